This design comes from an exercise in tuning for small area on the open sky130 flow, not from production work. The RTL was checked by simulation tests, not by an equivalence proof against the original design. The runs stand in the order in which they began. Some may have run side by side, so a run need not build on the results above it, and the first need not be the original design. Not every run is shown, and edits may drop behaviour that the tests do not exercise. The flow treats the clock pin as an ideal source, which a real chip does not have. Power figures rest on the tool's default switching activity, not on a simulated workload.

==> flow/design.v <==
module DP_RAM #(
	parameter WIDTH  = 8,              
	parameter DEPTH  = 16,             
	parameter ADDR_W = $clog2(DEPTH)   
)(
	input RSTn,
	input WR_CLK, RD_CLK,                  
	input WR_EN, RD_EN,                    
	input [ADDR_W-1:0] WR_ADDR, RD_ADDR,   
	input [WIDTH-1:0]  WR_DATA,            
	output logic [WIDTH-1:0] RD_DATA       
);
logic [WIDTH-1:0] ram_model [0:DEPTH-1];
integer i;
always_ff @(posedge WR_CLK) begin
	if (~RSTn) begin
		for (i = 0; i < DEPTH; i++) begin
			ram_model[i] <= 'h0;
		end
	end else if (WR_EN) ram_model[WR_ADDR] <= WR_DATA;
end
always_ff @(posedge RD_CLK) begin
	if (RD_EN)  RD_DATA <= ram_model[RD_ADDR];
end
endmodule
module SYNC_FIFO #(
	parameter WIDTH  = 8,              
	parameter DEPTH  = 16,             
	parameter PTR_W  = $clog2(DEPTH)   
)(
	input CLK,
	input RSTn,
	input WR_EN, RD_EN,                
	input [WIDTH-1:0] DATA_IN,         
	output FIFO_FULL, FIFO_EMPTY,      
	output [WIDTH-1:0] DATA_OUT        
);
logic [PTR_W-1:0] wr_pointer, rd_pointer;
logic [PTR_W:0] fifo_cnt;
logic ram_wr_en, ram_rd_en;
always_comb begin
  ram_wr_en = 1'b0;
  if (WR_EN && (~FIFO_FULL || RD_EN)) begin
    if (RD_EN && FIFO_EMPTY)
      ram_wr_en = 1'b0;
    else
      ram_wr_en = 1'b1;
  end
end
always_comb begin
  ram_rd_en = 1'b0;
  if (RD_EN && ~FIFO_EMPTY) begin
    if (WR_EN && FIFO_EMPTY)
      ram_rd_en = 1'b0;
    else
      ram_rd_en = 1'b1;
  end
end
logic [WIDTH-1:0] ram_data_out;
DP_RAM #(
	.WIDTH(WIDTH),
	.DEPTH(DEPTH),
	.ADDR_W(PTR_W)
) u0_dp_ram (
	.RSTn(RSTn),
	.WR_CLK(CLK),
	.RD_CLK(CLK),
	.WR_EN(ram_wr_en),
	.RD_EN(ram_rd_en),
	.WR_ADDR(wr_pointer),
	.RD_ADDR(rd_pointer),
	.WR_DATA(DATA_IN),
	.RD_DATA(ram_data_out)
);
always_ff @(posedge CLK) begin
  if (!RSTn) {rd_pointer, wr_pointer, fifo_cnt} <= 0;
  else begin
    case ({WR_EN, RD_EN})
      2'b10: if (!FIFO_FULL) begin
        wr_pointer <= wr_pointer + 1;
        fifo_cnt   <= fifo_cnt + 1;
      end
      2'b01: if (!FIFO_EMPTY) begin
        rd_pointer <= rd_pointer + 1;
        fifo_cnt   <= fifo_cnt - 1;
      end
      2'b11: begin
        wr_pointer <= wr_pointer + 1;
        rd_pointer <= rd_pointer + 1;
      end
      default: begin
        {rd_pointer, wr_pointer, fifo_cnt} <= {rd_pointer, wr_pointer, fifo_cnt};
      end
    endcase
  end
end
assign FIFO_FULL  = (fifo_cnt == 2**PTR_W);
assign FIFO_EMPTY = (fifo_cnt == 'h0);
logic bypass_en, bypass_en_reg;
assign bypass_en = FIFO_EMPTY && RD_EN && WR_EN;
logic [WIDTH-1:0] data_in_reg;
always_ff @(posedge CLK) begin
  if (!RSTn) begin
    data_in_reg   <= 'h0;
    bypass_en_reg <= 1'b0;
  end
  else begin
    data_in_reg   <= DATA_IN;
    bypass_en_reg <= bypass_en;
  end
end
assign DATA_OUT = bypass_en_reg ? data_in_reg : ram_data_out;
endmodule
==> flow/run.sh <==
#!/bin/bash
# synth_recipe.tcl (not shown) runs the flow's synth.tcl, then flattens the netlist and writes it again
# the make line also repeats each setting of config.mk as NAME=value (left out here)
make -C /OpenROAD-flow-scripts/flow DESIGN_CONFIG=/design/flow/config.mk WORK_HOME=/design/flow/orfs CLKGATE_MAP_FILE= SYNTH_SCRIPT=/design/flow/synth_recipe.tcl finish
==> flow/config.mk <==
export PLATFORM = sky130hd
export DESIGN_NAME = SYNC_FIFO
export DESIGN_NICKNAME = SYNC_FIFO
export VERILOG_FILES = /design/flow/design.v
export SDC_FILE = /design/flow/constraint.sdc
export NUM_CORES = 4
export LEC_CHECK = 0
export CAP_MARGIN = 20
export CORE_MARGIN = 2
export CORE_UTILIZATION = 40
export SLEW_MARGIN = 20
==> flow/constraint.sdc <==
create_clock -name core_clock -period 5.0 [get_ports {CLK}]
set_input_delay 1.0000 -clock core_clock [delete_from_list [all_inputs] [get_ports {CLK}]]
set_output_delay 1.0000 -clock core_clock [all_outputs]
set_load 0.01 [all_outputs]
==> results.yml, run 1 <==
floorplanning:
  chipHeight_um: 137
  die_w_um: 137
  coreArea_um2: 17300
  num_rows: 48
  ios: 22
  start_util: 0.410
  dieArea_um2: 18800
power:
  leakagePower_nw: 2.82
  internal_power_mw: 2.61
  power.density_nw_per_um2: 406
  p_sw_frac: 0.218
  p_total_mw: 3.33
  ir_drop_mv: 0.261
  pwr-share-clk: 0.422
  pwr-share-comb: 0.117
  pwr-share-seq: 0.461
  switchingPower_mw: 0.726
yosys:
  ys_ff_latch: 158
  synth-main-ff-cell: "edfxtp_1"
  syn_area_per_cell_um2: 13.0
  async_flop_share: 0
  synth_seq_area_share: 0.639
  yosysTopAreaCell: "edfxtp_1"
  synth_edf_count: 136
  synth.area.top_cells: "edfxtp_1 58%, mux4_2 10%, nor2_1 7.3%"
  ys_warn_count: 2
  syn_nets: 564
  synth_top_area_frac: 0.576
  synth.cell_area_um2: 7090
  syn_inst: 543
  synthDistinctLibCells: 37
global_routing:
  track_usage: 0.194
  use_met2: 0.304
  grt_pass1_vias: 4436
  gr-total-overflow: 0
  grt_start_max_net_pins: 41
  met3_usage: 0.0507
  busiest_layer: "met2"
  grt_first_pass_wirelength_um: 25900
  antenna_found_initial: 0
  use_met1: 0.262
routing:
  routed_wirelength_um: 17000
  wl_per_cell_um: 21.1
  drt_iter0_drc: 406
  ant_nets: 0
  vias: 4441
  first_pass_iters: 5
  drcViolationCount: 0
  vias_per_cell: 5.51
run_status:
  status: "timing/DRC/antenna clean"
final_layout:
  n_antenna_cell: 0
  final_cell_mix: "137 x nor2_1, 136 x edfxtp_1, 51 x nand2_1"
  stdcell_area_um2: 8220
  syn2layout_area_growth_pct: 16.0
  nFillCells: 1513
  stdcell_count: 806
  largest_register_ffs: 128
  drive_gt1_frac: 0.160
  nNetsFinal: 591
  postLayoutCoreUtil: 0.475
  final_common_cell: "nor2_1"
clocking:
  ctsResizeCount: 0
  cts_tree: "built"
  root_buffer: "clkbuf_16"
  htreeDepth: 4
  clk_pin_slew_ps: 60
  clock_sinks: 158
  postCtsHoldBufs: 0
  cts_buffers: 17
  clock_path_buffers: 2
  clk_latency_ps: 420
  postCtsSetupBuffers: 0
placement:
  gp_congestion: 0.868
  dp.cells: 776
  portBuffers: 21
  dpl_cell_area_um2: 7590
  hpwl_um: 12000
sta:
  fin_crit_ps: 3340
  slew_headroom: 0.490
  tns_ps: 0
  period_share: 0.668
  finalMaxSlewViolations: 0
  rsz0062_at_grt: "no"
  tightestPinTransition_ps: 764
  max_freq_ghz: 0.299
  hold_viol: 0
  finClkSkew_ps: 5.86
  setup_viol: 0
setup_path:
  start_kind: "flip-flop"
  end_kind: "output pin"
  cp_max_fo: 7
  worst_r2r_path_depth: 5
  worstPathRequired_ps: 4000
  crit_arrival_ps: 2340
  crit_type: "flip-flop to output pin"
worst_hold_path:
  hold_path_depth: 2
  hp-class: "flip-flop to flip-flop"
run:
  max_cap_viol_count: 0
==> cell families (layout without fill, tap and decap cells) <==
| logic type | count (synthesis) | in the layout | share of synthesized area |
|---|---|---|---|
| AOI/OAI and AO/OA | 55 | 55 | 0.0517 |
| xor gates and xnor gates | 8 | 8 | 0.00989 |
| adders and majority gates | 9 | 9 | 0.0170 |
| buffers and inverters | 43 | 81 | 0.0275 |
| DFF | 158 | 158 | 0.639 |
| muxes | 41 | 41 | 0.118 |
| and+or+nand+nor | 229 | 229 | 0.138 |
==> power groups by stage <==
| stage | Clock, mW | Sequential, mW | Combinational, mW |
|---|---|---|---|
| final | 1.41 | 1.54 | 0.390 |
| after global routing | 1.48 | 1.54 | 0.422 |
| after CTS | 1.42 | 1.54 | 0.392 |
| after detailed placement | 0 | 1.57 | 0.389 |
| after global placement | 0 | 1.56 | 0.385 |
| after floorplan | 0 | 1.55 | 0.274 |
==> per-layer routing <==
| metal | share of wire | up-vias | wire length, um |
|---|---|---|---|
| li1 | - | 2004 | - |
| met2 | 0.49 | 221 | 8320 |
| met4 | 0.016 | 0 | 265 |
| met5 | 0 | - | 0 |
| met1 | 0.41 | 2193 | 6910 |
| met3 | 0.090 | 23 | 1520 |
==> synth_stat cells, types with 2 or more instances <==
| master | n |
|---|---|
| a21boi_0 | 3 |
| a21oi_1 | 7 |
| a22oi_1 | 16 |
| and2_1 | 16 |
| buf_1 | 5 |
| buf_2 | 17 |
| clkbuf_1 | 12 |
| dfxtp_1 | 22 |
| edfxtp_1 | 136 |
| ha_1 | 8 |
| inv_1 | 6 |
| mux2_2 | 8 |
| mux4_2 | 33 |
| nand2_1 | 51 |
| nand2b_1 | 4 |
| nand3_1 | 4 |
| nand4_1 | 2 |
| nor2_1 | 137 |
| nor2b_1 | 8 |
| nor3_1 | 2 |
| o21ai_0 | 23 |
| o31ai_4 | 2 |
| xnor2_1 | 4 |
| xor2_1 | 4 |
==> area by class of cell <==
| class | instances | area [um^2] | share of cell area |
|---|---|---|---|
| clock inverters | 9 | 191 | 0.0233 |
| multi-input cells | 342 | 2370 | 0.288 |
| flip-flops and latches | 158 | 4530 | 0.551 |
| well taps | 225 | 282 | 0.0343 |
| inverters | 6 | 22.5 | 0.00274 |
| clock buffers | 21 | 440 | 0.0536 |
| repair buffers | 45 | 390 | 0.0475 |
==> critical path, stage by stage (launching register included) <==
cell and delay (ps):
dfxtp_1 380, or4_1 730, nor2_1 230, clkdlybuf4s50_1 570
==> final timing paths <==
path                               startpoint                         to  slack (ps)
worst max-delay path              fifo_cnt[0]                 FIFO_EMPTY        1660
worst min-delay path            wr_pointer[1]              wr_pointer[1]         540
worst max register to register    fifo_cnt[4]  u0_dp_ram.ram_model[6][3]        2570
worst min register to register  wr_pointer[1]              wr_pointer[1]         540
==> metrics by stage <==
stage	hold slack [ps]	setup slack [ps]
2_1_floorplan	495	2160
3_3_place_gp	525	1430
3_5_place_dp	535	1340
4_1_cts	543	1640
5_1_grt	585	1510
6_report	538	1660
==> run 2, diff against run 1 <==
==> flow/design.v (replaced) <==
module DP_RAM #(
	parameter WIDTH  = 8,
	parameter DEPTH  = 16,
	parameter ADDR_W = $clog2(DEPTH)
)(
	input RSTn,
	input WR_CLK, RD_CLK,
	input WR_EN, RD_EN,
	input [ADDR_W-1:0] WR_ADDR, RD_ADDR,
	input [WIDTH-1:0]  WR_DATA,
	output logic [WIDTH-1:0] RD_DATA
);
logic [WIDTH-1:0] ram_model [0:DEPTH-1];
always_ff @(posedge WR_CLK) if (WR_EN) ram_model[WR_ADDR] <= WR_DATA;
always_ff @(posedge RD_CLK) if (RD_EN) RD_DATA <= ram_model[RD_ADDR];
endmodule
module SYNC_FIFO #(
	parameter WIDTH  = 8,
	parameter DEPTH  = 16,
	parameter PTR_W  = $clog2(DEPTH)
)(
	input CLK,
	input RSTn,
	input WR_EN, RD_EN,
	input [WIDTH-1:0] DATA_IN,
	output FIFO_FULL, FIFO_EMPTY,
	output [WIDTH-1:0] DATA_OUT
);
logic [WIDTH-1:0] mem [0:DEPTH-1];
logic [PTR_W:0]   cnt;           
logic [WIDTH-1:0] dout;
assign FIFO_EMPTY = cnt[PTR_W];
assign FIFO_FULL  = ~cnt[PTR_W] & (&cnt[PTR_W-1:0]);
wire wr_acc = WR_EN & (~FIFO_FULL | RD_EN);
wire rd_acc = RD_EN & (~FIFO_EMPTY | WR_EN);
integer i;
always_ff @(posedge CLK) begin
  if (wr_acc) begin
    mem[0] <= DATA_IN;
    for (i = 1; i < DEPTH; i++) mem[i] <= mem[i-1];
  end
end
always_ff @(posedge CLK) begin
  if (!RSTn) cnt <= '1;
  else if (wr_acc & ~rd_acc) cnt <= cnt + 1'b1;
  else if (rd_acc & ~wr_acc) cnt <= cnt - 1'b1;
end
always_ff @(posedge CLK)
  dout <= FIFO_EMPTY ? DATA_IN : mem[cnt[PTR_W-1:0]];
assign DATA_OUT = dout;
endmodule
==> results.yml, run 2 <==
power:
  ir_drop_mv: 0.310
  power.density_nw_per_um2: 556
  p_total_mw: 3.68
  leakagePower_nw: 2.29
sta:
  max_freq_ghz: 0.282
  fin_crit_ps: 3550
  tns_ps: 0
  finalMaxSlewViolations: 0
  finClkSkew_ps: 10.7
  hold_viol: 0
  tightestPinTransition_ps: 928
  period_share: 0.710
  slew_headroom: 0.380
  setup_viol: 0
  rsz0062_at_grt: "no"
  whs_ps: 442
final_layout:
  largest_register_ffs: 128
  top_register: "mem"
  syn2layout_area_growth_pct: 13.6
  final_common_cell: "edfxtp_1"
  drive_gt1_frac: 0.124
  final_cell_mix: "128 x edfxtp_1, 26 x nand2_1, 21 x clkdlybuf4s50_1"
  nFillCells: 1234
  n_antenna_cell: 0
  nNetsFinal: 417
floorplanning:
  dieArea_um2: 15600
  start_util: 0.406
  coreArea_um2: 14400
  chipHeight_um: 125
  die_w_um: 125
  ios: 22
  num_rows: 44
clocking:
  cts_tree: "built"
  clk_latency_ps: 420
  htreeDepth: 4
  ctsResizeCount: 0
  postCtsHoldBufs: 0
  cts_buffers: 17
  clock_path_buffers: 2
  clock_sinks: 141
  postCtsSetupBuffers: 0
  clk_pin_slew_ps: 50
  root_buffer: "clkbuf_16"
yosys:
  synth.area.top_cells: "edfxtp_1 66%, dfxtp_1 4.5%, mux2i_1 2.4%"
  ys_ff_latch: 141
  syn_inst: 379
  async_flop_share: 0
  ys_warn_count: 2
  synth.cell_area_um2: 5840
  yosysTopAreaCell: "edfxtp_1"
  syn_nets: 396
  syn_area_per_cell_um2: 15.4
  yosysMostFrequentCell: "edfxtp_1"
  synthDistinctLibCells: 64
  synth-main-ff-cell: "edfxtp_1"
  synth_top_area_frac: 0.659
  synth_edf_count: 128
  yosys-top-cells-count: "128 x edfxtp_1, 26 x nand2_1, 17 x o21ai_0, 14 x mux2i_1, 14 x nand3_1"
  synth_seq_area_share: 0.703
global_routing:
  antenna_found_initial: 0
  grt_first_pass_wirelength_um: 20200
  track_usage: 0.173
  grt_pass1_vias: 3523
  grt_start_max_net_pins: 67
  gr-total-overflow: 0
routing:
  drt_iter0_drc: 372
  drcViolationCount: 0
  vias_per_cell: 5.83
  first_pass_iters: 5
  wl_per_cell_um: 21.6
  ant_nets: 0
  vias: 3475
  routed_wirelength_um: 12900
setup_path:
  crit_arrival_ps: 3910
  end_kind: "flip-flop"
  worst_path_largest_cell_delay_ps: 790
  cp_max_fo: 66
  worstPathRequired_ps: 5360
  path_buf_inv: 2
  crit_type: "primary input to flip-flop"
  start_kind: "primary input"
  cp_slowest_cell: "o41a_4"
  crit_top_cell: "ha_1"
  crit_family: "compound AO/OA/AOI/OAI gates"
  cp_cell_sequence: "clkdlybuf4s50_1 -> o41a_4 -> ha_1 -> inv_1 -> ha_1 -> a21o_1 -> a21oi_1 -> xnor2_1 -> or3_1 -> nand3_1"
worst_hold_path:
  hp-class: "flip-flop to flip-flop"
placement:
  portBuffers: 21
  gp_congestion: 0.823
  hpwl_um: 7750
run_status:
  status: "timing/DRC/antenna clean"
run:
  max_cap_viol_count: 0
[run 2: final timing paths]
| kind | end | slack [ps] | depth (start not counted) | startpoint |
|---|---|---|---|---|
| setup / recovery | cnt[4] | 1450 | 10 | RD_EN |
| hold / removal | mem[13][7] | 440 | 0 | mem[12][7] |
| setup reg to reg | cnt[4] | 1450 | 9 | cnt[4] |
| hold reg to reg | mem[13][7] | 440 | 0 | mem[12][7] |
[run 2: metrics by stage]
step | area (um^2) | utilization | std cells | setup WS [ps]
floorplan | 5840 | - | 379 | 667
global placement | 6110 | 0.425 | 565 | 1090
detailed placement | 6110 | 0.425 | 565 | 994
CTS | 6630 | 0.461 | 596 | 1440
global route | 6630 | 0.461 | 596 | 1230
finish | 6630 | 0.461 | 596 | 1450
[run 2: logic make-up (layout without fill, tap and decap cells)]
group,Yosys count,count (layout),share of synthesized area
AOI/OAI and AO/OA,91,91,0.116
xor gates and xnor gates,4,4,0.00600
adders and majority gates,5,5,0.0120
buffers and inverters,32,65,0.0418
DFF,141,141,0.703
muxes,24,24,0.0452
and+or+nand+nor,82,82,0.0761
[run 2: power by group]
| part | internal [mW] | switching, mW |
|---|---|---|
| Combinational | 0.359 | 0.603 |
| Sequential | 1.51 | 0.100 |
| Clock | 0.679 | 0.436 |
[run 2: final cells by class]
type,count,area (um^2),area share
inverter,8,30.0,0.00453
sequential,141,4100,0.619
clock buffer,28,507,0.0764
tap,184,230,0.0347
multi-input combinational,206,1500,0.226
clock inverter,3,12.5,0.00189
timing repair buffer,26,248,0.0374
[run 2: metal layers]
metal / vias to the layer above / track usage / wire (um)
met1: 1761 / 0.237 / 5630
met5: - / 0 / 0
met3: 22 / 0.0507 / 931
met2: 151 / 0.254 / 6070
met4: 0 / 0.0813 / 260
li1: 1541 / - / -
==> run 3, diff against run 2 <==
--- a/flow/design.v
+++ b/flow/design.v
@@ -45,7 +45,17 @@
   else if (wr_acc & ~rd_acc) cnt <= cnt + 1'b1;
   else if (rd_acc & ~wr_acc) cnt <= cnt - 1'b1;
 end
+logic [DEPTH-1:0] rsel;
+always_comb
+  for (int k = 0; k < DEPTH; k++)
+    rsel[k] = ~cnt[PTR_W] & (cnt[PTR_W-1:0] == k);
+logic [WIDTH-1:0] rdata;
+always_comb begin
+  rdata = {WIDTH{FIFO_EMPTY}} & DATA_IN;
+  for (int k = 0; k < DEPTH; k++)
+    rdata = rdata | ({WIDTH{rsel[k]}} & mem[k]);
+end
 always_ff @(posedge CLK)
-  dout <= FIFO_EMPTY ? DATA_IN : mem[cnt[PTR_W-1:0]];
+  dout <= rdata;
 assign DATA_OUT = dout;
 endmodule
==> flow/flow/run.sh (new file) <==
#!/bin/bash
# Standard layout, with a lighter clock tree (no dummy loads, small buffers)
# and the smallest buffer on each port.
set -euo pipefail
bash standard.sh finish \
  "CTS_ARGS=-sink_clustering_enable -repair_clock_nets -dont_use_dummy_load -buf_list {sky130_fd_sc_hd__clkbuf_4 sky130_fd_sc_hd__clkbuf_8} -sink_clustering_size 40 -sink_clustering_max_diameter 100" \
  "BUFFER_PORTS_ARGS=-buffer_cell sky130_fd_sc_hd__buf_1" \
  > make.log 2>&1
==> flow/standard.sh (new file) <==
#!/bin/bash
# synth_recipe.tcl (not shown) runs the flow's synth.tcl, then flattens the netlist and writes it again
# the make line also repeats each setting of config.mk as NAME=value (left out here)
make -C /OpenROAD-flow-scripts/flow DESIGN_CONFIG=/design/flow/config.mk WORK_HOME=/design/flow/orfs CLKGATE_MAP_FILE= SYNTH_SCRIPT=/design/flow/synth_recipe.tcl "${@:-finish}"
removed: flow/run.sh
==> results.yml, run 3 <==
run_status:
  status: "timing/DRC/antenna clean"
routing:
  drt_iter0_drc: 346
  dr_wl_met2_um: 5150
  top_layer: "met4"
  vias_per_cell: 5.84
  vias: 3065
  met1Wirelength_um: 5320
  first_pass_iters: 5
  ant_nets: 0
  dr_wl_met3_um: 1030
  routed_wirelength_um: 11700
  drcViolationCount: 0
  wl_per_cell_um: 22.3
sta:
  setup_viol: 0
  tightestPinTransition_ps: 984
  finalMaxSlewViolations: 0
  slew_headroom: 0.341
  max_freq_ghz: 0.283
  tns_ps: 0
  rsz0062_at_grt: "no"
  hold_viol: 0
  fin_crit_ps: 3530
  finClkSkew_ps: 22.0
  period_share: 0.707
placement:
  portBuffers: 21
  hpwl_um: 7230
  dpl_cell_area_um2: 5660
  gp_congestion: 0.811
power:
  ir_drop_mv: 0.312
  p_total_mw: 2.77
  leakagePower_nw: 1.92
  power.density_nw_per_um2: 470
yosys:
  ys_ff_latch: 141
  yosysTopAreaCell: "edfxtp_1"
  syn_inst: 319
  synth_seq_area_share: 0.760
  synthDistinctLibCells: 52
  syn_area_per_cell_um2: 16.9
  yosysMostFrequentCell: "edfxtp_1"
  synth_top_area_frac: 0.712
  ys_warn_count: 2
  synth.area.top_cells: "edfxtp_1 71%, a22oi_1 5.0%, dfxtp_1 4.8%"
  synth_edf_count: 128
  syn_nets: 336
  synth-main-ff-cell: "edfxtp_1"
  yosys-top-cells-count: "128 x edfxtp_1, 36 x a22oi_1, 13 x dfxtp_1, 11 x nand2_1"
  synth.cell_area_um2: 5400
  async_flop_share: 0
global_routing:
  grt_first_pass_wirelength_um: 18100
  grt_pass1_vias: 3037
  antenna_found_initial: 0
  gr-total-overflow: 0
  track_usage: 0.175
  grt_start_max_net_pins: 77
setup_path:
  crit_type: "flip-flop to flip-flop"
  start_kind: "flip-flop"
  end_kind: "flip-flop"
  reg2reg_slack_ps: 1470
  cp_max_fo: 54
  worstPathRequired_ps: 5360
  crit_arrival_ps: 3890
clocking:
  ctsResizeCount: 0
  clock_path_buffers: 2
  cts_buffers: 17
  postCtsHoldBufs: 0
  htreeDepth: 4
  postCtsSetupBuffers: 0
  root_buffer: "clkbuf_8"
  clk_pin_slew_ps: 70
  clock_sinks: 141
  clk_latency_ps: 440
  cts_tree: "built"
final_layout:
  final_cell_mix: "128 x edfxtp_1, 36 x a22oi_1, 21 x buf_1"
  postLayoutCoreUtil: 0.447
  stdcell_area_um2: 5900
  n_antenna_cell: 0
  drive_gt1_frac: 0.109
  top_register: "mem"
  syn2layout_area_growth_pct: 9.30
  largest_register_ffs: 128
  nFillCells: 1165
  final_common_cell: "edfxtp_1"
  nNetsFinal: 368
floorplanning:
  coreArea_um2: 13200
  start_util: 0.409
  num_rows: 42
  chipHeight_um: 120
  dieArea_um2: 14400
  die_w_um: 120
  ios: 22
run:
  max_cap_viol_count: 0
worst_hold_path:
  hp-class: "flip-flop to flip-flop"
## run 3: final timing paths
path,depth (start not counted),endpoint,startpoint
max,10,cnt[4],cnt[1]
min,0,mem[2][7],mem[1][7]
max reg2reg,10,cnt[4],cnt[1]
min reg2reg,0,mem[2][7],mem[1][7]
## run 3: cells by family (layout without fill, tap and decap cells)
family | after synthesis | after routing | synth area share
AO/OA/AOI/OAI | 73 | 73 | 0.102
buffers and inverters | 13 | 43 | 0.0130
adder cells (fa/ha/maj) | 5 | 5 | 0.0130
flip-flops | 141 | 141 | 0.760
XOR/XNOR | 4 | 4 | 0.00649
multiplexers | 14 | 14 | 0.0269
AND/OR/NAND/NOR | 69 | 69 | 0.0786
## run 3: critical path: stages (launching register included)
cell	delay (ps)
dfxtp_1	900
nand2_2	290
o31a_4	670
ha_1	340
inv_1	140
ha_1	290
a21o_1	190
a21oi_1	170
xnor2_1	90
or3_1	310
nand3_1	80
## run 3: layer usage
layer  GRT usage  vias to the layer above
met3      0.0547                       24
met4      0.0669                        0
met5           0                        -
met1       0.261                     1539
met2       0.238                      147
li1            -                     1355
## run 3: power by group
part           switching [mW]  leakage [nW]  total, mW  internal [mW]
Sequential              0.145          1.36       1.65           1.50
Combinational           0.292         0.445      0.471          0.179
Clock                   0.356         0.122      0.655          0.299
## run 3: layout make-up
class                           count  area, um^2  area share
Multi-Input combinational cell    165        1230       0.209
Sequential cell                   141        4100       0.696
Inverter                            2        7.51     0.00127
Timing Repair Buffer               24         101      0.0172
Tap cell                          176         220      0.0373
Clock buffer                       17         234      0.0397
## run 3: metrics by stage
step           worst slack [ps]  hold slack (ps)  instances
2_1_floorplan               566              418        319
3_3_place_gp               1580              423        508
3_5_place_dp               1440              432        508
4_1_cts                    1440              447        525
5_1_grt                    1150              457        525
6_report                   1470              445        525
==> run 4, diff against run 3 <==
==> flow/run.sh (new file) <==
#!/bin/bash
# synth_recipe.tcl (not shown) runs the flow's synth.tcl, then flattens the netlist and writes it again
# the make line also repeats each setting of config.mk as NAME=value (left out here)
make -C /OpenROAD-flow-scripts/flow DESIGN_CONFIG=/design/flow/config.mk WORK_HOME=/design/flow/orfs CLKGATE_MAP_FILE= SYNTH_SCRIPT=/design/flow/synth_recipe.tcl finish
removed: flow/flow/run.sh
removed: flow/standard.sh
==> results.yml, run 4 <==
sta:
  worst_slack_ps: 1330
  fin_crit_ps: 3670
  finalMaxSlewViolations: 0
  tightestPinTransition_ps: 1010
  finClkSkew_ps: 8.94
  rsz0062_at_grt: "no"
  slew_headroom: 0.324
  tns_ps: 0
  period_share: 0.733
  max_freq_ghz: 0.273
  hold_viol: 0
  setup_viol: 0
placement:
  place_ws_ps: 1500
  hpwl_um: 7360
  gp_congestion: 0.825
  portBuffers: 21
setup_path:
  start_kind: "flip-flop"
  end_kind: "output pin"
  crit_type: "flip-flop to output pin"
  worstPathRequired_ps: 4000
  crit_arrival_ps: 2670
  cp_max_fo: 18
yosys:
  synth_top_area_frac: 0.712
  syn_area_per_cell_um2: 16.9
  synth-main-ff-cell: "edfxtp_1"
  ys_ff_latch: 141
  synth.area.top_cells: "edfxtp_1 71%, a22oi_1 5.0%, dfxtp_1 4.8%"
  yosysMostFrequentCell: "edfxtp_1"
  yosys-top-cells-count: "128 x edfxtp_1, 36 x a22oi_1, 13 x dfxtp_1, 11 x nand2_1"
  synthDistinctLibCells: 52
  async_flop_share: 0
  yosysTopAreaCell: "edfxtp_1"
  syn_nets: 336
  synth.cell_area_um2: 5400
  synth_edf_count: 128
  syn_inst: 319
  ys_warn_count: 2
  synth_seq_area_share: 0.760
clocking:
  htreeDepth: 4
  clock_sinks: 141
  root_buffer: "clkbuf_16"
  ctsResizeCount: 0
  clock_path_buffers: 2
  cts_buffers: 17
  postCtsSetupBuffers: 0
  cts_tree: "built"
  clk_latency_ps: 420
  postCtsHoldBufs: 0
  clk_pin_slew_ps: 60
power:
  internal_power_mw: 2.58
  pwr-share-seq: 0.466
  ir_drop_mv: 0.275
  p_total_mw: 3.51
  pwr-share-comb: 0.158
  power.density_nw_per_um2: 545
  pwr-share-clk: 0.377
  leakagePower_nw: 2.16
  p_sw_frac: 0.265
  switchingPower_mw: 0.927
global_routing:
  gr-total-overflow: 0
  grt_start_max_net_pins: 82
  grt_pass1_vias: 3156
  grt_first_pass_wirelength_um: 18900
  track_usage: 0.184
  antenna_found_initial: 0
routing:
  ant_nets: 0
  vias: 3111
  wl_per_cell_um: 22.7
  routed_wirelength_um: 12300
  drcViolationCount: 0
  first_pass_iters: 8
  vias_per_cell: 5.74
  drt_iter0_drc: 367
final_layout:
  nFillCells: 1107
  n_antenna_cell: 0
  largest_register_ffs: 128
  syn2layout_area_growth_pct: 19.1
  final_common_cell: "edfxtp_1"
  drive_gt1_frac: 0.145
  nNetsFinal: 370
  postLayoutCoreUtil: 0.487
  multi_input_area_um2: 1230
  seq_area_um2: 4100
  final_cell_mix: "128 x edfxtp_1, 36 x a22oi_1, 21 x clkdlybuf4s50_1"
  top_register: "mem"
floorplanning:
  start_util: 0.409
  dieArea_um2: 14400
  ios: 22
  num_rows: 42
  coreArea_um2: 13200
  chipHeight_um: 120
  die_w_um: 120
run:
  max_cap_viol_count: 0
worst_hold_path:
  hp-class: "flip-flop to flip-flop"
run_status:
  status: "timing/DRC/antenna clean"
## run 4: final timing paths
path | startpoint | end | slack [ps] | cells past startpoint
setup / recovery | cnt[3] | FIFO_FULL | 1330 | 4
hold / removal | mem[3][5] | mem[4][5] | 450 | 0
setup reg to reg | cnt[4] | mem[11][5] | 1820 | 4
hold reg to reg | mem[3][5] | mem[4][5] | 450 | 0
## run 4: area by class of cell
cell class,count,share of cell area
Timing Repair Buffer,26,0.0385
Multi-Input combinational cell,165,0.192
Clock inverter,12,0.0265
Sequential cell,141,0.639
Inverter,2,0.00117
Clock buffer,20,0.0695
Tap cell,176,0.0343
## run 4: cell families (layout without fill, tap and decap cells)
group	Yosys count	count (layout)	share of synthesized area
muxes	14	14	0.0269
and+or+nand+nor	69	69	0.0786
AOI/OAI and AO/OA	73	73	0.102
xor gates and xnor gates	4	4	0.00649
adders and majority gates	5	5	0.0130
buffers and inverters	13	60	0.0130
DFF	141	141	0.760
## run 4: metal layers
metal  track usage  vias up  routed length (um)
li1              -     1380                   -
met1         0.261     1560                5540
met2         0.256      148                5450
met3        0.0551       23                1030
met4        0.0919        0                 280
met5             0        -                   0
## run 4: power groups by stage
stage               Sequential, mW  Clock [mW]  Combinational (mW)
floorplan                     1.60           0               0.367
global route                  1.65        1.39               0.599
global placement              1.64           0               0.546
detailed placement            1.65           0               0.552
CTS                           1.63        1.34               0.553
finish                        1.63        1.32               0.553
## run 4: worst max-delay path: stages, from the launching register on
cell and delay (ps):
dfxtp_1 760, nand3b_1 360, nor2_1 370, buf_4 210, clkdlybuf4s50_1 530
## run 4: through the flow
step                std cells  cell area, um^2  hold WS, ps
floorplan                 319             5400          418
global placement          510             5810          428
detailed placement        510             5810          434
CTS                       542             6430          447
global route              542             6430          459
finish                    542             6430          447
==> run 5, diff against run 4 <==
--- a/flow/design.v
+++ b/flow/design.v
@@ -31,20 +31,22 @@
 logic [WIDTH-1:0] dout;
 assign FIFO_EMPTY = cnt[PTR_W];
 assign FIFO_FULL  = ~cnt[PTR_W] & (&cnt[PTR_W-1:0]);
+wire grow   = WR_EN & ~RD_EN & ~FIFO_FULL;
+wire shrink = RD_EN & ~WR_EN & ~FIFO_EMPTY;
 wire wr_acc = WR_EN & (~FIFO_FULL | RD_EN);
-wire rd_acc = RD_EN & (~FIFO_EMPTY | WR_EN);
-integer i;
 always_ff @(posedge CLK) begin
   if (wr_acc) begin
     mem[0] <= DATA_IN;
-    for (i = 1; i < DEPTH; i++) mem[i] <= mem[i-1];
+    for (int i = 1; i < DEPTH; i++) mem[i] <= mem[i-1];
   end
 end
-always_ff @(posedge CLK) begin
-  if (!RSTn) cnt <= '1;
-  else if (wr_acc & ~rd_acc) cnt <= cnt + 1'b1;
-  else if (rd_acc & ~wr_acc) cnt <= cnt - 1'b1;
+logic [PTR_W:0] tgl;
+always_comb begin
+  tgl[0] = grow | shrink;
+  for (int i = 1; i <= PTR_W; i++) tgl[i] = tgl[i-1] & (cnt[i-1] ^ shrink);
 end
+always_ff @(posedge CLK)
+  cnt <= RSTn ? (cnt ^ tgl) : '1;
 logic [DEPTH-1:0] rsel;
 always_comb
   for (int k = 0; k < DEPTH; k++)
==> flow/flow/run.sh (new file) <==
#!/bin/bash
# Standard layout with three changes:
#  - synthesis maps logic with ABC's default (area-leaning) script instead of
#    ORFS's speed script; everything else in synth_recipe.tcl is unchanged
#  - a lighter clock tree (small clock buffers, no dummy loads), with
#    post_cts.tcl upsizing any clock buffer whose flip-flops see a slow edge
#  - the smallest buffer on each port
set -euo pipefail
{ echo 'proc abc {args} {'
  echo '  set out {}; set skip 0'
  echo '  foreach a $args { if {$skip} { set skip 0; continue }; if {$a in {-script -constr -D}} { set skip 1; continue }; lappend out $a }'
  echo '  yosys abc {*}$out'
  echo '}'
  cat synth_recipe.tcl; } > my_synth.tcl
bash standard.sh finish \
  "SYNTH_SCRIPT=$PWD/my_synth.tcl" \
  "POST_CTS_TCL=$PWD/flow/post_cts.tcl" "CLK_SLEW_TARGET=0.95e-10" \
  "CTS_ARGS=-sink_clustering_enable -repair_clock_nets -dont_use_dummy_load -buf_list sky130_fd_sc_hd__clkbuf_4" \
  "BUFFER_PORTS_ARGS=-buffer_cell sky130_fd_sc_hd__buf_1" \
  > make.log 2>&1
==> flow/flow/post_cts.tcl (new file) <==
# After CTS: upsize any clock buffer whose sinks see a slew above the
# threshold, one drive step at a time, then re-legalize the placement.
set clk_slew_limit 1.00e-10
if { [info exists ::env(CLK_SLEW_TARGET)] } { set clk_slew_limit $::env(CLK_SLEW_TARGET) }
set up_next [dict create \
  sky130_fd_sc_hd__clkbuf_1 sky130_fd_sc_hd__clkbuf_2 \
  sky130_fd_sc_hd__clkbuf_2 sky130_fd_sc_hd__clkbuf_4 \
  sky130_fd_sc_hd__clkbuf_4 sky130_fd_sc_hd__clkbuf_8 \
  sky130_fd_sc_hd__clkbuf_8 sky130_fd_sc_hd__clkbuf_16]
proc clk_sink_slew { inst } {
  set mx 0
  set net [[$inst findITerm X] getNet]
  foreach it [$net getITerms] {
    if { [$it isOutputSignal] } { continue }
    if { [string match *clkbuf* [[[$it getInst] getMaster] getName]] } { continue }
    set pin [get_pins [[$it getInst] getName]/[[$it getMTerm] getName]]
    foreach s [list [get_property $pin slew_max_rise] [get_property $pin slew_max_fall]] {
      if { $s > $mx } { set mx $s }
    }
  }
  return $mx
}
for { set pass 0 } { $pass < 4 } { incr pass } {
  estimate_parasitics -placement
  set changed 0
  foreach inst [[ord::get_db_block] getInsts] {
    set m [[$inst getMaster] getName]
    if { ![dict exists $up_next $m] } { continue }
    if { [[[$inst findITerm X] getNet] getSigType] ne "CLOCK" } { continue }
    set s [clk_sink_slew $inst]
    if { $s * 1e-9 > $clk_slew_limit } {
      puts "post_cts: [$inst getName] $m sink slew $s -> [dict get $up_next $m]"
      replace_cell [get_cells [$inst getName]] [dict get $up_next $m]
      incr changed
    }
  }
  if { $changed == 0 } { break }
}
detailed_placement
check_placement -verbose
estimate_parasitics -placement
==> flow/standard.sh (new file) <==
#!/bin/bash
# synth_recipe.tcl (not shown) runs the flow's synth.tcl, then flattens the netlist and writes it again
# the make line also repeats each setting of config.mk as NAME=value (left out here)
make -C /OpenROAD-flow-scripts/flow DESIGN_CONFIG=/design/flow/config.mk WORK_HOME=/design/flow/orfs CLKGATE_MAP_FILE= SYNTH_SCRIPT=/design/flow/synth_recipe.tcl "${@:-finish}"
removed: flow/run.sh
==> results.yml, run 5 <==
placement:
  hpwl_um: 6430
  dpl_cell_area_um2: 5380
  gp_congestion: 0.814
  portBuffers: 21
  dp.cells: 465
final_layout:
  largest_register_ffs: 128
  stdcell_area_um2: 5580
  final_cell_mix: "128 x edfxtp_1, 31 x a222oi_1, 21 x buf_1"
  final_common_cell: "edfxtp_1"
  top_register: "mem"
  n_antenna_cell: 0
  drive_gt1_frac: 0.0698
  nNetsFinal: 329
  syn2layout_area_growth_pct: 10.9
  stdcell_count: 483
routing:
  vias_per_cell: 6.07
  drt_iter0_drc: 620
  routed_wirelength_um: 11100
  first_pass_iters: 8
  drcViolationCount: 0
  vias: 2933
  wl_per_cell_um: 23.0
  ant_nets: 0
yosys:
  synth_seq_area_share: 0.816
  syn_area_per_cell_um2: 18.4
  synth.area.top_cells: "edfxtp_1 76%, a222oi_1 6.2%, dfxtp_1 5.2%"
  syn_nets: 286
  yosysTopAreaCell: "edfxtp_1"
  syn_inst: 274
  ys_ff_latch: 141
  ys_warn_count: 2
  async_flop_share: 0
  synth-main-ff-cell: "edfxtp_1"
  synth_edf_count: 128
  yosysMostFrequentCell: "edfxtp_1"
  yosys-top-cells-count: "128 x edfxtp_1, 31 x a222oi_1, 16 x a22oi_1, 15 x nand2_1"
  synthDistinctLibCells: 29
  synth_top_area_frac: 0.764
  synth.cell_area_um2: 5030
global_routing:
  gr-total-overflow: 0
  met3_usage: 0.0628
  grt_first_pass_wirelength_um: 16700
  antenna_found_initial: 0
  use_met2: 0.250
  use_met1: 0.257
  grt_pass1_vias: 2831
  track_usage: 0.178
  grt_start_max_net_pins: 56
  busiest_layer: "met1"
sta:
  finClkSkew_ps: 32.0
  period_share: 0.670
  whs_ps: 430
  fin_crit_ps: 3350
  max_freq_ghz: 0.298
  finalMaxSlewViolations: 0
  tns_ps: 0
  setup_viol: 0
  slew_headroom: 0.399
  rsz0062_at_grt: "no"
  tightestPinTransition_ps: 897
  hold_viol: 0
power:
  internal_power_mw: 1.66
  power.density_nw_per_um2: 384
  ir_drop_mv: 0.176
  leakagePower_nw: 1.80
  pwr-share-comb: 0.054
  pwr-share-seq: 0.679
  pwr-share-clk: 0.267
  p_sw_frac: 0.225
  switchingPower_mw: 0.482
setup_path:
  start_kind: "flip-flop"
  crit_arrival_ps: 2350
  worst_r2r_path_depth: 4
  end_kind: "output pin"
  cp_max_fo: 17
  crit_type: "flip-flop to output pin"
  reg2reg_slack_ps: 2130
  worstPathRequired_ps: 4000
floorplanning:
  num_rows: 40
  chipHeight_um: 116
  start_util: 0.414
  coreArea_um2: 12200
  ios: 22
  dieArea_um2: 13500
  die_w_um: 116
clocking:
  cts_tree: "built"
  clk_pin_slew_ps: 90
  clk_latency_ps: 570
  clock_sinks: 141
worst_hold_path:
  hold_path_depth: 0
  hp-class: "flip-flop to flip-flop"
run:
  max_cap_viol_count: 0
run_status:
  status: "timing/DRC/antenna clean"
==> run 5: kinds of logic (layout without fill, tap and decap cells) <==
group / Yosys count / count (layout) / synth area share
buffers and inverters: 4 / 45 / 0.00298
flip-flops: 141 / 141 / 0.816
AO/OA/AOI/OAI: 61 / 61 / 0.105
AND/OR/NAND/NOR: 67 / 67 / 0.0748
XOR/XNOR: 1 / 1 / 0.00174
==> run 5: metal layers <==
layer  share of wire  vias up
met5               0        -
met4           0.023        0
met3            0.11       29
met2            0.44      195
met1            0.42     1458
li1                -     1251
==> run 5: path summary, 6_finish.rpt <==
check	end	start
worst max register to register	mem[14][2]	cnt[4]
worst min-delay path	mem[6][7]	mem[5][7]
worst max-delay path	FIFO_FULL	cnt[4]
worst min register to register	mem[6][7]	mem[5][7]
==> run 5: cell type report <==
| type | count | area [um^2] |
|---|---|---|
| Clock buffer | 17 | 178 |
| Inverter | 4 | 15.0 |
| Timing Repair Buffer | 24 | 146 |
| Sequential cell | 141 | 4100 |
| Tap cell | 168 | 210 |
| Multi-Input combinational cell | 129 | 930 |
| Fill cell | 1056 | 6580 |
==> run 5: worst max-delay path, cell delays in order (launching register included) <==
cell	delay, ps
dfxtp_1	560
and3b_1	380
and3_1	630
buf_1	220
==> run 5: metrics by stage <==
step           setup slack (ps)   util  power [mW]
3_3_place_gp               1870  0.442        1.59
2_1_floorplan              1240      -        1.53
6_report                   1650  0.459        2.15
5_1_grt                    1530  0.459        2.23
3_5_place_dp               1780  0.442        1.59
==> run 5: power groups by stage <==
stage          logic (mW)  clock network [mW]  registers (mW)
2_1_floorplan      0.0653                   0            1.47
3_3_place_gp        0.110                   0            1.48
3_5_place_dp        0.112                   0            1.48
5_1_grt             0.127               0.633            1.47
6_report            0.116               0.573            1.46
==> run 6, diff against run 5 <==
--- a/flow/design.v
+++ b/flow/design.v
@@ -41,23 +41,48 @@
   end
 end
 logic [PTR_W:0] tgl;
-always_comb begin
-  tgl[0] = grow | shrink;
-  for (int i = 1; i <= PTR_W; i++) tgl[i] = tgl[i-1] & (cnt[i-1] ^ shrink);
+assign tgl[0] = grow | shrink;
+for (genvar i = 1; i <= PTR_W; i++) begin : g_tgl
+  assign tgl[i] = tgl[i-1] & (cnt[i-1] ^ shrink);
 end
 always_ff @(posedge CLK)
   cnt <= RSTn ? (cnt ^ tgl) : '1;
-logic [DEPTH-1:0] rsel;
-always_comb
-  for (int k = 0; k < DEPTH; k++)
-    rsel[k] = ~cnt[PTR_W] & (cnt[PTR_W-1:0] == k);
+logic [DEPTH:0] rsel;
+FIFO_RDDEC u_rddec (.CNT(cnt), .SEL(rsel));
 logic [WIDTH-1:0] rdata;
-always_comb begin
-  rdata = {WIDTH{FIFO_EMPTY}} & DATA_IN;
-  for (int k = 0; k < DEPTH; k++)
-    rdata = rdata | ({WIDTH{rsel[k]}} & mem[k]);
+for (genvar b = 0; b < WIDTH; b++) begin : g_rdmux
+  logic [DEPTH:0] d;
+  for (genvar k = 0; k < DEPTH; k++) begin : g_d
+    assign d[k] = mem[k][b];
+  end
+  assign d[DEPTH] = DATA_IN[b];
+  FIFO_RDMUX u_rdmux (.SEL(rsel), .D(d), .Y(rdata[b]));
 end
 always_ff @(posedge CLK)
   dout <= rdata;
 assign DATA_OUT = dout;
 endmodule
+module FIFO_RDDEC (
+	input  [4:0]  CNT,
+	output [16:0] SEL
+);
+for (genvar k = 0; k < 15; k++) begin : g_sel
+  assign SEL[k] = (CNT[3:0] == k);    
+end
+assign SEL[15] = (CNT[3:0] == 4'd15) & ~CNT[4];
+assign SEL[16] = CNT[4];
+endmodule
+module FIFO_RDMUX (
+	input  [16:0] SEL,
+	input  [16:0] D,
+	output        Y
+);
+wire [5:0] g_n;
+for (genvar k = 0; k < 5; k++) begin : g_aoi
+  assign g_n[k] = ~((SEL[3*k]   & D[3*k])   |
+                    (SEL[3*k+1] & D[3*k+1]) |
+                    (SEL[3*k+2] & D[3*k+2]));
+end
+assign g_n[5] = ~((SEL[15] & D[15]) | (SEL[16] & D[16]));
+assign Y = ~(g_n[0] & g_n[1] & g_n[2]) | ~(g_n[3] & g_n[4] & g_n[5]);
+endmodule
==> flow/flow/run.sh (replaced) <==
#!/bin/bash
# Standard layout (standard.sh) with these changes:
#  - synthesis: synth_pre.tcl replaces ORFS's ABC call (see there); the read
#    mux bit and the read decoder are kept as modules until after mapping,
#    then flattened by synth_recipe.tcl as usual
#  - a lighter clock tree (clkbuf_4, no dummy loads), with post_cts.tcl
#    upsizing any clock buffer whose flip-flops see a slow clock edge
#  - the smallest buffer on each port
# make's output goes to make.log; each ORFS step logs under orfs/logs/.
set -euo pipefail
cat flow/synth_pre.tcl synth_recipe.tcl > my_synth.tcl
bash standard.sh finish \
  "SYNTH_SCRIPT=$PWD/my_synth.tcl" \
  "SYNTH_KEEP_MODULES=FIFO_RDMUX FIFO_RDDEC" \
  "ABC_AMAP_MODULES=FIFO_RDMUX" \
  "POST_CTS_TCL=$PWD/flow/post_cts.tcl" "CLK_SLEW_TARGET=1.1e-10" \
  "CTS_ARGS=-sink_clustering_enable -repair_clock_nets -dont_use_dummy_load -buf_list sky130_fd_sc_hd__clkbuf_4" \
  "BUFFER_PORTS_ARGS=-buffer_cell sky130_fd_sc_hd__buf_1" \
  > make.log 2>&1
==> flow/flow/synth_pre.tcl (new file) <==
# Sourced ahead of synth_recipe.tcl. Replaces ORFS's ABC call: the modules in
# ABC_AMAP_MODULES (kept whole through mapping) are mapped with ABC's area
# mapper, the rest with ABC's default script. ORFS's delay target and output
# load are dropped: the layout's repair sizes the cells afterwards.
proc abc {args} {
  set out {}; set skip 0
  foreach a $args {
    if { $skip } { set skip 0; continue }
    if { $a in {-script -constr -D} } { set skip 1; continue }
    lappend out $a
  }
  if { [info exists ::env(ABC_AMAP_MODULES)] && $::env(ABC_AMAP_MODULES) ne "" } {
    yosys abc {*}$out -script "+strash;amap" {*}$::env(ABC_AMAP_MODULES)
  }
  # cells already mapped above are left alone by this call
  yosys abc {*}$out
}
==> results.yml, run 6 <==
setup_path:
  worstPathRequired_ps: 4000
  crit_type: "flip-flop to output pin"
  crit_family: "flip-flops"
  cp_slowest_cell: "dfxtp_1"
  path_buf_inv: 1
  worst_path_largest_cell_delay_ps: 620
  reg2reg_slack_ps: 2790
  cp_cell_sequence: "nand2_1 -> nor2_1 -> buf_1"
  cp_max_fo: 14
  end_kind: "output pin"
  start_kind: "flip-flop"
  crit_arrival_ps: 1720
floorplanning:
  chipHeight_um: 115
  coreArea_um2: 12100
  dieArea_um2: 13300
  num_rows: 40
  start_util: 0.410
  ios: 22
  die_w_um: 115
sta:
  finClkSkew_ps: 29.6
  max_freq_ghz: 0.368
  hold_viol: 0
  slew_headroom: 0.311
  tns_ps: 0
  setup_viol: 0
  tightestPinTransition_ps: 1030
  period_share: 0.544
  fin_crit_ps: 2720
  finalMaxSlewViolations: 0
  whs_ps: 432
  rsz0062_at_grt: "no"
final_layout:
  final_cell_mix: "128 x edfxtp_1, 40 x a222oi_1, 21 x buf_1"
  drive_gt1_frac: 0.0870
  stdcell_count: 468
  stdcell_area_um2: 5460
  largest_register_ffs: 128
  nFillCells: 1029
  syn2layout_area_growth_pct: 10.3
  final_common_cell: "edfxtp_1"
  top_register: "mem"
  nNetsFinal: 313
routing:
  ant_nets: 0
  wl_per_cell_um: 20.1
  routed_wirelength_um: 9410
  vias: 2693
  drcViolationCount: 0
  drt_iter0_drc: 513
  vias_per_cell: 5.75
  first_pass_iters: 8
run_status:
  status: "timing/DRC/antenna clean"
global_routing:
  antenna_found_initial: 1
  track_usage: 0.154
  grt_start_max_net_pins: 129
  gr-total-overflow: 0
  grt_first_pass_wirelength_um: 14800
  grt_pass1_vias: 2553
yosys:
  ys_warn_count: 2
  synth_top_area_frac: 0.777
  synth_edf_count: 128
  synth-main-ff-cell: "edfxtp_1"
  ys_ff_latch: 141
  synth_seq_area_share: 0.830
  synth.cell_area_um2: 4950
  synth.area.top_cells: "edfxtp_1 78%, a222oi_1 8.1%, dfxtp_1 5.3%"
  yosysMostFrequentCell: "edfxtp_1"
  syn_nets: 267
  yosysTopAreaCell: "edfxtp_1"
  syn_inst: 255
  yosys-top-cells-count: "128 x edfxtp_1, 40 x a222oi_1, 13 x dfxtp_1, 13 x nand2_1, 10 x nor2_1"
  synthDistinctLibCells: 26
  async_flop_share: 0
  syn_area_per_cell_um2: 19.4
placement:
  hpwl_um: 5710
  dpl_cell_area_um2: 5310
  portBuffers: 21
  gp_congestion: 0.798
  dp.cells: 450
run:
  max_cap_viol_count: 0
power:
  p_total_mw: 2.21
  power.density_nw_per_um2: 405
  leakagePower_nw: 1.75
  ir_drop_mv: 0.115
worst_hold_path:
  hp-class: "flip-flop to flip-flop"
clocking:
  clk_pin_slew_ps: 100
  clock_sinks: 141
  clk_latency_ps: 510
  cts_tree: "built"
[run 6: cell count changes in the layout (fill, tap and decap cells not counted), sizes merged, moves of 4 or more]
| cell | delta |
|---|---|
| nor2 | +5 |
| a221oi | +7 |
| nand2b | +4 |
| a222oi | +9 |
| a22oi | -16 |
| and2 | -13 |
| nor3 | +5 |
| buf | +4 |
| nand3 | -6 |
[run 6: where the power goes]
| group | total [mW] | internal (mW) | switching, mW |
|---|---|---|---|
| Sequential | 1.50 | 1.43 | 0.0730 |
| Clock | 0.503 | 0.181 | 0.323 |
| Combinational | 0.205 | 0.0733 | 0.132 |
[run 6: kinds of logic (layout without fill, tap and decap cells)]
kind of cell	count (synthesis)	count (layout)	share of synthesized area
buffers and inverters	2	46	0.00228
AOI/OAI and AO/OA	59	59	0.111
DFF	141	141	0.830
other	0	1	0
muxes	1	1	0.00202
xor gates and xnor gates	2	2	0.00354
and+or+nand+nor	50	50	0.0516
[run 6: metrics by stage]
step / setup slack, ps / util
2_1_floorplan: 1240 / -
3_3_place_gp: 2610 / 0.440
3_5_place_dp: 2550 / 0.440
5_1_grt: 2130 / 0.453
6_report: 2280 / 0.453
[run 6: per-layer routing]
layer | global-route usage | wire length, um | part of all wire | up-vias
met3 | 0.0453 | 739 | 0.079 | 4
met5 | 0 | 0 | 0 | -
met4 | 0.0618 | 63 | 0.0067 | 0
met1 | 0.224 | 4250 | 0.45 | 1332
li1 | - | - | - | 1221
met2 | 0.220 | 4360 | 0.46 | 136
[run 6: area by class of cell]
type | instances | area (um^2) | area share
Antenna cell | 1 | 2.50 | 0.000458
Clock buffer | 17 | 146 | 0.0268
Inverter | 1 | 3.75 | 0.000688
Multi-Input combinational cell | 112 | 848 | 0.155
Sequential cell | 141 | 4100 | 0.752
Tap cell | 168 | 210 | 0.0385
Timing Repair Buffer | 28 | 144 | 0.0264
[run 6: worst paths after layout]
| check | startpoint | end | cells after the start |
|---|---|---|---|
| setup / recovery | cnt[1] | FIFO_FULL | 3 |
| hold / removal | mem[9][7] | mem[10][7] | 0 |
| setup reg to reg | cnt[1] | dout[6] | 6 |
| hold reg to reg | mem[9][7] | mem[10][7] | 0 |
[run 6: modules after synthesis (local to each module, per instance)]
module      copies in the design  cell area (um^2)  cells
FIFO_RDDEC                     1               111     23
FIFO_RDMUX                     8              68.8      8
SYNC_FIFO                      1              4290    168
==> run 7, diff against run 6 <==
--- a/flow/config.mk
+++ b/flow/config.mk
@@ -5,7 +5,7 @@
 export SDC_FILE = /design/flow/constraint.sdc
 export NUM_CORES = 4
 export LEC_CHECK = 0
-export CAP_MARGIN = 20
+export CAP_MARGIN = 5
 export CORE_MARGIN = 2
 export CORE_UTILIZATION = 40
-export SLEW_MARGIN = 20
+export SLEW_MARGIN = 5
==> results.yml, run 7 <==
sta:
  max_freq_ghz: 0.370
  fin_crit_ps: 2700
  tightestPinTransition_ps: 1090
  finalMaxSlewViolations: 0
  setup_viol: 0
  period_share: 0.540
  rsz0062_at_grt: "no"
  tns_ps: 0
  worst_slack_ps: 2300
  slew_headroom: 0.270
  hold_viol: 0
  finClkSkew_ps: 31.1
routing:
  drcViolationCount: 0
  vias: 2670
  ant_nets: 0
  first_pass_iters: 8
  wl_per_cell_um: 20.1
  routed_wirelength_um: 9400
  vias_per_cell: 5.71
  drt_iter0_drc: 513
yosys:
  synth_top_area_frac: 0.777
  syn_area_per_cell_um2: 19.4
  synth-main-ff-cell: "edfxtp_1"
  yosysTopAreaCell: "edfxtp_1"
  async_flop_share: 0
  yosysMostFrequentCell: "edfxtp_1"
  syn_inst: 255
  ys_warn_count: 2
  synth.cell_area_um2: 4950
  synth_seq_area_share: 0.830
  synth_edf_count: 128
  synthDistinctLibCells: 26
  syn_nets: 267
  ys_ff_latch: 141
  synth.area.top_cells: "edfxtp_1 78%, a222oi_1 8.1%, dfxtp_1 5.3%"
  yosys-top-cells-count: "128 x edfxtp_1, 40 x a222oi_1, 13 x dfxtp_1, 13 x nand2_1, 10 x nor2_1"
run:
  max_cap_viol_count: 0
final_layout:
  stdcell_area_um2: 5450
  nNetsFinal: 313
  top_register: "mem"
  drive_gt1_frac: 0.0836
  syn2layout_area_growth_pct: 10.2
  final_common_cell: "edfxtp_1"
  final_cell_mix: "128 x edfxtp_1, 40 x a222oi_1, 21 x buf_1"
  largest_register_ffs: 128
placement:
  hpwl_um: 5710
  gp_congestion: 0.798
  dpl_cell_area_um2: 5310
  portBuffers: 21
  place_ws_ps: 2550
global_routing:
  grt_pass1_vias: 2553
  track_usage: 0.154
  gr-total-overflow: 0
  antenna_found_initial: 1
  grt_start_max_net_pins: 129
  grt_first_pass_wirelength_um: 14800
setup_path:
  end_kind: "output pin"
  cp_max_fo: 14
  startpoint: "cnt[1]"
  start_kind: "flip-flop"
  crit_arrival_ps: 1700
  rr_startpoint: "cnt[2]"
  worstPathRequired_ps: 4000
  crit_type: "flip-flop to output pin"
power:
  power.density_nw_per_um2: 405
  ir_drop_mv: 0.115
  leakagePower_nw: 1.75
worst_hold_path:
  hp-class: "flip-flop to flip-flop"
  min_from: "mem[0][2]"
floorplanning:
  num_rows: 40
  dieArea_um2: 13300
  coreArea_um2: 12100
  ios: 22
  chipHeight_um: 115
  start_util: 0.410
  die_w_um: 115
clocking:
  clk_latency_ps: 510
  clk_pin_slew_ps: 90
  cts_tree: "built"
  clock_sinks: 141
run_status:
  status: "timing/DRC/antenna clean"
run 7: modules after synthesis (local to each module, per instance):
module,flops+latches,cells,area (um^2),copies in the design
FIFO_RDMUX,0,8,68.8,8
SYNC_FIFO,141,168,4290,1
FIFO_RDDEC,0,23,111,1
run 7: cell type report:
class | count | area, um^2
multi-input cells | 112 | 843
clock buffers | 17 | 146
flip-flops and latches | 141 | 4100
well taps | 168 | 210
repair buffers | 28 | 144
diodes | 1 | 2.50
inverters | 1 | 3.75
fillers | 1030 | 6610
run 7: cell families (layout without fill, tap and decap cells):
logic type	Yosys count	in the layout	synth area share
buf+inv	2	46	0.00228
mux	1	1	0.00202
xor+xnor	2	2	0.00354
flops	141	141	0.830
compound gates	59	59	0.111
simple gates	50	50	0.0516
other cells	0	1	0
run 7: worst paths after layout:
check                           depth (start not counted)   endpoint  slack [ps]
worst max-delay path                                    3  FIFO_FULL        2300
worst min register to register                          0  mem[1][2]         430
worst max register to register                          6    dout[2]        2770
worst min-delay path                                    0  mem[1][2]         430
run 7: power by group:
group	total, mW	internal, mW	switching [mW]
Combinational	0.205	0.0732	0.131
Clock	0.503	0.181	0.322
Sequential	1.50	1.43	0.0727
run 7: per-stage QoR:
stage | cells | power (mW) | utilization | hold slack, ps
detailed placement | 450 | 1.73 | 0.440 | 434
global route | 468 | 2.32 | 0.452 | 441
global placement | 450 | 1.73 | 0.440 | 430
finish | 468 | 2.21 | 0.452 | 432
floorplan | 255 | 1.64 | - | 425
run 7: worst max-delay path: stages (launching register included):
cell and delay (ps):
dfxtp_1 610, nand2_1 130, nor2_1 280, buf_1 190
run 7: layer usage:
layer	GRT usage	vias to the layer above	wire length (um)
li1	-	1221	-
met1	0.224	1340	4390
met2	0.220	103	4290
met3	0.0453	6	623
met4	0.0618	0	99
met5	0	-	0
==> run 8, diff against run 7 <==
--- a/flow/flow/run.sh
+++ b/flow/flow/run.sh
@@ -13,7 +13,7 @@
   "SYNTH_SCRIPT=$PWD/my_synth.tcl" \
   "SYNTH_KEEP_MODULES=FIFO_RDMUX FIFO_RDDEC" \
   "ABC_AMAP_MODULES=FIFO_RDMUX" \
-  "POST_CTS_TCL=$PWD/flow/post_cts.tcl" "CLK_SLEW_TARGET=1.1e-10" \
+  "POST_CTS_TCL=$PWD/flow/post_cts.tcl" "CLK_SLEW_TARGET=1.2e-10" \
   "CTS_ARGS=-sink_clustering_enable -repair_clock_nets -dont_use_dummy_load -buf_list sky130_fd_sc_hd__clkbuf_4" \
   "BUFFER_PORTS_ARGS=-buffer_cell sky130_fd_sc_hd__buf_1" \
   > make.log 2>&1
==> results.yml, run 8 <==
setup_path:
  worstPathRequired_ps: 4000
  cp_max_fo: 14
  crit_type: "flip-flop to output pin"
  crit_arrival_ps: 1690
  end_kind: "output pin"
  start_kind: "flip-flop"
yosys:
  yosysMostFrequentCell: "edfxtp_1"
  yosysTopAreaCell: "edfxtp_1"
  ys_ff_latch: 141
  async_flop_share: 0
  syn_inst: 255
  ys_warn_count: 2
  syn_area_per_cell_um2: 19.4
  synth_top_area_frac: 0.777
  synth-main-ff-cell: "edfxtp_1"
  yosys-top-cells-count: "128 x edfxtp_1, 40 x a222oi_1, 13 x dfxtp_1, 13 x nand2_1, 10 x nor2_1"
  syn_nets: 267
  synthDistinctLibCells: 26
  synth_edf_count: 128
  synth_seq_area_share: 0.830
  synth.cell_area_um2: 4950
  synth.area.top_cells: "edfxtp_1 78%, a222oi_1 8.1%, dfxtp_1 5.3%"
global_routing:
  grt_pass1_vias: 2552
  use_met2: 0.219
  antenna_found_initial: 1
  grt_start_max_net_pins: 129
  grt_first_pass_wirelength_um: 14800
  busiest_layer: "met1"
  met3_usage: 0.0453
  track_usage: 0.154
  gr-total-overflow: 0
  use_met1: 0.225
power:
  power.density_nw_per_um2: 404
  pwr-share-seq: 0.683
  p_sw_frac: 0.242
  leakagePower_nw: 1.75
  switchingPower_mw: 0.531
  ir_drop_mv: 0.113
  pwr-share-clk: 0.223
  pwr-share-comb: 0.093
  internal_power_mw: 1.67
final_layout:
  final_common_cell: "edfxtp_1"
  syn2layout_area_growth_pct: 9.99
  drive_gt1_frac: 0.0836
  top_register: "mem"
  postLayoutCoreUtil: 0.451
  final_cell_mix: "128 x edfxtp_1, 40 x a222oi_1, 21 x buf_1"
  stdcell_count: 468
  largest_register_ffs: 128
  stdcell_area_um2: 5440
  nNetsFinal: 313
clocking:
  clock_sinks: 141
  cts_tree: "built"
  clk_latency_ps: 510
  clk_pin_slew_ps: 120
floorplanning:
  num_rows: 40
  start_util: 0.410
  coreArea_um2: 12100
  chipHeight_um: 115
  ios: 22
  dieArea_um2: 13300
  die_w_um: 115
sta:
  period_share: 0.539
  hold_viol: 0
  fin_crit_ps: 2690
  slew_headroom: 0.248
  tns_ps: 0
  whs_ps: 424
  finClkSkew_ps: 40.7
  finalMaxSlewViolations: 0
  tightestPinTransition_ps: 1120
  rsz0062_at_grt: "no"
  max_freq_ghz: 0.371
  setup_viol: 0
routing:
  drcViolationCount: 0
  routed_wirelength_um: 9500
  wl_per_cell_um: 20.3
  vias: 2708
  ant_nets: 0
  vias_per_cell: 5.79
  drt_iter0_drc: 497
  first_pass_iters: 8
placement:
  portBuffers: 21
  dpl_cell_area_um2: 5310
  dp.cells: 450
  gp_congestion: 0.798
  hpwl_um: 5710
worst_hold_path:
  hp-class: "flip-flop to flip-flop"
run:
  max_cap_viol_count: 0
run_status:
  status: "timing/DRC/antenna clean"
==> run 8: modules after synthesis (local to each module, per instance) <==
module	area, um^2	cells inside	flip-flops and latches	times used
SYNC_FIFO	4290	168	141	1
FIFO_RDDEC	111	23	0	1
FIFO_RDMUX	68.8	8	0	8
==> run 8: worst paths after layout <==
check	from	endpoint	slack (ps)	cells after the start
max	cnt[1]	FIFO_FULL	2310	3
min reg2reg	mem[4][0]	mem[5][0]	420	0
min	mem[4][0]	mem[5][0]	420	0
max reg2reg	cnt[2]	dout[5]	2760	6
==> run 8: kinds of logic after synthesis <==
logic type      synth area share
buf+inv                  0.00228
simple gates              0.0516
mux                      0.00202
compound gates             0.111
flops                      0.830
xor+xnor                 0.00354
==> run 8: critical path, stage by stage (launching register included) <==
cell	delay, ps
dfxtp_1	610
nand2_1	130
nor2_1	290
buf_1	190
==> run 8: layout make-up <==
type / instances / area [um^2]
clock buffers: 17 / 134
multi-input cells: 112 / 843
inverters: 1 / 3.75
well taps: 168 / 210
fillers: 1034 / 6620
repair buffers: 28 / 144
diodes: 1 / 2.50
flip-flops and latches: 141 / 4100
==> run 8: power groups by stage <==
stage	registers (mW)	logic, mW	clock network [mW]
after floorplan	1.51	0.128	0
after global placement	1.52	0.206	0
after detailed placement	1.53	0.208	0
after global routing	1.52	0.228	0.553
final	1.50	0.205	0.490
==> run 8: metal layers <==
| metal | wire length, um | vias to the layer above |
|---|---|---|
| met2 | 4320 | 118 |
| met4 | 78 | 0 |
| li1 | - | 1224 |
| met5 | 0 | - |
| met3 | 669 | 8 |
| met1 | 4420 | 1358 |
==> run 8: per-stage QoR <==
step | power [mW] | worst slack, ps
final | 2.20 | 2310
after floorplan | 1.64 | 1240
after global routing | 2.30 | 2160
after detailed placement | 1.73 | 2550
after global placement | 1.73 | 2610
==> run 9, diff against run 8 <==
--- a/flow/config.mk
+++ b/flow/config.mk
@@ -7,5 +7,6 @@
 export LEC_CHECK = 0
 export CAP_MARGIN = 5
 export CORE_MARGIN = 2
-export CORE_UTILIZATION = 40
+export CORE_UTILIZATION = 55
+export PLACE_DENSITY = 0.65
 export SLEW_MARGIN = 5
==> results.yml, run 9 <==
worst_hold_path:
  min_from: "mem[3][0]"
  hp-class: "flip-flop to flip-flop"
floorplanning:
  ios: 22
  dieArea_um2: 9770
  chipHeight_um: 98.8
  num_rows: 34
  die_w_um: 98.8
  coreArea_um2: 8720
  start_util: 0.567
routing:
  vias: 2721
  drcViolationCount: 0
  vias_per_cell: 6.72
  wl_per_cell_um: 23.2
  ant_nets: 0
  routed_wirelength_um: 9410
  first_pass_iters: 7
  drt_iter0_drc: 332
placement:
  hpwl_um: 5800
  portBuffers: 21
  gp_congestion: 0.811
yosys:
  yosysTopAreaCell: "edfxtp_1"
  synthDistinctLibCells: 26
  ys_warn_count: 2
  synth_edf_count: 128
  synth-main-ff-cell: "edfxtp_1"
  syn_nets: 267
  yosysMostFrequentCell: "edfxtp_1"
  yosys-top-cells-count: "128 x edfxtp_1, 40 x a222oi_1, 13 x dfxtp_1, 13 x nand2_1, 10 x nor2_1"
  ys_ff_latch: 141
  syn_area_per_cell_um2: 19.4
  async_flop_share: 0
  synth.area.top_cells: "edfxtp_1 78%, a222oi_1 8.1%, dfxtp_1 5.3%"
  synth.cell_area_um2: 4950
  synth_top_area_frac: 0.777
  syn_inst: 255
  synth_seq_area_share: 0.830
sta:
  tns_ps: 0
  tightestPinTransition_ps: 1220
  rsz0062_at_grt: "no"
  period_share: 0.544
  finClkSkew_ps: 31.7
  hold_viol: 0
  finalMaxSlewViolations: 0
  fin_crit_ps: 2720
  slew_headroom: 0.179
  whs_ps: 429
  setup_viol: 0
  max_freq_ghz: 0.368
final_layout:
  final_cell_mix: "128 x edfxtp_1, 40 x a222oi_1, 21 x buf_1"
  seq_area_um2: 4100
  final_common_cell: "edfxtp_1"
  syn2layout_area_growth_pct: 7.87
  nNetsFinal: 311
  nFillCells: 646
  drive_gt1_frac: 0.0774
  multi_input_area_um2: 843
  largest_register_ffs: 128
  top_register: "mem"
  n_antenna_cell: 0
setup_path:
  worstPathRequired_ps: 4000
  start_kind: "flip-flop"
  crit_arrival_ps: 1720
  startpoint: "cnt[4]"
  rr_startpoint: "cnt[4]"
  crit_type: "flip-flop to output pin"
  end_kind: "output pin"
  cp_max_fo: 15
global_routing:
  gr-total-overflow: 0
  track_usage: 0.208
  antenna_found_initial: 0
  grt_start_max_net_pins: 86
  grt_first_pass_wirelength_um: 14900
  grt_pass1_vias: 2545
power:
  ir_drop_mv: 0.292
  leakagePower_nw: 1.73
  power.density_nw_per_um2: 411
run:
  max_cap_viol_count: 0
clocking:
  cts_tree: "built"
  clock_sinks: 141
  clk_latency_ps: 490
  clk_pin_slew_ps: 110
run_status:
  status: "timing/DRC/antenna clean"
## run 9: changes by cell type in the layout (fill, tap and decap cells not counted)
cell     delta
buf_12      -1
buf_4       -1
diode_2     -1
## run 9: path summary, 6_finish.rpt
check	slack (ps)	to	cells past startpoint
max	2280	FIFO_FULL	3
min	430	mem[4][0]	0
max reg2reg	2580	mem[0][6]	4
min reg2reg	430	mem[4][0]	0
## run 9: worst max-delay path: stages, from the launching register on
cell,delay [ps]
dfxtp_1,500
nand3b_1,260
nor2_1,280
buf_1,190
## run 9: area by class of cell
cell class / instances / share of cell area
sequential: 141 / 0.769
multi-input combinational: 112 / 0.158
tap: 108 / 0.0253
clock buffer: 17 / 0.0251
timing repair buffer: 26 / 0.0218
inverter: 1 / 0.000703
## run 9: per-module statistics from Yosys, one instance, submodules excluded
module      flops+latches  cells inside
SYNC_FIFO             141           168
FIFO_RDDEC              0            23
FIFO_RDMUX              0             8
## run 9: kinds of logic after synthesis
| kind of cell | Yosys count | share of synthesized area |
|---|---|---|
| DFF | 141 | 0.830 |
| AOI/OAI and AO/OA | 59 | 0.111 |
| and+or+nand+nor | 50 | 0.0516 |
| xor gates and xnor gates | 2 | 0.00354 |
| buffers and inverters | 2 | 0.00228 |
| muxes | 1 | 0.00202 |
## run 9: per-layer routing
layer  part of all wire  track usage
met4              0.012       0.0632
met2               0.43        0.272
met3               0.10       0.0652
met5                  0            0
met1               0.45        0.334
## run 9: power breakdown
| group | switching (mW) | total (mW) | internal (mW) |
|---|---|---|---|
| registers | 0.0752 | 1.50 | 1.43 |
| clock network | 0.322 | 0.486 | 0.164 |
| logic | 0.132 | 0.203 | 0.0718 |
| total | 0.528 | 2.19 | 1.66 |
## run 9: through the flow
| step | instances | instance area (um^2) | util | setup WS [ps] | total power [mW] |
|---|---|---|---|---|---|
| finish | 405 | 5340 | 0.612 | 2280 | 2.19 |
| global placement | 388 | 5200 | 0.597 | 2340 | 1.72 |
| floorplan | 255 | 4960 | - | 1240 | 1.64 |
| detailed placement | 388 | 5200 | 0.597 | 2290 | 1.73 |
| global route | 405 | 5340 | 0.612 | 2140 | 2.29 |
==> run 10, diff against run 9 <==
--- a/flow/config.mk
+++ b/flow/config.mk
@@ -7,6 +7,6 @@
 export LEC_CHECK = 0
 export CAP_MARGIN = 5
 export CORE_MARGIN = 2
-export CORE_UTILIZATION = 55
-export PLACE_DENSITY = 0.65
+export CORE_UTILIZATION = 65
+export PLACE_DENSITY = 0.75
 export SLEW_MARGIN = 5
==> results.yml, run 10 <==
yosys:
  syn_inst: 255
  synth.area.top_cells: "edfxtp_1 78%, a222oi_1 8.1%, dfxtp_1 5.3%"
  yosysTopAreaCell: "edfxtp_1"
  async_flop_share: 0
  ys_warn_count: 2
  ys_ff_latch: 141
  synth_top_area_frac: 0.777
  syn_nets: 267
  synth-main-ff-cell: "edfxtp_1"
  synth_edf_count: 128
  synthDistinctLibCells: 26
  syn_area_per_cell_um2: 19.4
  yosysMostFrequentCell: "edfxtp_1"
  yosys-top-cells-count: "128 x edfxtp_1, 40 x a222oi_1, 13 x dfxtp_1, 13 x nand2_1, 10 x nor2_1"
  synth.cell_area_um2: 4950
  synth_seq_area_share: 0.830
setup_path:
  startpoint: "cnt[2]"
  worst_r2r_path_depth: 6
  rr_startpoint: "cnt[2]"
  critPathCapture: "FIFO_FULL"
  crit_arrival_ps: 1710
  r2r-end: "dout[6]"
  worstPathRequired_ps: 4000
  crit_type: "flip-flop to output pin"
  reg2reg_slack_ps: 2840
  cp_max_fo: 12
  start_kind: "flip-flop"
  end_kind: "output pin"
floorplanning:
  chipHeight_um: 91.2
  ios: 22
  dieArea_um2: 8320
  num_rows: 31
  start_util: 0.675
  die_w_um: 91.2
  coreArea_um2: 7330
power:
  leakagePower_nw: 1.73
  ir_drop_mv: 0.269
  power.density_nw_per_um2: 409
routing:
  ant_nets: 0
  wl_per_cell_um: 22.7
  first_pass_iters: 6
  vias: 2733
  vias_per_cell: 6.92
  routed_wirelength_um: 8960
  drt_iter0_drc: 455
  drcViolationCount: 0
final_layout:
  final_common_cell: "edfxtp_1"
  nNetsFinal: 310
  nFillCells: 436
  final_cell_mix: "128 x edfxtp_1, 40 x a222oi_1, 21 x buf_1"
  n_antenna_cell: 0
  drive_gt1_frac: 0.0743
  stdcell_area_um2: 5320
  top_register: "mem"
  largest_register_ffs: 128
  postLayoutCoreUtil: 0.726
  multi_input_area_um2: 843
  seq_area_um2: 4100
  syn2layout_area_growth_pct: 7.61
  stdcell_count: 395
global_routing:
  grt_start_max_net_pins: 129
  grt_pass1_vias: 2569
  grt_first_pass_wirelength_um: 14300
  track_usage: 0.237
  gr-total-overflow: 0
  antenna_found_initial: 0
placement:
  gp_congestion: 0.834
  hpwl_um: 5650
  dp.cells: 378
  portBuffers: 21
  dpl_cell_area_um2: 5200
sta:
  rsz0062_at_grt: "no"
  fin_crit_ps: 2710
  slew_headroom: 0.180
  tightestPinTransition_ps: 1220
  finClkSkew_ps: 43.6
  finalMaxSlewViolations: 0
  setup_viol: 0
  max_freq_ghz: 0.369
  hold_viol: 0
  period_share: 0.542
  tns_ps: 0
run_status:
  status: "timing/DRC/antenna clean"
clocking:
  clk_latency_ps: 510
  clk_pin_slew_ps: 120
  cts_tree: "built"
  clock_sinks: 141
worst_hold_path:
  hp-class: "flip-flop to flip-flop"
run:
  max_cap_viol_count: 0
-- run 10: cell counts after synthesis --
No cell type changed its count.
-- run 10: metal layers --
| metal | wire (um) | track usage |
|---|---|---|
| met1 | 3840 | 0.370 |
| met2 | 4020 | 0.324 |
| met3 | 1000 | 0.0705 |
| met4 | 103 | 0.0783 |
| met5 | 0 | 0 |
-- run 10: cells by family after synthesis --
logic type             after synthesis  share of synthesized area
AO/OA/AOI/OAI                       59                      0.111
XOR/XNOR                             2                    0.00354
buffers and inverters                2                    0.00228
flip-flops                         141                      0.830
multiplexers                         1                    0.00202
AND/OR/NAND/NOR                     50                     0.0516
-- run 10: how the worst min path moves through the flow --
stage	end	from	slack, ps	depth (start not counted)
detailed placement	mem[11][5]	mem[10][5]	430	0
global placement	mem[14][3]	mem[13][3]	430	0
floorplan	mem[11][0]	mem[10][0]	430	0
global route	mem[8][7]	mem[7][7]	450	0
finish	mem[4][0]	mem[3][0]	430	0
-- run 10: power by group --
| part | switching, mW | internal [mW] |
|---|---|---|
| clock network | 0.315 | 0.156 |
| logic | 0.131 | 0.0729 |
| registers | 0.0761 | 1.43 |
| total | 0.522 | 1.66 |
-- run 10: worst max-delay path: stages (launching register included) --
cell	delay (ps)
dfxtp_1	590
nand3b_1	150
nor2_1	280
buf_1	190
-- run 10: Yosys stat by module (local to each module, per instance) --
| module | times used | cells inside |
|---|---|---|
| FIFO_RDDEC | 1 | 23 |
| FIFO_RDMUX | 8 | 8 |
| SYNC_FIFO | 1 | 168 |
-- run 10: through the flow --
step | hold WS [ps] | setup slack [ps] | total power, mW
after floorplan | 425 | 1240 | 1.64
after global placement | 426 | 2630 | 1.72
after detailed placement | 431 | 2550 | 1.73
after global routing | 449 | 2120 | 2.28
final | 427 | 2290 | 2.18
-- run 10: area by class of cell --
class                   instances  area share
flip-flops and latches        141       0.771
multi-input cells             112       0.158
well taps                      99      0.0233
clock buffers                  17      0.0240
inverters                       1    0.000705
repair buffers                 25      0.0228
==> run 11, diff against run 10 <==
==> flow/flow/run.sh (replaced) <==
#!/bin/bash
# Standard layout (standard.sh) with these changes:
#  - synthesis: synth_pre.tcl replaces ORFS's ABC call (see there); the read
#    mux bit and the read decoder are kept as modules until after mapping,
#    then flattened by synth_recipe.tcl as usual; the mux bit and the top
#    module's own logic use ABC's area mapper
#  - a lighter clock tree (clkbuf_4, no dummy loads), with post_cts.tcl
#    upsizing any clock buffer whose flip-flops see a slow clock edge
#  - the smallest buffer on each port
# make's output goes to make.log; each ORFS step logs under orfs/logs/.
set -euo pipefail
cat flow/synth_pre.tcl synth_recipe.tcl > my_synth.tcl
bash standard.sh finish \
  "SYNTH_SCRIPT=$PWD/my_synth.tcl" \
  "SYNTH_KEEP_MODULES=FIFO_RDMUX FIFO_RDDEC" \
  "ABC_AMAP_MODULES=FIFO_RDMUX SYNC_FIFO" \
  "POST_CTS_TCL=$PWD/flow/post_cts.tcl" "CLK_SLEW_TARGET=1.2e-10" \
  "CTS_ARGS=-sink_clustering_enable -repair_clock_nets -dont_use_dummy_load -buf_list sky130_fd_sc_hd__clkbuf_4" \
  "BUFFER_PORTS_ARGS=-buffer_cell sky130_fd_sc_hd__buf_1" \
  > make.log 2>&1
--- a/flow/config.mk
+++ b/flow/config.mk
@@ -7,6 +7,6 @@
 export LEC_CHECK = 0
 export CAP_MARGIN = 5
 export CORE_MARGIN = 2
-export CORE_UTILIZATION = 65
-export PLACE_DENSITY = 0.75
+export CORE_UTILIZATION = 55
+export PLACE_DENSITY = 0.65
 export SLEW_MARGIN = 5
==> results.yml, run 11 <==
power:
  p_sw_frac: 0.223
  pwr-share-clk: 0.237
  power.density_nw_per_um2: 385
  leakagePower_nw: 1.73
  p_total_mw: 2.05
  internal_power_mw: 1.59
  pwr-share-comb: 0.064
  ir_drop_mv: 0.194
  pwr-share-seq: 0.699
  switchingPower_mw: 0.458
global_routing:
  antenna_found_initial: 0
  track_usage: 0.202
  grt_first_pass_wirelength_um: 14500
  grt_start_max_net_pins: 86
  grt_pass1_vias: 2487
  gr-total-overflow: 0
floorplanning:
  dieArea_um2: 9740
  ios: 22
  die_w_um: 98.7
  chipHeight_um: 98.7
  start_util: 0.566
  num_rows: 34
  coreArea_um2: 8720
sta:
  tns_ps: 0
  tightestPinTransition_ps: 1180
  whs_ps: 427
  hold_viol: 0
  period_share: 0.584
  max_freq_ghz: 0.343
  finalMaxSlewViolations: 0
  fin_crit_ps: 2920
  setup_viol: 0
  finClkSkew_ps: 31.6
  slew_headroom: 0.208
  rsz0062_at_grt: "no"
  worst_slack_ps: 2080
yosys:
  yosys.area_share.xor_xnor: 0
  synth.area.top_cells: "edfxtp_1 78%, a222oi_1 8.1%, dfxtp_1 5.3%"
  ys_ff_latch: 141
  synth_top_family_by_area: "compound AO/OA/AOI/OAI gates"
  synth.area.mux_share: 0
  async_flop_share: 0
  ys_warn_count: 2
  yosysTopAreaCell: "edfxtp_1"
  synth_top_area_frac: 0.779
  synth.cell_area_um2: 4930
  synth-main-ff-cell: "edfxtp_1"
  synth_edf_count: 128
  yosys.area_share.simple: 0.0441
  syn_area_per_cell_um2: 18.9
  yosys.area_share.adder: 0
  syn_inst: 261
  synthDistinctLibCells: 18
  synth_compound_area_frac: 0.116
  syn_nets: 273
  synth_seq_area_share: 0.832
  yosysMostFrequentCell: "edfxtp_1"
  yosys-top-cells-count: "128 x edfxtp_1, 40 x a222oi_1, 13 x dfxtp_1, 13 x nor2_1, 11 x nand2_1"
routing:
  vias_per_cell: 6.67
  drt_iter0_drc: 421
  drcViolationCount: 0
  ant_nets: 0
  routed_wirelength_um: 9370
  vias: 2746
  first_pass_iters: 5
  wl_per_cell_um: 22.7
placement:
  hpwl_um: 5920
  gp_congestion: 0.935
  dpl_cell_area_um2: 5190
  portBuffers: 21
  dp.cells: 395
  place_ws_ps: 1680
run:
  max_cap_viol_count: 0
final_layout:
  drive_gt1_frac: 0.0789
  stdcell_area_um2: 5330
  syn2layout_area_growth_pct: 7.96
  largest_register_ffs: 128
  nFillCells: 645
  final_common_cell: "edfxtp_1"
  stdcell_count: 412
  final_cell_mix: "128 x edfxtp_1, 40 x a222oi_1, 21 x buf_1"
  nNetsFinal: 318
  postLayoutCoreUtil: 0.611
  top_register: "mem"
  n_antenna_cell: 0
setup_path:
  crit_type: "primary input to flip-flop"
  start_kind: "primary input"
  crit_arrival_ps: 3330
  end_kind: "flip-flop"
  worstPathRequired_ps: 5410
  cp_max_fo: 5
clocking:
  clk_latency_ps: 500
  clk_pin_slew_ps: 120
  cts_tree: "built"
  clock_sinks: 141
run_status:
  status: "timing/DRC/antenna clean"
worst_hold_path:
  hp-class: "flip-flop to flip-flop"
run 11: cell count changes in the layout (fill, tap and decap cells not counted), moves of 3 or more:
cell	previous run	this run
a21oi_1	0	4
nor2_1	10	13
buf_4	3	6
clkinv_1	1	9
o221ai_1	0	3
run 11: power groups by stage:
stage	Combinational [mW]	Sequential, mW	Clock (mW)
after floorplan	0.0792	1.45	0
after detailed placement	0.132	1.46	0
final	0.131	1.43	0.486
after global placement	0.130	1.45	0
after global routing	0.145	1.44	0.545
run 11: path summary, 6_finish.rpt:
path                    from          to  slack (ps)  depth (start not counted)
setup / recovery       RD_EN      cnt[4]        2080                         15
hold reg to reg   mem[13][1]  mem[14][1]         430                          0
setup reg to reg      cnt[2]      cnt[4]        2130                         13
hold / removal    mem[13][1]  mem[14][1]         430                          0
run 11: layer usage:
metal  GRT usage  vias to the layer above  wire length [um]
met4      0.0506                        0                63
met2       0.283                      142              4270
met5           0                        -                 0
met1       0.315                     1365              4240
li1            -                     1235                 -
met3      0.0631                        4               802
run 11: cell type report:
cell class / instances / area (um^2) / area share
Clock buffer: 17 / 134 / 0.0251
Inverter: 9 / 33.8 / 0.00634
Multi-Input combinational cell: 110 / 796 / 0.149
Sequential cell: 141 / 4100 / 0.770
Tap cell: 108 / 135 / 0.0254
Timing Repair Buffer: 27 / 124 / 0.0233
run 11: critical path: stages:
cell	delay, ps
buf_1	120
clkinv_1	100
nor3_1	470
clkinv_1	280
nor2_1	160
a21oi_1	50
nor2_1	180
o221ai_1	190
clkinv_1	110
o221ai_1	140
clkinv_1	100
o221ai_1	130
nor2_1	120
a21oi_1	50
o21ai_0	140
run 11: cells by family (layout without fill, tap and decap cells):
kind of cell	count (synthesis)	in the layout
AO/OA/AOI/OAI	64	64
buffers and inverters	10	53
flip-flops	141	141
AND/OR/NAND/NOR	46	46
run 11: modules after synthesis, one instance, submodules excluded:
module / cells / times used / flip-flops and latches / cell area (um^2)
FIFO_RDMUX: 8 / 8 / 0 / 68.8
FIFO_RDDEC: 23 / 1 / 0 / 111
SYNC_FIFO: 174 / 1 / 141 / 4270

[afterwards: timing with drivers on the ports]
In the flow no input, the clock included, has a driving cell. The finished layouts below were timed again as built, in two steps.
Step 1: set_driving_cell puts a clkbuf_16 on CLK and a buf_2 on each other input, an assumption about the parent block.
Step 2 moves the port delays by t, midway between the first and last clock arrival at a register: inputs arrive t later, outputs are due t later. That takes back most of the time a late clock gives input paths.
Three values: ideal ports, drivers, drivers and shift; two values: the first two.
| run | t, ns | setup slack, ns | worst hold slack (ns) |
|---|---|---|---|
| run 1 | 0.460 | 1.661 / 1.619 / 1.312 | 0.538 / 0.538 / 0.538 |
| run 2 | 0.460 | 1.449 / 1.452 / 1.006 | 0.442 / 0.442 / 0.442 |
| run 3 | 0.467 | 1.466 / 1.466 / 1.466 | 0.445 / 0.445 / 0.445 |
| run 4 | 0.462 | 1.335 / 1.293 / 1.509 | 0.447 / 0.447 / 0.447 |
| run 5 | 0.587 | 1.648 / 1.615 / 2.129 | 0.430 / 0.430 / 0.430 |
| run 6 | 0.524 | 2.280 / 2.247 / 2.498 | 0.432 / 0.432 / 0.432 |
| run 7 | 0.526 | 2.298 / 2.265 / 2.521 | 0.432 / 0.432 / 0.432 |
| run 8 | 0.524 | 2.306 / 2.273 / 2.497 | 0.424 / 0.424 / 0.424 |
| run 9 | 0.511 | 2.279 / 2.247 / 2.261 | 0.429 / 0.429 / 0.429 |
| run 10 | 0.515 | 2.289 / 2.258 / 2.529 | 0.427 / 0.427 / 0.427 |
| run 11 | 0.516 | 2.081 / 2.057 / 1.570 | 0.427 / 0.427 / 0.427 |
After both steps every run listed still meets setup and hold. For run 11, which loses most, drivers alone change the setup slack by -0.024 ns; drivers and shift together by -0.511 ns.
